Context: an optimization exercise on an open-source flow, tuned for small area. The choices shown serve that exercise and are no tape-out recipe.
Function was checked by simulation only, so behaviour that the tests miss may differ from the original.
The runs stand in the order in which they began. Some may have run side by side, so a run need not build on the results above it, and the first need not be the original design.
The series may have gaps, and a smaller design here may also do less where the tests do not look.
Power is estimated from default activity; no workload was simulated.

--- flow/design.v ---
`timescale 1ns / 1ns
module gp1(input wire a, b,
output wire g, p);
assign g = a & b;
assign p = a | b;
endmodule
module gp4(input wire [3:0] gin, pin,
input wire cin,
output wire gout, pout,
output wire [2:0] cout);
assign cout[0] = gin[0] | (pin[0] & cin);
assign cout[1] = gin[1] | (pin[1] & gin[0]) | (pin[1] & pin[0] & cin);
assign cout[2] = gin[2] | (pin[2] & gin[1]) | (pin[2] & pin[1] & gin[0]) |  (pin[2] & pin[1] & pin[0] & cin);
assign pout = &pin; 
assign gout = gin[3] | (pin[3] & gin[2]) | 
              (pin[3] & pin[2] & gin[1]) | 
              (pin[3] & pin[2] & pin[1] & gin[0]);   
endmodule
module gp8(input wire [7:0] gin, pin,
input wire cin,
output wire gout, pout,
output wire [6:0] cout);
wire [1:0] g4, p4;
wire [2:0] c_low, c_high;
wire       carry4;
gp4 gp_low (
    .gin(gin[3:0]),
    .pin(pin[3:0]),
    .cin(cin),
    .gout(g4[0]),
    .pout(p4[0]),
    .cout(c_low));
assign carry4 = g4[0] | (p4[0] & cin);
 gp4 gp_high (
    .gin(gin[7:4]),
    .pin(pin[7:4]),
    .cin(carry4),
    .gout(g4[1]),
    .pout(p4[1]),
    .cout(c_high)
);
assign cout = {c_high, carry4, c_low};
assign pout = p4[1] & p4[0];
assign gout = g4[1] | (p4[1] & g4[0]);
endmodule
module cla
(input wire [31:0]  a, b,
input wire         cin,
output wire [31:0] sum);
wire [31:0] gin, pin;
wire [3:0]  g8, p8;
wire [30:0] c;
wire [2:0]  carry8;
genvar i;
generate
for (i = 0; i < 32; i = i + 1) begin : GP1
gp1 gp1_inst (.a(a[i]), .b(b[i]), .g(gin[i]), .p(pin[i]));
end
endgenerate
gp8 gp8_0 (.gin(gin[7:0]),   .pin(pin[7:0]),   .cin(cin),        .gout(g8[0]), .pout(p8[0]), .cout(c[6:0]));
gp8 gp8_1 (.gin(gin[15:8]),  .pin(pin[15:8]),  .cin(carry8[0]),  .gout(g8[1]), .pout(p8[1]), .cout(c[14:8]));
gp8 gp8_2 (.gin(gin[23:16]), .pin(pin[23:16]), .cin(carry8[1]),  .gout(g8[2]), .pout(p8[2]), .cout(c[22:16]));
gp8 gp8_3 (.gin(gin[31:24]), .pin(pin[31:24]), .cin(carry8[2]),  .gout(g8[3]), .pout(p8[3]), .cout(c[30:24]));
assign carry8[0] = g8[0] | (p8[0] & cin);
assign carry8[1] = g8[1] | (p8[1] & carry8[0]);
assign carry8[2] = g8[2] | (p8[2] & carry8[1]);
assign c[7]  = carry8[0];
assign c[15] = carry8[1];
assign c[23] = carry8[2];
assign sum[0] = a[0] ^ b[0] ^ cin;
assign sum[31:1] = a[31:1] ^ b[31:1] ^ c[30:0];
endmodule
module RegFile (
    input          [        4:0] rd,
    input          [31:0] rd_data,
    input          [        4:0] rs1,
    output reg     [31:0] rs1_data,
    input          [        4:0] rs2,
    output reg     [31:0] rs2_data,
    input                        clk,
    input                        we,
    input                        rst
);
  localparam NumRegs = 32;
  reg [31:0] regs[0:NumRegs-1];
  integer i;
  always @(posedge clk) begin
    if (rst) begin
      for (i = 0; i < 32; i = i + 1) begin
        regs[i] <= 32'd0;
      end
    end else begin
      if (we && (rd != 5'd0)) begin
        regs[rd] <= rd_data;
      end
    end
  end
  always @(*) begin
    rs1_data = regs[rs1];
    rs2_data = regs[rs2];
  end
endmodule
module DatapathSingleCycle (
    input                        clk,
    input                        rst,
    output reg                   halt,
    output        [31:0]  pc_to_imem,
    input         [31:0]  inst_from_imem,
    output reg    [31:0]  addr_to_dmem,
    input         [31:0]  load_data_from_dmem,
    output reg    [31:0]  store_data_to_dmem,
    output reg    [        3:0]  store_we_to_dmem,
    input      ack_from_rsa,
    output reg rsa_en,
    output reg mem_en
);
  wire [          6:0] inst_funct7;
  wire [          4:0] inst_rs2;
  wire [          4:0] inst_rs1;
  wire [          2:0] inst_funct3;
  wire [          4:0] inst_rd;
  wire [6:0] inst_opcode;
  assign {inst_funct7, inst_rs2, inst_rs1, inst_funct3, inst_rd, inst_opcode} = inst_from_imem;
  wire [11:0] imm_i = inst_from_imem[31:20];
  wire [ 4:0] imm_shamt = inst_from_imem[24:20];
  wire [11:0] imm_s = {inst_funct7, inst_rd};
  wire [12:0] imm_b;
  assign {imm_b[12], imm_b[10:1], imm_b[11], imm_b[0]} = {inst_funct7, inst_rd, 1'b0};
  wire [20:0] imm_j;
  assign {imm_j[20], imm_j[10:1], imm_j[11], imm_j[19:12], imm_j[0]} = {inst_from_imem[31:12], 1'b0};
  wire [31:0] imm_i_sext = {{20{imm_i[11]}}, imm_i[11:0]};
  wire [31:0] imm_s_sext = {{20{imm_s[11]}}, imm_s[11:0]};
  wire [31:0] imm_b_sext = {{19{imm_b[12]}}, imm_b[12:0]};
  wire [31:0] imm_j_sext = {{11{imm_j[20]}}, imm_j[20:0]};
  localparam [6:0] OpLoad    = 7'b00_000_11;
  localparam [6:0] OpStore   = 7'b01_000_11;
  localparam [6:0] OpBranch  = 7'b11_000_11;
  localparam [6:0] OpJalr    = 7'b11_001_11;
  localparam [6:0] OpMiscMem = 7'b00_011_11;
  localparam [6:0] OpJal     = 7'b11_011_11;
  localparam [6:0] OpRegImm  = 7'b00_100_11;
  localparam [6:0] OpRegReg  = 7'b01_100_11;
  localparam [6:0] OpEnviron = 7'b11_100_11;
  localparam [6:0] OpAuipc   = 7'b00_101_11;
  localparam [6:0] OpLui     = 7'b01_101_11;
  reg [31:0] pcNext, pcCurrent;
  always @(posedge clk) begin
    if (rst) begin
      pcCurrent <= 32'd0;
    end 
    else if(rsa_en) begin
      if (ack_from_rsa)
        pcCurrent <= pcNext;  
      else
        pcCurrent <= pcCurrent;  
    end
    else begin
      pcCurrent <= pcNext;
    end
  end
  assign pc_to_imem = pcCurrent;
  reg regfile_we;
  reg [31:0] wb_data;
  reg take_branch;
  reg illegal_inst;
  wire [31:0] rs1_data;
  wire [31:0] rs2_data;
  RegFile rf (
    .clk      (clk),
    .rst      (rst),
    .we       (regfile_we),
    .rd       (inst_rd),
    .rd_data  (wb_data),
    .rs1      (inst_rs1),
    .rs2      (inst_rs2),
    .rs1_data (rs1_data),
    .rs2_data (rs2_data)
  );
  wire [31:0] cla_result;
  cla alu_adder (
        .a   (rs1_data),
        .b   (~rs2_data), 
        .cin (1'b1),
        .sum (cla_result)
  );
  always @(*) begin
    illegal_inst       = 1'b0;
    regfile_we         = 1'b0;
    wb_data            = 32'd0;
    addr_to_dmem       = 32'd0;
    store_data_to_dmem = 32'd0;
    store_we_to_dmem   = 4'b0000;
    halt               = 1'b0;
    take_branch        = 1'b0;
    rsa_en             = 1'b0;
    mem_en             = 1'b0;
    pcNext             = pcCurrent + 4;
    case (inst_opcode)
      OpLui: begin
        regfile_we = 1'b1;
        wb_data    = {inst_from_imem[31:12], 12'd0};
      end
      OpAuipc: begin
         regfile_we = 1'b1;
         wb_data    = pcCurrent + {inst_from_imem[31:12], 12'd0};
      end
      OpJal: begin
        regfile_we = 1'b1;
        pcNext     = pcCurrent + imm_j_sext;
        wb_data    = pcCurrent + 4;
      end
      OpJalr: begin
        regfile_we = 1'b1;
        pcNext     = (rs1_data + imm_i_sext) & ~32'd1;
        wb_data    = pcCurrent + 4;
      end
      OpBranch: begin
        case (inst_funct3)
          3'b000: take_branch = (rs1_data == rs2_data);  
          3'b001: take_branch = (rs1_data != rs2_data);  
          3'b100: take_branch = ($signed(rs1_data) < $signed(rs2_data));  
          3'b101: take_branch = ($signed(rs1_data) >= $signed(rs2_data));  
          3'b110: take_branch = (rs1_data < rs2_data);  
          3'b111: take_branch = (rs1_data >= rs2_data);  
          default: illegal_inst = 1'b1;
        endcase
        if(take_branch) begin
          pcNext = pcCurrent + imm_b_sext;
        end
      end
      OpLoad: begin
        regfile_we   = 1'b1;
        addr_to_dmem = rs1_data + imm_i_sext;
        if(addr_to_dmem[19:16] != 4'h4) begin 
          rsa_en = 1'b1;
          mem_en = 1'b0;
        end
        else begin
          rsa_en = 1'b0;
          mem_en = 1'b1;
        end
        case (inst_funct3)
          3'b000: wb_data = {{24{load_data_from_dmem[7]}}, load_data_from_dmem[7:0]};  
          3'b001: wb_data = {{16{load_data_from_dmem[15]}}, load_data_from_dmem[15:0]};  
          3'b010: begin 
            wb_data = load_data_from_dmem;  
          end
          3'b100: wb_data = {24'b0, load_data_from_dmem[7:0]};  
          3'b101: wb_data = {16'b0, load_data_from_dmem[15:0]};  
          default: illegal_inst = 1'b1;
        endcase
      end
      OpStore: begin
        addr_to_dmem = rs1_data + imm_s_sext;
        if(addr_to_dmem[19:16] != 4'h4) begin 
          rsa_en = 1'b1;
          mem_en = 1'b0;
        end
        else begin
          rsa_en = 1'b0;
          mem_en = 1'b1;
        end
        case (inst_funct3)
          3'b000: begin  
            store_data_to_dmem = {4{rs2_data[7:0]}};
            store_we_to_dmem   = 4'b0001;
          end
          3'b001: begin  
            store_data_to_dmem = {2{rs2_data[15:0]}};
            store_we_to_dmem   = 4'b0011;
          end
          3'b010: begin  
            store_data_to_dmem = rs2_data;
            store_we_to_dmem   = 4'b1111;
          end
          default: illegal_inst = 1'b1;
        endcase
      end
      OpRegImm: begin
        regfile_we = 1'b1;
        case (inst_funct3)
          3'b000: wb_data = rs1_data + imm_i_sext;  
          3'b010: wb_data = ($signed(rs1_data) < $signed(imm_i_sext)) ? 32'd1 : 32'd0;  
          3'b011: wb_data = (rs1_data < imm_i_sext) ? 32'd1 : 32'd0;  
          3'b100: wb_data = rs1_data ^ imm_i_sext;  
          3'b110: wb_data = rs1_data | imm_i_sext;  
          3'b111: wb_data = rs1_data & imm_i_sext;  
          3'b001: begin  
            if(inst_funct7 == 7'd0) wb_data = rs1_data << imm_shamt;
          end
          3'b101: begin 
            if(inst_funct7 == 7'd0)        wb_data = rs1_data >> imm_shamt;  
            else if(inst_funct7[5] == 1'b1) wb_data = $signed(rs1_data) >>> imm_shamt;  
          end
          default: illegal_inst = 1'b1;
        endcase
      end
      OpRegReg: begin
        regfile_we = 1'b1;
        case (inst_funct3)
          3'b000: begin 
            if(inst_funct7 == 7'd0)        wb_data = rs1_data + rs2_data;  
            else if(inst_funct7 == 7'b0100000) wb_data = rs1_data - rs2_data;  
          end
          3'b001: begin 
                              wb_data = rs1_data << rs2_data[4:0];    
          end
          3'b010: begin 
                               wb_data = ($signed(rs1_data) < $signed(rs2_data)) ? 32'd1 : 32'd0;  
          end
          3'b011: begin 
                           wb_data = (rs1_data < rs2_data) ? 32'd1 : 32'd0;  
          end
          3'b100: begin 
                           wb_data = rs1_data ^ rs2_data;  
          end
          3'b101: begin 
            if(inst_funct7 == 7'd0)        wb_data = rs1_data >> rs2_data[4:0];  
            else if(inst_funct7 == 7'b0100000) wb_data = $signed(rs1_data) >>> rs2_data[4:0];  
          end
          3'b110: begin 
                        wb_data = rs1_data | rs2_data;  
          end
          3'b111: begin 
                       wb_data = rs1_data & rs2_data;  
          end
          default: illegal_inst = 1'b1;
        endcase
      end
      OpEnviron: begin
        if (inst_opcode == 7'h73) begin
           halt = 1'b1;
        end
      end
      OpMiscMem: begin
      end
      default: begin
        illegal_inst = 1'b1;
      end
    endcase
  end
endmodule
--- flow/run.sh ---
#!/bin/bash
# synth_recipe.tcl (not shown) runs the flow's synth.tcl, then flattens the netlist and writes it again
# the make line also repeats each setting of config.mk as NAME=value (left out here)
make -C /OpenROAD-flow-scripts/flow DESIGN_CONFIG=/design/flow/config.mk WORK_HOME=/design/flow/orfs CLKGATE_MAP_FILE= SYNTH_SCRIPT=/design/flow/synth_recipe.tcl finish
--- flow/config.mk ---
export PLATFORM = sky130hd
export DESIGN_NAME = DatapathSingleCycle
export DESIGN_NICKNAME = DatapathSingleCycle
export VERILOG_FILES = /design/flow/design.v
export SDC_FILE = /design/flow/constraint.sdc
export NUM_CORES = 4
export LEC_CHECK = 0
export CAP_MARGIN = 20
export CORE_MARGIN = 2
export CORE_UTILIZATION = 40
export PLACE_DENSITY = 0.6
export SETUP_SLACK_MARGIN = 0.2
export SLEW_MARGIN = 20
--- flow/constraint.sdc ---
create_clock -name core_clock -period 12.0 [get_ports {clk}]
set_input_delay 2.4000 -clock core_clock [delete_from_list [all_inputs] [get_ports {clk}]]
set_output_delay 2.4000 -clock core_clock [all_outputs]
set_load 0.01 [all_outputs]
==> impl_metrics.json, run 1 <==
{
  "dr.first_iter.drc_count": 12674,
  "rr_startpoint": "rf.regs[22][11]$_SDFFCE_PN0P_",
  "final_core_util": 0.4478,
  "cp-end-kind": "output port",
  "post-route-drc-count": 0,
  "async_flop_share": 0,
  "ys_types": 113,
  "ir_drop_mv": 0.1261,
  "start_kind": "input port",
  "crit_arrival_ns": 9.26,
  "regArea_sq_um": 31370,
  "cts_resized": 0,
  "track_usage": 0.4202,
  "setup_tns_ns": 0,
  "rr_endpoint": "rf.regs[28][19]$_SDFFCE_PN0P_",
  "synth-edff-count": 1024,
  "grt_max_degree": 116,
  "multi_input_area_sq_um": 43810,
  "hpwlAfterDp_um": 302100,
  "ys_warn_count": 2,
  "synth_top_area_share": 0.3903,
  "grt_overflow": 0,
  "syn_inst": 7741,
  "clk_path_buf_depth": 3,
  "die-area_sq_um": 200500,
  "reg2reg_depth": 17,
  "area_growth_pct": 11.07,
  "worstPathMaxFanout": 14,
  "layout_worst_path_cycle_share": 0.9713,
  "ys.flop_type": "edfxtp_1",
  "antenna_found_initial": 24,
  "num_io_pins": 170,
  "antenna_left": 0,
  "synth_seq_area_share": 0.3982,
  "crit_buf_inv": 5,
  "postLayoutCellArea_sq_um": 87500,
  "finalHoldViolCount": 0,
  "vias_per_cell": 6.985,
  "cts-root-buf": "clkbuf_16",
  "nFillCells": 18562,
  "rsz0062_at_grt": "no",
  "tritoncts": "yes",
  "wl_per_cell_um": 41.31,
  "r2r_slack_ns": 3.54,
  "avgSynthCellArea_sq_um": 10.18,
  "cp.required_ns": 9.60,
  "io_buffers": 168,
  "fp.dieW_um": 447.8,
  "worstPathCellList": "clkdlybuf4s50_1 > nand4b_2 > buf_4 > o22ai_1 > nor4_1 > nand3_1 > inv_1 > ha_1 > nand2_1 > o21ai_0 > a21oi_1 > o21bai_1 > xor2_1 > buf_4 > nand2_1 > o41ai_1 > clkdlybuf4s50_1",
  "synth_area_leaders": "edfxtp_1 (39%), mux4_2 (10%), mux2i_1 (8.4%), nor2_1 (6.6%), ha_1 (4.4%)",
  "num_vias": 73020,
  "finalWirelength_um": 431800,
  "skew_ns": 0.06708,
  "min_from": "pcCurrent[31]$_SDFFE_PP0P_",
  "hold_path.class": "reg2reg",
  "dpl_cell_area_sq_um": 83810,
  "min_period_ns": 11.66,
  "post-cts-setup-buffers": 0,
  "yosysTopAreaCell": "edfxtp_1",
  "cp_slowest_cell": "nand4b_2",
  "critPathKind": "in2out",
  "timing.fmax_mhz": 85.79,
  "clock-sinks": 1055,
  "layout.nets": 8075,
  "crit_cells": 17,
  "grt_pass1_wl_um": 581800,
  "gp_congestion": 1.134,
  "clk_latency_ns": 0.80,
  "hold_end": "pcCurrent[31]$_SDFFE_PP0P_",
  "min_path_cells": 2,
  "worst_slew_pin_slew_ns": 1.296,
  "relSlewSlack": 0.1136,
  "rows": 162,
  "synth-seq-cells": 1055,
  "syn_area_sq_um": 78780,
  "cpPeakStageDelay_ns": 0.97,
  "cts_buffers": 114,
  "grt_pass1_vias": 68721,
  "die_y_um": 447.8,
  "htree_levels": 3,
  "p_leak_uw": 0.03144,
  "dr.pass1.iters": 7,
  "cap_violations": 0,
  "path_clk_slew_ns": 0.07,
  "status": "no timing/DRC/antenna violations",
  "path_delay_family": "buffers and inverters",
  "finalMaxSlewViolations": 0,
  "setup_violations": 0,
  "core_area_sq_um": 195400,
  "power_density_nw_per_um2": 130.1,
  "drive_above_1_share": 0.1568,
  "initial_utilization": 0.4032,
  "holdBufCountCts": 0
}
-- cell usage in the layout (no fill, tap or decap), types with 100 or more instances in the layout --
cell type,n
nor2_1,1377
edfxtp_1,1024
mux2i_1,658
a21oi_1,444
nand2_1,378
buf_4,373
mux4_2,350
o21ai_0,297
ha_1,279
a22oi_1,174
o22ai_1,167
clkdlybuf4s50_1,155
nand3_1,141
inv_1,129
clkbuf_16,115
nor3_1,100
-- registers in the layout, summed over array words and instances, names as in the netlist --
| register | cells |
|---|---|
| rf.regs | 1024 |
| pcCurrent | 31 |
-- stage by stage --
step           cells  power (uW)  hold WS, ns  worst slack [ns]
2_1_floorplan   7773        6270       0.5520             3.165
3_3_place_gp   10222        7819       0.5951            0.7285
3_5_place_dp   10224        7804       0.5972            0.6011
4_1_cts        10437       11200       0.6052            0.5668
5_1_grt        10447       11570       0.6102            0.2184
6_report       10454       11380       0.5991            0.3441
-- worst min-delay path: stages (launching register included) --
cell and delay, ns:
dfxtp_1 0.39, nor2_1 0.13, nor3_1 0.05
-- cell type report --
class | count | share of cell area
Antenna cell | 11 | 0.0003146
Clock buffer | 138 | 0.03388
Clock inverter | 75 | 0.006892
Inverter | 150 | 0.006521
Multi-Input combinational cell | 5842 | 0.5007
Sequential cell | 1055 | 0.3585
Tap cell | 2624 | 0.03752
Timing Repair Buffer | 559 | 0.05564
-- worst max path at each step --
stage / from / to
floorplan: inst_from_imem[17] / mem_en
global placement: inst_from_imem[15] / mem_en
finish: inst_from_imem[15] / mem_en
global route: inst_from_imem[15] / mem_en
CTS: inst_from_imem[15] / mem_en
detailed placement: inst_from_imem[15] / mem_en
-- where the power goes --
part / total [uW] / switching [uW] / internal, uW
combinational: 3660 / 2570 / 1090
clock: 3460 / 1590 / 1870
sequential: 4270 / 99.6 / 4170
-- layer usage --
metal / global-route usage / vias to the layer above / share of wire
met1: 0.5262 / 36245 / 0.36
met5: 0 / - / 0.00026
met4: 0.3273 / 16 / 0.096
met2: 0.6106 / 6187 / 0.42
met3: 0.1177 / 1510 / 0.13
li1: - / 29062 / -
-- Yosys cell counts, drive strengths merged (99+ instances only) --
library cell / number
nand2: 410
mux4: 352
xnor2: 99
clkbuf: 360
mux2i: 664
nor2: 1472
o22ai: 167
o21ai: 311
nor3: 109
edfxtp: 1024
buf: 366
nand3: 146
a21oi: 450
a22oi: 174
ha: 279
inv: 150
-- cell families (layout without fill, tap and decap cells) --
family                   after synthesis  count (layout)  share of synthesized area
multiplexers                        1055            1055                     0.1911
AND/OR/NAND/NOR                     2486            2486                     0.1394
adder cells (fa/ha/maj)              286             286                    0.04609
flip-flops                          1055            1055                     0.3982
AO/OA/AOI/OAI                       1813            1813                     0.1528
other                                  1              44                 0.00004760
XOR/XNOR                             169             169                    0.01879
buffers and inverters                876             922                    0.05363
==> run 2, diff against run 1 <==
==> flow/design.v (replaced) <==
`timescale 1ns / 1ns
module g_inv   (input a, output y);        assign y = ~a;            endmodule
module g_nand2 (input a, b, output y);     assign y = ~(a & b);      endmodule
module g_nor2  (input a, b, output y);     assign y = ~(a | b);      endmodule
module g_nor2b (input a, bn, output y);    assign y = ~a & bn;       endmodule
module g_and2  (input a, b, output y);     assign y = a & b;         endmodule
module g_xor2  (input a, b, output y);     assign y = a ^ b;         endmodule
module g_xnor2 (input a, b, output y);     assign y = ~(a ^ b);      endmodule
module g_a21oi (input a1, a2, b1, output y); assign y = ~((a1 & a2) | b1); endmodule
module g_o21ai (input a1, a2, b1, output y); assign y = ~((a1 | a2) & b1); endmodule
module g_mux2i (input a0, a1, s, output y);  assign y = ~(s ? a1 : a0);    endmodule
module g_ao22  (input a1, a2, b1, b2, output y); assign y = (a1 & a2) | (b1 & b2); endmodule
module g_ha    (input a, b, output s, co);  assign s = a ^ b; assign co = a & b; endmodule
module g_aoi222 (input a1, a2, b1, b2, c1, c2, output y);
  assign y = ~((a1 & a2) | (b1 & b2) | (c1 & c2));
endmodule
module rf_read (input [991:0] q, input [31:1] sel, output [31:0] data);
  genvar b, g;
  generate
    for (b = 0; b < 32; b = b + 1) begin : bit_
      wire [10:0] n;
      for (g = 0; g < 10; g = g + 1) begin : grp
        g_aoi222 u (.a1(sel[3*g+1]), .a2(q[32*(3*g)+b]),
                    .b1(sel[3*g+2]), .b2(q[32*(3*g+1)+b]),
                    .c1(sel[3*g+3]), .c2(q[32*(3*g+2)+b]), .y(n[g]));
      end
      g_nand2 u31 (.a(sel[31]), .b(q[32*30+b]), .y(n[10]));
      assign data[b] = ~&n;
    end
  endgenerate
endmodule
module alu_add (input [31:0] a, input [31:0] b, input ci,
                output [31:0] s, output co, output [31:0] p, output [31:0] g);
  wire n129;
  wire n131;
  wire n133;
  wire n135;
  wire n137;
  wire n139;
  wire n141;
  wire n143;
  wire n145;
  wire n147;
  wire n149;
  wire n151;
  wire n153;
  wire n155;
  wire n157;
  wire n159;
  wire n161;
  wire n163;
  wire n165;
  wire n167;
  wire n169;
  wire n171;
  wire n173;
  wire n175;
  wire n177;
  wire n179;
  wire n181;
  wire n183;
  wire n185;
  wire n187;
  wire n189;
  wire n191;
  wire n193;
  wire n195;
  wire n197;
  wire n199;
  wire n201;
  wire n203;
  wire n205;
  wire n207;
  wire n209;
  wire n211;
  wire n213;
  wire n215;
  wire n217;
  wire n219;
  wire n221;
  wire n223;
  wire n225;
  wire n227;
  wire n229;
  wire n231;
  wire n233;
  wire n235;
  wire n237;
  wire n239;
  wire n241;
  wire n243;
  wire n245;
  wire n247;
  wire n249;
  wire n251;
  wire n253;
  wire n255;
  wire n257;
  wire n259;
  wire n261;
  wire n263;
  wire n265;
  wire n267;
  wire n269;
  wire n271;
  wire n273;
  wire n275;
  wire n277;
  wire n279;
  wire n281;
  wire n283;
  wire n285;
  wire n287;
  wire n289;
  wire n291;
  wire n293;
  wire n295;
  wire n297;
  wire n299;
  wire n301;
  wire n303;
  wire n305;
  wire n307;
  wire n309;
  wire n311;
  wire n313;
  wire n315;
  wire n317;
  g_xor2 u2 (.y(p[0]), .a(a[0]), .b(b[0]));
  g_xor2 u4 (.y(p[1]), .a(a[1]), .b(b[1]));
  g_xor2 u6 (.y(p[2]), .a(a[2]), .b(b[2]));
  g_xor2 u8 (.y(p[3]), .a(a[3]), .b(b[3]));
  g_xor2 u10 (.y(p[4]), .a(a[4]), .b(b[4]));
  g_xor2 u12 (.y(p[5]), .a(a[5]), .b(b[5]));
  g_xor2 u14 (.y(p[6]), .a(a[6]), .b(b[6]));
  g_xor2 u16 (.y(p[7]), .a(a[7]), .b(b[7]));
  g_xor2 u18 (.y(p[8]), .a(a[8]), .b(b[8]));
  g_xor2 u20 (.y(p[9]), .a(a[9]), .b(b[9]));
  g_xor2 u22 (.y(p[10]), .a(a[10]), .b(b[10]));
  g_xor2 u24 (.y(p[11]), .a(a[11]), .b(b[11]));
  g_xor2 u26 (.y(p[12]), .a(a[12]), .b(b[12]));
  g_xor2 u28 (.y(p[13]), .a(a[13]), .b(b[13]));
  g_xor2 u30 (.y(p[14]), .a(a[14]), .b(b[14]));
  g_xor2 u32 (.y(p[15]), .a(a[15]), .b(b[15]));
  g_xor2 u34 (.y(p[16]), .a(a[16]), .b(b[16]));
  g_xor2 u36 (.y(p[17]), .a(a[17]), .b(b[17]));
  g_xor2 u38 (.y(p[18]), .a(a[18]), .b(b[18]));
  g_xor2 u40 (.y(p[19]), .a(a[19]), .b(b[19]));
  g_xor2 u42 (.y(p[20]), .a(a[20]), .b(b[20]));
  g_xor2 u44 (.y(p[21]), .a(a[21]), .b(b[21]));
  g_xor2 u46 (.y(p[22]), .a(a[22]), .b(b[22]));
  g_xor2 u48 (.y(p[23]), .a(a[23]), .b(b[23]));
  g_xor2 u50 (.y(p[24]), .a(a[24]), .b(b[24]));
  g_xor2 u52 (.y(p[25]), .a(a[25]), .b(b[25]));
  g_xor2 u54 (.y(p[26]), .a(a[26]), .b(b[26]));
  g_xor2 u56 (.y(p[27]), .a(a[27]), .b(b[27]));
  g_xor2 u58 (.y(p[28]), .a(a[28]), .b(b[28]));
  g_xor2 u60 (.y(p[29]), .a(a[29]), .b(b[29]));
  g_xor2 u62 (.y(p[30]), .a(a[30]), .b(b[30]));
  g_xor2 u64 (.y(p[31]), .a(a[31]), .b(b[31]));
  g_and2 u66 (.y(g[0]), .a(a[0]), .b(b[0]));
  g_and2 u68 (.y(g[1]), .a(a[1]), .b(b[1]));
  g_and2 u70 (.y(g[2]), .a(a[2]), .b(b[2]));
  g_and2 u72 (.y(g[3]), .a(a[3]), .b(b[3]));
  g_and2 u74 (.y(g[4]), .a(a[4]), .b(b[4]));
  g_and2 u76 (.y(g[5]), .a(a[5]), .b(b[5]));
  g_and2 u78 (.y(g[6]), .a(a[6]), .b(b[6]));
  g_and2 u80 (.y(g[7]), .a(a[7]), .b(b[7]));
  g_and2 u82 (.y(g[8]), .a(a[8]), .b(b[8]));
  g_and2 u84 (.y(g[9]), .a(a[9]), .b(b[9]));
  g_and2 u86 (.y(g[10]), .a(a[10]), .b(b[10]));
  g_and2 u88 (.y(g[11]), .a(a[11]), .b(b[11]));
  g_and2 u90 (.y(g[12]), .a(a[12]), .b(b[12]));
  g_and2 u92 (.y(g[13]), .a(a[13]), .b(b[13]));
  g_and2 u94 (.y(g[14]), .a(a[14]), .b(b[14]));
  g_and2 u96 (.y(g[15]), .a(a[15]), .b(b[15]));
  g_and2 u98 (.y(g[16]), .a(a[16]), .b(b[16]));
  g_and2 u100 (.y(g[17]), .a(a[17]), .b(b[17]));
  g_and2 u102 (.y(g[18]), .a(a[18]), .b(b[18]));
  g_and2 u104 (.y(g[19]), .a(a[19]), .b(b[19]));
  g_and2 u106 (.y(g[20]), .a(a[20]), .b(b[20]));
  g_and2 u108 (.y(g[21]), .a(a[21]), .b(b[21]));
  g_and2 u110 (.y(g[22]), .a(a[22]), .b(b[22]));
  g_and2 u112 (.y(g[23]), .a(a[23]), .b(b[23]));
  g_and2 u114 (.y(g[24]), .a(a[24]), .b(b[24]));
  g_and2 u116 (.y(g[25]), .a(a[25]), .b(b[25]));
  g_and2 u118 (.y(g[26]), .a(a[26]), .b(b[26]));
  g_and2 u120 (.y(g[27]), .a(a[27]), .b(b[27]));
  g_and2 u122 (.y(g[28]), .a(a[28]), .b(b[28]));
  g_and2 u124 (.y(g[29]), .a(a[29]), .b(b[29]));
  g_and2 u126 (.y(g[30]), .a(a[30]), .b(b[30]));
  g_and2 u128 (.y(g[31]), .a(a[31]), .b(b[31]));
  g_a21oi u130 (.y(n129), .a1(p[0]), .a2(ci), .b1(g[0]));
  g_inv u132 (.y(n131), .a(n129));
  g_a21oi u134 (.y(n133), .a1(p[1]), .a2(n131), .b1(g[1]));
  g_a21oi u136 (.y(n135), .a1(p[3]), .a2(g[2]), .b1(g[3]));
  g_nand2 u138 (.y(n137), .a(p[3]), .b(p[2]));
  g_a21oi u140 (.y(n139), .a1(p[5]), .a2(g[4]), .b1(g[5]));
  g_nand2 u142 (.y(n141), .a(p[5]), .b(p[4]));
  g_a21oi u144 (.y(n143), .a1(p[7]), .a2(g[6]), .b1(g[7]));
  g_nand2 u146 (.y(n145), .a(p[7]), .b(p[6]));
  g_a21oi u148 (.y(n147), .a1(p[9]), .a2(g[8]), .b1(g[9]));
  g_nand2 u150 (.y(n149), .a(p[9]), .b(p[8]));
  g_a21oi u152 (.y(n151), .a1(p[11]), .a2(g[10]), .b1(g[11]));
  g_nand2 u154 (.y(n153), .a(p[11]), .b(p[10]));
  g_a21oi u156 (.y(n155), .a1(p[13]), .a2(g[12]), .b1(g[13]));
  g_nand2 u158 (.y(n157), .a(p[13]), .b(p[12]));
  g_a21oi u160 (.y(n159), .a1(p[15]), .a2(g[14]), .b1(g[15]));
  g_nand2 u162 (.y(n161), .a(p[15]), .b(p[14]));
  g_a21oi u164 (.y(n163), .a1(p[17]), .a2(g[16]), .b1(g[17]));
  g_nand2 u166 (.y(n165), .a(p[17]), .b(p[16]));
  g_a21oi u168 (.y(n167), .a1(p[19]), .a2(g[18]), .b1(g[19]));
  g_nand2 u170 (.y(n169), .a(p[19]), .b(p[18]));
  g_a21oi u172 (.y(n171), .a1(p[21]), .a2(g[20]), .b1(g[21]));
  g_nand2 u174 (.y(n173), .a(p[21]), .b(p[20]));
  g_a21oi u176 (.y(n175), .a1(p[23]), .a2(g[22]), .b1(g[23]));
  g_nand2 u178 (.y(n177), .a(p[23]), .b(p[22]));
  g_a21oi u180 (.y(n179), .a1(p[25]), .a2(g[24]), .b1(g[25]));
  g_nand2 u182 (.y(n181), .a(p[25]), .b(p[24]));
  g_a21oi u184 (.y(n183), .a1(p[27]), .a2(g[26]), .b1(g[27]));
  g_nand2 u186 (.y(n185), .a(p[27]), .b(p[26]));
  g_a21oi u188 (.y(n187), .a1(p[29]), .a2(g[28]), .b1(g[29]));
  g_nand2 u190 (.y(n189), .a(p[29]), .b(p[28]));
  g_a21oi u192 (.y(n191), .a1(p[31]), .a2(g[30]), .b1(g[31]));
  g_nand2 u194 (.y(n193), .a(p[31]), .b(p[30]));
  g_o21ai u196 (.y(n195), .a1(n137), .a2(n133), .b1(n135));
  g_o21ai u198 (.y(n197), .a1(n145), .a2(n139), .b1(n143));
  g_nor2 u200 (.y(n199), .a(n145), .b(n141));
  g_o21ai u202 (.y(n201), .a1(n153), .a2(n147), .b1(n151));
  g_nor2 u204 (.y(n203), .a(n153), .b(n149));
  g_o21ai u206 (.y(n205), .a1(n161), .a2(n155), .b1(n159));
  g_nor2 u208 (.y(n207), .a(n161), .b(n157));
  g_o21ai u210 (.y(n209), .a1(n169), .a2(n163), .b1(n167));
  g_nor2 u212 (.y(n211), .a(n169), .b(n165));
  g_o21ai u214 (.y(n213), .a1(n177), .a2(n171), .b1(n175));
  g_nor2 u216 (.y(n215), .a(n177), .b(n173));
  g_o21ai u218 (.y(n217), .a1(n185), .a2(n179), .b1(n183));
  g_nor2 u220 (.y(n219), .a(n185), .b(n181));
  g_o21ai u222 (.y(n221), .a1(n193), .a2(n187), .b1(n191));
  g_nor2 u224 (.y(n223), .a(n193), .b(n189));
  g_a21oi u226 (.y(n225), .a1(n199), .a2(n195), .b1(n197));
  g_a21oi u228 (.y(n227), .a1(n207), .a2(n201), .b1(n205));
  g_nand2 u230 (.y(n229), .a(n207), .b(n203));
  g_a21oi u232 (.y(n231), .a1(n215), .a2(n209), .b1(n213));
  g_nand2 u234 (.y(n233), .a(n215), .b(n211));
  g_a21oi u236 (.y(n235), .a1(n223), .a2(n217), .b1(n221));
  g_nand2 u238 (.y(n237), .a(n223), .b(n219));
  g_o21ai u240 (.y(n239), .a1(n229), .a2(n225), .b1(n227));
  g_o21ai u242 (.y(n241), .a1(n237), .a2(n231), .b1(n235));
  g_nor2 u244 (.y(n243), .a(n237), .b(n233));
  g_a21oi u246 (.y(n245), .a1(n243), .a2(n239), .b1(n241));
  g_inv u248 (.y(n247), .a(n239));
  g_o21ai u250 (.y(n249), .a1(n233), .a2(n247), .b1(n231));
  g_inv u252 (.y(n251), .a(n225));
  g_a21oi u254 (.y(n253), .a1(n203), .a2(n251), .b1(n201));
  g_a21oi u256 (.y(n255), .a1(n211), .a2(n239), .b1(n209));
  g_a21oi u258 (.y(n257), .a1(n219), .a2(n249), .b1(n217));
  g_inv u260 (.y(n259), .a(n195));
  g_o21ai u262 (.y(n261), .a1(n141), .a2(n259), .b1(n139));
  g_o21ai u264 (.y(n263), .a1(n149), .a2(n225), .b1(n147));
  g_o21ai u266 (.y(n265), .a1(n157), .a2(n253), .b1(n155));
  g_inv u268 (.y(n267), .a(n239));
  g_o21ai u270 (.y(n269), .a1(n165), .a2(n267), .b1(n163));
  g_o21ai u272 (.y(n271), .a1(n173), .a2(n255), .b1(n171));
  g_inv u274 (.y(n273), .a(n249));
  g_o21ai u276 (.y(n275), .a1(n181), .a2(n273), .b1(n179));
  g_o21ai u278 (.y(n277), .a1(n189), .a2(n257), .b1(n187));
  g_inv u280 (.y(n279), .a(n133));
  g_a21oi u282 (.y(n281), .a1(p[2]), .a2(n279), .b1(g[2]));
  g_a21oi u284 (.y(n283), .a1(p[4]), .a2(n195), .b1(g[4]));
  g_a21oi u286 (.y(n285), .a1(p[6]), .a2(n261), .b1(g[6]));
  g_inv u288 (.y(n287), .a(n225));
  g_a21oi u290 (.y(n289), .a1(p[8]), .a2(n287), .b1(g[8]));
  g_a21oi u292 (.y(n291), .a1(p[10]), .a2(n263), .b1(g[10]));
  g_inv u294 (.y(n293), .a(n253));
  g_a21oi u296 (.y(n295), .a1(p[12]), .a2(n293), .b1(g[12]));
  g_a21oi u298 (.y(n297), .a1(p[14]), .a2(n265), .b1(g[14]));
  g_a21oi u300 (.y(n299), .a1(p[16]), .a2(n239), .b1(g[16]));
  g_a21oi u302 (.y(n301), .a1(p[18]), .a2(n269), .b1(g[18]));
  g_inv u304 (.y(n303), .a(n255));
  g_a21oi u306 (.y(n305), .a1(p[20]), .a2(n303), .b1(g[20]));
  g_a21oi u308 (.y(n307), .a1(p[22]), .a2(n271), .b1(g[22]));
  g_a21oi u310 (.y(n309), .a1(p[24]), .a2(n249), .b1(g[24]));
  g_a21oi u312 (.y(n311), .a1(p[26]), .a2(n275), .b1(g[26]));
  g_inv u314 (.y(n313), .a(n257));
  g_a21oi u316 (.y(n315), .a1(p[28]), .a2(n313), .b1(g[28]));
  g_a21oi u318 (.y(n317), .a1(p[30]), .a2(n277), .b1(g[30]));
  g_xor2 u320 (.y(s[0]), .a(p[0]), .b(ci));
  g_xnor2 u322 (.y(s[1]), .a(p[1]), .b(n129));
  g_xnor2 u324 (.y(s[2]), .a(p[2]), .b(n133));
  g_xnor2 u326 (.y(s[3]), .a(p[3]), .b(n281));
  g_xor2 u328 (.y(s[4]), .a(p[4]), .b(n195));
  g_xnor2 u330 (.y(s[5]), .a(p[5]), .b(n283));
  g_xor2 u332 (.y(s[6]), .a(p[6]), .b(n261));
  g_xnor2 u334 (.y(s[7]), .a(p[7]), .b(n285));
  g_xnor2 u336 (.y(s[8]), .a(p[8]), .b(n225));
  g_xnor2 u338 (.y(s[9]), .a(p[9]), .b(n289));
  g_xor2 u340 (.y(s[10]), .a(p[10]), .b(n263));
  g_xnor2 u342 (.y(s[11]), .a(p[11]), .b(n291));
  g_xnor2 u344 (.y(s[12]), .a(p[12]), .b(n253));
  g_xnor2 u346 (.y(s[13]), .a(p[13]), .b(n295));
  g_xor2 u348 (.y(s[14]), .a(p[14]), .b(n265));
  g_xnor2 u350 (.y(s[15]), .a(p[15]), .b(n297));
  g_xor2 u352 (.y(s[16]), .a(p[16]), .b(n239));
  g_xnor2 u354 (.y(s[17]), .a(p[17]), .b(n299));
  g_xor2 u356 (.y(s[18]), .a(p[18]), .b(n269));
  g_xnor2 u358 (.y(s[19]), .a(p[19]), .b(n301));
  g_xnor2 u360 (.y(s[20]), .a(p[20]), .b(n255));
  g_xnor2 u362 (.y(s[21]), .a(p[21]), .b(n305));
  g_xor2 u364 (.y(s[22]), .a(p[22]), .b(n271));
  g_xnor2 u366 (.y(s[23]), .a(p[23]), .b(n307));
  g_xor2 u368 (.y(s[24]), .a(p[24]), .b(n249));
  g_xnor2 u370 (.y(s[25]), .a(p[25]), .b(n309));
  g_xor2 u372 (.y(s[26]), .a(p[26]), .b(n275));
  g_xnor2 u374 (.y(s[27]), .a(p[27]), .b(n311));
  g_xnor2 u376 (.y(s[28]), .a(p[28]), .b(n257));
  g_xnor2 u378 (.y(s[29]), .a(p[29]), .b(n315));
  g_xor2 u380 (.y(s[30]), .a(p[30]), .b(n277));
  g_xnor2 u382 (.y(s[31]), .a(p[31]), .b(n317));
  g_inv u384 (.y(co), .a(n245));
endmodule
module pc_add (input [31:0] a, input [31:0] b, output [31:1] s);
  wire n3;
  wire n5;
  wire n9;
  wire n11;
  wire n13;
  wire n17;
  wire n19;
  wire n21;
  wire n25;
  wire n27;
  wire n29;
  wire n33;
  wire n35;
  wire n37;
  wire n41;
  wire n43;
  wire n45;
  wire n49;
  wire n51;
  wire n53;
  wire n57;
  wire n59;
  wire n61;
  wire n65;
  wire n67;
  wire n69;
  wire n73;
  wire n75;
  wire n77;
  wire n81;
  wire n83;
  wire n85;
  wire n89;
  wire n91;
  wire n93;
  wire n97;
  wire n99;
  wire n101;
  wire n105;
  wire n107;
  wire n109;
  wire n113;
  wire n115;
  wire n117;
  wire n121;
  wire n123;
  wire n125;
  wire n129;
  wire n131;
  wire n133;
  wire n137;
  wire n139;
  wire n141;
  wire n145;
  wire n147;
  wire n149;
  wire n153;
  wire n155;
  wire n157;
  wire n161;
  wire n163;
  wire n165;
  wire n169;
  wire n171;
  wire n173;
  wire n177;
  wire n179;
  wire n181;
  wire n185;
  wire n187;
  wire n189;
  wire n193;
  wire n195;
  wire n197;
  wire n201;
  wire n203;
  wire n205;
  wire n209;
  wire n211;
  wire n213;
  wire n217;
  wire n219;
  wire n221;
  wire n225;
  wire n227;
  wire n229;
  wire n233;
  wire n235;
  wire n237;
  g_xor2 u2 (.y(s[1]), .a(a[1]), .b(b[1]));
  g_and2 u4 (.y(n3), .a(a[1]), .b(b[1]));
  g_xor2 u6 (.y(n5), .a(a[2]), .b(b[2]));
  g_xor2 u8 (.y(s[2]), .a(n5), .b(n3));
  g_and2 u10 (.y(n9), .a(a[2]), .b(b[2]));
  g_a21oi u12 (.y(n11), .a1(n5), .a2(n3), .b1(n9));
  g_xnor2 u14 (.y(n13), .a(a[3]), .b(b[3]));
  g_xor2 u16 (.y(s[3]), .a(n13), .b(n11));
  g_nand2 u18 (.y(n17), .a(a[3]), .b(b[3]));
  g_o21ai u20 (.y(n19), .a1(n13), .a2(n11), .b1(n17));
  g_xor2 u22 (.y(n21), .a(a[4]), .b(b[4]));
  g_xor2 u24 (.y(s[4]), .a(n21), .b(n19));
  g_and2 u26 (.y(n25), .a(a[4]), .b(b[4]));
  g_a21oi u28 (.y(n27), .a1(n21), .a2(n19), .b1(n25));
  g_xnor2 u30 (.y(n29), .a(a[5]), .b(b[5]));
  g_xor2 u32 (.y(s[5]), .a(n29), .b(n27));
  g_nand2 u34 (.y(n33), .a(a[5]), .b(b[5]));
  g_o21ai u36 (.y(n35), .a1(n29), .a2(n27), .b1(n33));
  g_xor2 u38 (.y(n37), .a(a[6]), .b(b[6]));
  g_xor2 u40 (.y(s[6]), .a(n37), .b(n35));
  g_and2 u42 (.y(n41), .a(a[6]), .b(b[6]));
  g_a21oi u44 (.y(n43), .a1(n37), .a2(n35), .b1(n41));
  g_xnor2 u46 (.y(n45), .a(a[7]), .b(b[7]));
  g_xor2 u48 (.y(s[7]), .a(n45), .b(n43));
  g_nand2 u50 (.y(n49), .a(a[7]), .b(b[7]));
  g_o21ai u52 (.y(n51), .a1(n45), .a2(n43), .b1(n49));
  g_xor2 u54 (.y(n53), .a(a[8]), .b(b[8]));
  g_xor2 u56 (.y(s[8]), .a(n53), .b(n51));
  g_and2 u58 (.y(n57), .a(a[8]), .b(b[8]));
  g_a21oi u60 (.y(n59), .a1(n53), .a2(n51), .b1(n57));
  g_xnor2 u62 (.y(n61), .a(a[9]), .b(b[9]));
  g_xor2 u64 (.y(s[9]), .a(n61), .b(n59));
  g_nand2 u66 (.y(n65), .a(a[9]), .b(b[9]));
  g_o21ai u68 (.y(n67), .a1(n61), .a2(n59), .b1(n65));
  g_xor2 u70 (.y(n69), .a(a[10]), .b(b[10]));
  g_xor2 u72 (.y(s[10]), .a(n69), .b(n67));
  g_and2 u74 (.y(n73), .a(a[10]), .b(b[10]));
  g_a21oi u76 (.y(n75), .a1(n69), .a2(n67), .b1(n73));
  g_xnor2 u78 (.y(n77), .a(a[11]), .b(b[11]));
  g_xor2 u80 (.y(s[11]), .a(n77), .b(n75));
  g_nand2 u82 (.y(n81), .a(a[11]), .b(b[11]));
  g_o21ai u84 (.y(n83), .a1(n77), .a2(n75), .b1(n81));
  g_xor2 u86 (.y(n85), .a(a[12]), .b(b[12]));
  g_xor2 u88 (.y(s[12]), .a(n85), .b(n83));
  g_and2 u90 (.y(n89), .a(a[12]), .b(b[12]));
  g_a21oi u92 (.y(n91), .a1(n85), .a2(n83), .b1(n89));
  g_xnor2 u94 (.y(n93), .a(a[13]), .b(b[13]));
  g_xor2 u96 (.y(s[13]), .a(n93), .b(n91));
  g_nand2 u98 (.y(n97), .a(a[13]), .b(b[13]));
  g_o21ai u100 (.y(n99), .a1(n93), .a2(n91), .b1(n97));
  g_xor2 u102 (.y(n101), .a(a[14]), .b(b[14]));
  g_xor2 u104 (.y(s[14]), .a(n101), .b(n99));
  g_and2 u106 (.y(n105), .a(a[14]), .b(b[14]));
  g_a21oi u108 (.y(n107), .a1(n101), .a2(n99), .b1(n105));
  g_xnor2 u110 (.y(n109), .a(a[15]), .b(b[15]));
  g_xor2 u112 (.y(s[15]), .a(n109), .b(n107));
  g_nand2 u114 (.y(n113), .a(a[15]), .b(b[15]));
  g_o21ai u116 (.y(n115), .a1(n109), .a2(n107), .b1(n113));
  g_xor2 u118 (.y(n117), .a(a[16]), .b(b[16]));
  g_xor2 u120 (.y(s[16]), .a(n117), .b(n115));
  g_and2 u122 (.y(n121), .a(a[16]), .b(b[16]));
  g_a21oi u124 (.y(n123), .a1(n117), .a2(n115), .b1(n121));
  g_xnor2 u126 (.y(n125), .a(a[17]), .b(b[17]));
  g_xor2 u128 (.y(s[17]), .a(n125), .b(n123));
  g_nand2 u130 (.y(n129), .a(a[17]), .b(b[17]));
  g_o21ai u132 (.y(n131), .a1(n125), .a2(n123), .b1(n129));
  g_xor2 u134 (.y(n133), .a(a[18]), .b(b[18]));
  g_xor2 u136 (.y(s[18]), .a(n133), .b(n131));
  g_and2 u138 (.y(n137), .a(a[18]), .b(b[18]));
  g_a21oi u140 (.y(n139), .a1(n133), .a2(n131), .b1(n137));
  g_xnor2 u142 (.y(n141), .a(a[19]), .b(b[19]));
  g_xor2 u144 (.y(s[19]), .a(n141), .b(n139));
  g_nand2 u146 (.y(n145), .a(a[19]), .b(b[19]));
  g_o21ai u148 (.y(n147), .a1(n141), .a2(n139), .b1(n145));
  g_xor2 u150 (.y(n149), .a(a[20]), .b(b[20]));
  g_xor2 u152 (.y(s[20]), .a(n149), .b(n147));
  g_and2 u154 (.y(n153), .a(a[20]), .b(b[20]));
  g_a21oi u156 (.y(n155), .a1(n149), .a2(n147), .b1(n153));
  g_xnor2 u158 (.y(n157), .a(a[21]), .b(b[21]));
  g_xor2 u160 (.y(s[21]), .a(n157), .b(n155));
  g_nand2 u162 (.y(n161), .a(a[21]), .b(b[21]));
  g_o21ai u164 (.y(n163), .a1(n157), .a2(n155), .b1(n161));
  g_xor2 u166 (.y(n165), .a(a[22]), .b(b[22]));
  g_xor2 u168 (.y(s[22]), .a(n165), .b(n163));
  g_and2 u170 (.y(n169), .a(a[22]), .b(b[22]));
  g_a21oi u172 (.y(n171), .a1(n165), .a2(n163), .b1(n169));
  g_xnor2 u174 (.y(n173), .a(a[23]), .b(b[23]));
  g_xor2 u176 (.y(s[23]), .a(n173), .b(n171));
  g_nand2 u178 (.y(n177), .a(a[23]), .b(b[23]));
  g_o21ai u180 (.y(n179), .a1(n173), .a2(n171), .b1(n177));
  g_xor2 u182 (.y(n181), .a(a[24]), .b(b[24]));
  g_xor2 u184 (.y(s[24]), .a(n181), .b(n179));
  g_and2 u186 (.y(n185), .a(a[24]), .b(b[24]));
  g_a21oi u188 (.y(n187), .a1(n181), .a2(n179), .b1(n185));
  g_xnor2 u190 (.y(n189), .a(a[25]), .b(b[25]));
  g_xor2 u192 (.y(s[25]), .a(n189), .b(n187));
  g_nand2 u194 (.y(n193), .a(a[25]), .b(b[25]));
  g_o21ai u196 (.y(n195), .a1(n189), .a2(n187), .b1(n193));
  g_xor2 u198 (.y(n197), .a(a[26]), .b(b[26]));
  g_xor2 u200 (.y(s[26]), .a(n197), .b(n195));
  g_and2 u202 (.y(n201), .a(a[26]), .b(b[26]));
  g_a21oi u204 (.y(n203), .a1(n197), .a2(n195), .b1(n201));
  g_xnor2 u206 (.y(n205), .a(a[27]), .b(b[27]));
  g_xor2 u208 (.y(s[27]), .a(n205), .b(n203));
  g_nand2 u210 (.y(n209), .a(a[27]), .b(b[27]));
  g_o21ai u212 (.y(n211), .a1(n205), .a2(n203), .b1(n209));
  g_xor2 u214 (.y(n213), .a(a[28]), .b(b[28]));
  g_xor2 u216 (.y(s[28]), .a(n213), .b(n211));
  g_and2 u218 (.y(n217), .a(a[28]), .b(b[28]));
  g_a21oi u220 (.y(n219), .a1(n213), .a2(n211), .b1(n217));
  g_xnor2 u222 (.y(n221), .a(a[29]), .b(b[29]));
  g_xor2 u224 (.y(s[29]), .a(n221), .b(n219));
  g_nand2 u226 (.y(n225), .a(a[29]), .b(b[29]));
  g_o21ai u228 (.y(n227), .a1(n221), .a2(n219), .b1(n225));
  g_xor2 u230 (.y(n229), .a(a[30]), .b(b[30]));
  g_xor2 u232 (.y(s[30]), .a(n229), .b(n227));
  g_and2 u234 (.y(n233), .a(a[30]), .b(b[30]));
  g_a21oi u236 (.y(n235), .a1(n229), .a2(n227), .b1(n233));
  g_xnor2 u238 (.y(n237), .a(a[31]), .b(b[31]));
  g_xor2 u240 (.y(s[31]), .a(n237), .b(n235));
endmodule
module pc_inc (input [29:0] a, output [29:0] s);
  wire n4;
  wire n7;
  wire n10;
  wire n13;
  wire n16;
  wire n19;
  wire n22;
  wire n25;
  wire n28;
  wire n31;
  wire n34;
  wire n37;
  wire n40;
  wire n43;
  wire n46;
  wire n49;
  wire n52;
  wire n55;
  wire n58;
  wire n61;
  wire n64;
  wire n67;
  wire n70;
  wire n73;
  wire n76;
  wire n79;
  wire n82;
  wire n85;
  g_inv u2 (.y(s[0]), .a(a[0]));
  g_ha u5 (.a(a[1]), .b(a[0]), .s(s[1]), .co(n4));
  g_ha u8 (.a(a[2]), .b(n4), .s(s[2]), .co(n7));
  g_ha u11 (.a(a[3]), .b(n7), .s(s[3]), .co(n10));
  g_ha u14 (.a(a[4]), .b(n10), .s(s[4]), .co(n13));
  g_ha u17 (.a(a[5]), .b(n13), .s(s[5]), .co(n16));
  g_ha u20 (.a(a[6]), .b(n16), .s(s[6]), .co(n19));
  g_ha u23 (.a(a[7]), .b(n19), .s(s[7]), .co(n22));
  g_ha u26 (.a(a[8]), .b(n22), .s(s[8]), .co(n25));
  g_ha u29 (.a(a[9]), .b(n25), .s(s[9]), .co(n28));
  g_ha u32 (.a(a[10]), .b(n28), .s(s[10]), .co(n31));
  g_ha u35 (.a(a[11]), .b(n31), .s(s[11]), .co(n34));
  g_ha u38 (.a(a[12]), .b(n34), .s(s[12]), .co(n37));
  g_ha u41 (.a(a[13]), .b(n37), .s(s[13]), .co(n40));
  g_ha u44 (.a(a[14]), .b(n40), .s(s[14]), .co(n43));
  g_ha u47 (.a(a[15]), .b(n43), .s(s[15]), .co(n46));
  g_ha u50 (.a(a[16]), .b(n46), .s(s[16]), .co(n49));
  g_ha u53 (.a(a[17]), .b(n49), .s(s[17]), .co(n52));
  g_ha u56 (.a(a[18]), .b(n52), .s(s[18]), .co(n55));
  g_ha u59 (.a(a[19]), .b(n55), .s(s[19]), .co(n58));
  g_ha u62 (.a(a[20]), .b(n58), .s(s[20]), .co(n61));
  g_ha u65 (.a(a[21]), .b(n61), .s(s[21]), .co(n64));
  g_ha u68 (.a(a[22]), .b(n64), .s(s[22]), .co(n67));
  g_ha u71 (.a(a[23]), .b(n67), .s(s[23]), .co(n70));
  g_ha u74 (.a(a[24]), .b(n70), .s(s[24]), .co(n73));
  g_ha u77 (.a(a[25]), .b(n73), .s(s[25]), .co(n76));
  g_ha u80 (.a(a[26]), .b(n76), .s(s[26]), .co(n79));
  g_ha u83 (.a(a[27]), .b(n79), .s(s[27]), .co(n82));
  g_ha u86 (.a(a[28]), .b(n82), .s(s[28]), .co(n85));
  g_xor2 u88 (.y(s[29]), .a(a[29]), .b(n85));
endmodule
module shr32 (input [31:0] xn, input fill, input [4:0] sh, output [31:0] y);
  wire n1;
  wire n3;
  wire n5;
  wire n7;
  wire n9;
  wire n11;
  wire n13;
  wire n15;
  wire n17;
  wire n19;
  wire n21;
  wire n23;
  wire n25;
  wire n27;
  wire n29;
  wire n31;
  wire n33;
  wire n35;
  wire n37;
  wire n39;
  wire n41;
  wire n43;
  wire n45;
  wire n47;
  wire n49;
  wire n51;
  wire n53;
  wire n55;
  wire n57;
  wire n59;
  wire n61;
  wire n63;
  wire n65;
  wire n67;
  wire n69;
  wire n71;
  wire n73;
  wire n75;
  wire n77;
  wire n79;
  wire n81;
  wire n83;
  wire n85;
  wire n87;
  wire n89;
  wire n91;
  wire n93;
  wire n95;
  wire n97;
  wire n99;
  wire n101;
  wire n103;
  wire n105;
  wire n107;
  wire n109;
  wire n111;
  wire n113;
  wire n115;
  wire n117;
  wire n119;
  wire n121;
  wire n123;
  wire n125;
  wire n127;
  wire n129;
  wire n131;
  wire n133;
  wire n135;
  wire n137;
  wire n139;
  wire n141;
  wire n143;
  wire n145;
  wire n147;
  wire n149;
  wire n151;
  wire n153;
  wire n155;
  wire n157;
  wire n159;
  wire n161;
  wire n163;
  wire n165;
  wire n167;
  wire n169;
  wire n171;
  wire n173;
  wire n175;
  wire n177;
  wire n179;
  wire n181;
  wire n183;
  wire n185;
  wire n187;
  wire n189;
  wire n191;
  wire n193;
  wire n195;
  wire n197;
  wire n199;
  wire n201;
  wire n203;
  wire n205;
  wire n207;
  wire n209;
  wire n211;
  wire n213;
  wire n215;
  wire n217;
  wire n219;
  wire n221;
  wire n223;
  wire n225;
  wire n227;
  wire n229;
  wire n231;
  wire n233;
  wire n235;
  wire n237;
  wire n239;
  wire n241;
  wire n243;
  wire n245;
  wire n247;
  wire n249;
  wire n251;
  wire n253;
  wire n255;
  wire n257;
  g_inv u2 (.y(n1), .a(fill));
  g_mux2i u4 (.y(n3), .a0(xn[0]), .a1(xn[1]), .s(sh[0]));
  g_mux2i u6 (.y(n5), .a0(xn[1]), .a1(xn[2]), .s(sh[0]));
  g_mux2i u8 (.y(n7), .a0(xn[2]), .a1(xn[3]), .s(sh[0]));
  g_mux2i u10 (.y(n9), .a0(xn[3]), .a1(xn[4]), .s(sh[0]));
  g_mux2i u12 (.y(n11), .a0(xn[4]), .a1(xn[5]), .s(sh[0]));
  g_mux2i u14 (.y(n13), .a0(xn[5]), .a1(xn[6]), .s(sh[0]));
  g_mux2i u16 (.y(n15), .a0(xn[6]), .a1(xn[7]), .s(sh[0]));
  g_mux2i u18 (.y(n17), .a0(xn[7]), .a1(xn[8]), .s(sh[0]));
  g_mux2i u20 (.y(n19), .a0(xn[8]), .a1(xn[9]), .s(sh[0]));
  g_mux2i u22 (.y(n21), .a0(xn[9]), .a1(xn[10]), .s(sh[0]));
  g_mux2i u24 (.y(n23), .a0(xn[10]), .a1(xn[11]), .s(sh[0]));
  g_mux2i u26 (.y(n25), .a0(xn[11]), .a1(xn[12]), .s(sh[0]));
  g_mux2i u28 (.y(n27), .a0(xn[12]), .a1(xn[13]), .s(sh[0]));
  g_mux2i u30 (.y(n29), .a0(xn[13]), .a1(xn[14]), .s(sh[0]));
  g_mux2i u32 (.y(n31), .a0(xn[14]), .a1(xn[15]), .s(sh[0]));
  g_mux2i u34 (.y(n33), .a0(xn[15]), .a1(xn[16]), .s(sh[0]));
  g_mux2i u36 (.y(n35), .a0(xn[16]), .a1(xn[17]), .s(sh[0]));
  g_mux2i u38 (.y(n37), .a0(xn[17]), .a1(xn[18]), .s(sh[0]));
  g_mux2i u40 (.y(n39), .a0(xn[18]), .a1(xn[19]), .s(sh[0]));
  g_mux2i u42 (.y(n41), .a0(xn[19]), .a1(xn[20]), .s(sh[0]));
  g_mux2i u44 (.y(n43), .a0(xn[20]), .a1(xn[21]), .s(sh[0]));
  g_mux2i u46 (.y(n45), .a0(xn[21]), .a1(xn[22]), .s(sh[0]));
  g_mux2i u48 (.y(n47), .a0(xn[22]), .a1(xn[23]), .s(sh[0]));
  g_mux2i u50 (.y(n49), .a0(xn[23]), .a1(xn[24]), .s(sh[0]));
  g_mux2i u52 (.y(n51), .a0(xn[24]), .a1(xn[25]), .s(sh[0]));
  g_mux2i u54 (.y(n53), .a0(xn[25]), .a1(xn[26]), .s(sh[0]));
  g_mux2i u56 (.y(n55), .a0(xn[26]), .a1(xn[27]), .s(sh[0]));
  g_mux2i u58 (.y(n57), .a0(xn[27]), .a1(xn[28]), .s(sh[0]));
  g_mux2i u60 (.y(n59), .a0(xn[28]), .a1(xn[29]), .s(sh[0]));
  g_mux2i u62 (.y(n61), .a0(xn[29]), .a1(xn[30]), .s(sh[0]));
  g_mux2i u64 (.y(n63), .a0(xn[30]), .a1(xn[31]), .s(sh[0]));
  g_mux2i u66 (.y(n65), .a0(xn[31]), .a1(n1), .s(sh[0]));
  g_mux2i u68 (.y(n67), .a0(n3), .a1(n7), .s(sh[1]));
  g_mux2i u70 (.y(n69), .a0(n5), .a1(n9), .s(sh[1]));
  g_mux2i u72 (.y(n71), .a0(n7), .a1(n11), .s(sh[1]));
  g_mux2i u74 (.y(n73), .a0(n9), .a1(n13), .s(sh[1]));
  g_mux2i u76 (.y(n75), .a0(n11), .a1(n15), .s(sh[1]));
  g_mux2i u78 (.y(n77), .a0(n13), .a1(n17), .s(sh[1]));
  g_mux2i u80 (.y(n79), .a0(n15), .a1(n19), .s(sh[1]));
  g_mux2i u82 (.y(n81), .a0(n17), .a1(n21), .s(sh[1]));
  g_mux2i u84 (.y(n83), .a0(n19), .a1(n23), .s(sh[1]));
  g_mux2i u86 (.y(n85), .a0(n21), .a1(n25), .s(sh[1]));
  g_mux2i u88 (.y(n87), .a0(n23), .a1(n27), .s(sh[1]));
  g_mux2i u90 (.y(n89), .a0(n25), .a1(n29), .s(sh[1]));
  g_mux2i u92 (.y(n91), .a0(n27), .a1(n31), .s(sh[1]));
  g_mux2i u94 (.y(n93), .a0(n29), .a1(n33), .s(sh[1]));
  g_mux2i u96 (.y(n95), .a0(n31), .a1(n35), .s(sh[1]));
  g_mux2i u98 (.y(n97), .a0(n33), .a1(n37), .s(sh[1]));
  g_mux2i u100 (.y(n99), .a0(n35), .a1(n39), .s(sh[1]));
  g_mux2i u102 (.y(n101), .a0(n37), .a1(n41), .s(sh[1]));
  g_mux2i u104 (.y(n103), .a0(n39), .a1(n43), .s(sh[1]));
  g_mux2i u106 (.y(n105), .a0(n41), .a1(n45), .s(sh[1]));
  g_mux2i u108 (.y(n107), .a0(n43), .a1(n47), .s(sh[1]));
  g_mux2i u110 (.y(n109), .a0(n45), .a1(n49), .s(sh[1]));
  g_mux2i u112 (.y(n111), .a0(n47), .a1(n51), .s(sh[1]));
  g_mux2i u114 (.y(n113), .a0(n49), .a1(n53), .s(sh[1]));
  g_mux2i u116 (.y(n115), .a0(n51), .a1(n55), .s(sh[1]));
  g_mux2i u118 (.y(n117), .a0(n53), .a1(n57), .s(sh[1]));
  g_mux2i u120 (.y(n119), .a0(n55), .a1(n59), .s(sh[1]));
  g_mux2i u122 (.y(n121), .a0(n57), .a1(n61), .s(sh[1]));
  g_mux2i u124 (.y(n123), .a0(n59), .a1(n63), .s(sh[1]));
  g_mux2i u126 (.y(n125), .a0(n61), .a1(n65), .s(sh[1]));
  g_mux2i u128 (.y(n127), .a0(n63), .a1(fill), .s(sh[1]));
  g_mux2i u130 (.y(n129), .a0(n65), .a1(fill), .s(sh[1]));
  g_mux2i u132 (.y(n131), .a0(n67), .a1(n75), .s(sh[2]));
  g_mux2i u134 (.y(n133), .a0(n69), .a1(n77), .s(sh[2]));
  g_mux2i u136 (.y(n135), .a0(n71), .a1(n79), .s(sh[2]));
  g_mux2i u138 (.y(n137), .a0(n73), .a1(n81), .s(sh[2]));
  g_mux2i u140 (.y(n139), .a0(n75), .a1(n83), .s(sh[2]));
  g_mux2i u142 (.y(n141), .a0(n77), .a1(n85), .s(sh[2]));
  g_mux2i u144 (.y(n143), .a0(n79), .a1(n87), .s(sh[2]));
  g_mux2i u146 (.y(n145), .a0(n81), .a1(n89), .s(sh[2]));
  g_mux2i u148 (.y(n147), .a0(n83), .a1(n91), .s(sh[2]));
  g_mux2i u150 (.y(n149), .a0(n85), .a1(n93), .s(sh[2]));
  g_mux2i u152 (.y(n151), .a0(n87), .a1(n95), .s(sh[2]));
  g_mux2i u154 (.y(n153), .a0(n89), .a1(n97), .s(sh[2]));
  g_mux2i u156 (.y(n155), .a0(n91), .a1(n99), .s(sh[2]));
  g_mux2i u158 (.y(n157), .a0(n93), .a1(n101), .s(sh[2]));
  g_mux2i u160 (.y(n159), .a0(n95), .a1(n103), .s(sh[2]));
  g_mux2i u162 (.y(n161), .a0(n97), .a1(n105), .s(sh[2]));
  g_mux2i u164 (.y(n163), .a0(n99), .a1(n107), .s(sh[2]));
  g_mux2i u166 (.y(n165), .a0(n101), .a1(n109), .s(sh[2]));
  g_mux2i u168 (.y(n167), .a0(n103), .a1(n111), .s(sh[2]));
  g_mux2i u170 (.y(n169), .a0(n105), .a1(n113), .s(sh[2]));
  g_mux2i u172 (.y(n171), .a0(n107), .a1(n115), .s(sh[2]));
  g_mux2i u174 (.y(n173), .a0(n109), .a1(n117), .s(sh[2]));
  g_mux2i u176 (.y(n175), .a0(n111), .a1(n119), .s(sh[2]));
  g_mux2i u178 (.y(n177), .a0(n113), .a1(n121), .s(sh[2]));
  g_mux2i u180 (.y(n179), .a0(n115), .a1(n123), .s(sh[2]));
  g_mux2i u182 (.y(n181), .a0(n117), .a1(n125), .s(sh[2]));
  g_mux2i u184 (.y(n183), .a0(n119), .a1(n127), .s(sh[2]));
  g_mux2i u186 (.y(n185), .a0(n121), .a1(n129), .s(sh[2]));
  g_mux2i u188 (.y(n187), .a0(n123), .a1(n1), .s(sh[2]));
  g_mux2i u190 (.y(n189), .a0(n125), .a1(n1), .s(sh[2]));
  g_mux2i u192 (.y(n191), .a0(n127), .a1(n1), .s(sh[2]));
  g_mux2i u194 (.y(n193), .a0(n129), .a1(n1), .s(sh[2]));
  g_mux2i u196 (.y(n195), .a0(n131), .a1(n147), .s(sh[3]));
  g_mux2i u198 (.y(n197), .a0(n133), .a1(n149), .s(sh[3]));
  g_mux2i u200 (.y(n199), .a0(n135), .a1(n151), .s(sh[3]));
  g_mux2i u202 (.y(n201), .a0(n137), .a1(n153), .s(sh[3]));
  g_mux2i u204 (.y(n203), .a0(n139), .a1(n155), .s(sh[3]));
  g_mux2i u206 (.y(n205), .a0(n141), .a1(n157), .s(sh[3]));
  g_mux2i u208 (.y(n207), .a0(n143), .a1(n159), .s(sh[3]));
  g_mux2i u210 (.y(n209), .a0(n145), .a1(n161), .s(sh[3]));
  g_mux2i u212 (.y(n211), .a0(n147), .a1(n163), .s(sh[3]));
  g_mux2i u214 (.y(n213), .a0(n149), .a1(n165), .s(sh[3]));
  g_mux2i u216 (.y(n215), .a0(n151), .a1(n167), .s(sh[3]));
  g_mux2i u218 (.y(n217), .a0(n153), .a1(n169), .s(sh[3]));
  g_mux2i u220 (.y(n219), .a0(n155), .a1(n171), .s(sh[3]));
  g_mux2i u222 (.y(n221), .a0(n157), .a1(n173), .s(sh[3]));
  g_mux2i u224 (.y(n223), .a0(n159), .a1(n175), .s(sh[3]));
  g_mux2i u226 (.y(n225), .a0(n161), .a1(n177), .s(sh[3]));
  g_mux2i u228 (.y(n227), .a0(n163), .a1(n179), .s(sh[3]));
  g_mux2i u230 (.y(n229), .a0(n165), .a1(n181), .s(sh[3]));
  g_mux2i u232 (.y(n231), .a0(n167), .a1(n183), .s(sh[3]));
  g_mux2i u234 (.y(n233), .a0(n169), .a1(n185), .s(sh[3]));
  g_mux2i u236 (.y(n235), .a0(n171), .a1(n187), .s(sh[3]));
  g_mux2i u238 (.y(n237), .a0(n173), .a1(n189), .s(sh[3]));
  g_mux2i u240 (.y(n239), .a0(n175), .a1(n191), .s(sh[3]));
  g_mux2i u242 (.y(n241), .a0(n177), .a1(n193), .s(sh[3]));
  g_mux2i u244 (.y(n243), .a0(n179), .a1(fill), .s(sh[3]));
  g_mux2i u246 (.y(n245), .a0(n181), .a1(fill), .s(sh[3]));
  g_mux2i u248 (.y(n247), .a0(n183), .a1(fill), .s(sh[3]));
  g_mux2i u250 (.y(n249), .a0(n185), .a1(fill), .s(sh[3]));
  g_mux2i u252 (.y(n251), .a0(n187), .a1(fill), .s(sh[3]));
  g_mux2i u254 (.y(n253), .a0(n189), .a1(fill), .s(sh[3]));
  g_mux2i u256 (.y(n255), .a0(n191), .a1(fill), .s(sh[3]));
  g_mux2i u258 (.y(n257), .a0(n193), .a1(fill), .s(sh[3]));
  g_mux2i u260 (.y(y[0]), .a0(n195), .a1(n227), .s(sh[4]));
  g_mux2i u262 (.y(y[1]), .a0(n197), .a1(n229), .s(sh[4]));
  g_mux2i u264 (.y(y[2]), .a0(n199), .a1(n231), .s(sh[4]));
  g_mux2i u266 (.y(y[3]), .a0(n201), .a1(n233), .s(sh[4]));
  g_mux2i u268 (.y(y[4]), .a0(n203), .a1(n235), .s(sh[4]));
  g_mux2i u270 (.y(y[5]), .a0(n205), .a1(n237), .s(sh[4]));
  g_mux2i u272 (.y(y[6]), .a0(n207), .a1(n239), .s(sh[4]));
  g_mux2i u274 (.y(y[7]), .a0(n209), .a1(n241), .s(sh[4]));
  g_mux2i u276 (.y(y[8]), .a0(n211), .a1(n243), .s(sh[4]));
  g_mux2i u278 (.y(y[9]), .a0(n213), .a1(n245), .s(sh[4]));
  g_mux2i u280 (.y(y[10]), .a0(n215), .a1(n247), .s(sh[4]));
  g_mux2i u282 (.y(y[11]), .a0(n217), .a1(n249), .s(sh[4]));
  g_mux2i u284 (.y(y[12]), .a0(n219), .a1(n251), .s(sh[4]));
  g_mux2i u286 (.y(y[13]), .a0(n221), .a1(n253), .s(sh[4]));
  g_mux2i u288 (.y(y[14]), .a0(n223), .a1(n255), .s(sh[4]));
  g_mux2i u290 (.y(y[15]), .a0(n225), .a1(n257), .s(sh[4]));
  g_mux2i u292 (.y(y[16]), .a0(n227), .a1(n1), .s(sh[4]));
  g_mux2i u294 (.y(y[17]), .a0(n229), .a1(n1), .s(sh[4]));
  g_mux2i u296 (.y(y[18]), .a0(n231), .a1(n1), .s(sh[4]));
  g_mux2i u298 (.y(y[19]), .a0(n233), .a1(n1), .s(sh[4]));
  g_mux2i u300 (.y(y[20]), .a0(n235), .a1(n1), .s(sh[4]));
  g_mux2i u302 (.y(y[21]), .a0(n237), .a1(n1), .s(sh[4]));
  g_mux2i u304 (.y(y[22]), .a0(n239), .a1(n1), .s(sh[4]));
  g_mux2i u306 (.y(y[23]), .a0(n241), .a1(n1), .s(sh[4]));
  g_mux2i u308 (.y(y[24]), .a0(n243), .a1(n1), .s(sh[4]));
  g_mux2i u310 (.y(y[25]), .a0(n245), .a1(n1), .s(sh[4]));
  g_mux2i u312 (.y(y[26]), .a0(n247), .a1(n1), .s(sh[4]));
  g_mux2i u314 (.y(y[27]), .a0(n249), .a1(n1), .s(sh[4]));
  g_mux2i u316 (.y(y[28]), .a0(n251), .a1(n1), .s(sh[4]));
  g_mux2i u318 (.y(y[29]), .a0(n253), .a1(n1), .s(sh[4]));
  g_mux2i u320 (.y(y[30]), .a0(n255), .a1(n1), .s(sh[4]));
  g_mux2i u322 (.y(y[31]), .a0(n257), .a1(n1), .s(sh[4]));
endmodule
module DatapathSingleCycle (
    input             clk,
    input             rst,
    output            halt,
    output     [31:0] pc_to_imem,
    input      [31:0] inst_from_imem,
    output     [31:0] addr_to_dmem,
    input      [31:0] load_data_from_dmem,
    output     [31:0] store_data_to_dmem,
    output     [ 3:0] store_we_to_dmem,
    input             ack_from_rsa,
    output            rsa_en,
    output            mem_en
);
  wire [31:0] inst = inst_from_imem;
  wire [ 4:0] rd   = inst[11:7];
  wire [ 2:0] f3   = inst[14:12];
  wire [ 4:0] rs1  = inst[19:15];
  wire [ 4:0] rs2  = inst[24:20];
  wire [4:0] opc = inst[6:2];
  wire is_load   = (opc == 5'b00000);
  wire is_store  = (opc == 5'b01000);
  wire is_branch = (opc == 5'b11000);
  wire is_jalr   = (opc == 5'b11001);
  wire is_jal    = (opc == 5'b11011);
  wire is_opimm  = (opc == 5'b00100);
  wire is_op     = (opc == 5'b01100);
  wire is_auipc  = (opc == 5'b00101);
  wire is_lui    = (opc == 5'b01101);
  wire is_sys    = (opc == 5'b11100);
  wire is_alu    = is_op | is_opimm;
  genvar gi;
  reg  [31:0]  pc;
  reg  [991:0] rfq;    
  assign pc_to_imem = pc;
  wire [31:1] sel1, sel2, sel_rd;
  generate
    for (gi = 1; gi < 32; gi = gi + 1) begin : dec_
      assign sel1[gi]   = (rs1 == gi);
      assign sel2[gi]   = (rs2 == gi);
      assign sel_rd[gi] = (rd == gi);
    end
  endgenerate
  wire [31:0] rs1_data, rs2_data;
  rf_read rp1 (.q(rfq), .sel(sel1), .data(rs1_data));
  rf_read rp2 (.q(rfq), .sel(sel2), .data(rs2_data));
  wire        use_rs2 = is_op | is_branch;
  wire        do_sub  = is_branch | (is_alu & (f3[2:1] == 2'b01)) |
                        (is_op & (f3 == 3'b000) & inst[30]);
  wire [31:0] imm_is  = {{21{inst[31]}}, inst[30:25],
                         is_store ? inst[11:7] : inst[24:20]};
  wire [31:0] opb_x   = use_rs2 ? (rs2_data ^ {32{do_sub}}) : (imm_is ^ {32{do_sub}});
  wire [31:0] sum, ap, ag;
  wire        carry;
  alu_add adder (.a(rs1_data), .b(opb_x), .ci(do_sub), .s(sum), .co(carry), .p(ap), .g(ag));
  wire eq  = &ap;
  wire ltu = ~carry;
  wire lt  = (rs1_data[31] ^ ~opb_x[31]) ? rs1_data[31] : ~carry;
  wire        sh_left = ~f3[2];
  wire [31:0] shx_n;
  generate
    for (gi = 0; gi < 32; gi = gi + 1) begin : shin_
      g_mux2i u (.a0(rs1_data[gi]), .a1(rs1_data[31-gi]), .s(sh_left), .y(shx_n[gi]));
    end
  endgenerate
  wire        sh_fill = inst[30] & rs1_data[31] & ~sh_left;
  wire [31:0] shr;
  shr32 shifter (.xn(shx_n), .fill(sh_fill), .sh(opb_x[4:0]), .y(shr));
  reg br_cond;
  always @(*) begin
    case ({f3[2], f3[1]})
      2'b00: br_cond = eq;
      2'b10: br_cond = lt;
      default: br_cond = ltu;
    endcase
  end
  wire take = is_jal | (is_branch & (br_cond ^ f3[0]));
  wire [31:0] imm_b  = {{20{inst[31]}}, inst[7], inst[30:25], inst[11:8], 1'b0};
  wire [31:0] imm_j  = {{12{inst[31]}}, inst[19:12], inst[20], inst[30:21], 1'b0};
  wire [31:0] imm_u  = {inst[31:12], 12'd0};
  wire [31:0] pc_imm = is_branch ? imm_b : (is_jal ? imm_j : imm_u);
  wire [31:0] pc_tgt, pc_inc;
  pc_add tgt_adder (.a(pc), .b(pc_imm), .s(pc_tgt[31:1]));
  assign pc_tgt[0] = pc[0];
  wire [31:2] pc_inc_hi;
  pc_inc inc_adder (.a(pc[31:2]), .s(pc_inc_hi));
  assign pc_inc = {pc_inc_hi, pc[1:0]};
  wire is_mem = is_load | is_store;
  wire in_mem_region = (sum[19:16] == 4'h4);
  assign addr_to_dmem = sum;
  assign rsa_en = is_mem & ~in_mem_region;
  assign mem_en = is_mem & in_mem_region;
  assign store_we_to_dmem = is_store ? {f3[1], f3[1], f3[1] | f3[0], 1'b1} : 4'b0000;
  assign store_data_to_dmem = {f3[1] ? rs2_data[31:24] : (f3[0] ? rs2_data[15:8] : rs2_data[7:0]),
                               f3[1] ? rs2_data[23:16] : rs2_data[7:0],
                               f3[1] | f3[0] ? rs2_data[15:8] : rs2_data[7:0],
                               rs2_data[7:0]};
  assign halt = is_sys;
  wire stall  = rsa_en & ~ack_from_rsa;
  wire run    = ~rst & ~stall;
  wire e_hold = ~rst & stall;
  wire e_jalr = run & is_jalr;
  wire e_tgt  = run & take;
  wire e_inc  = run & ~is_jalr & ~take;
  wire [31:0] pc_d;
  generate
    for (gi = 0; gi < 32; gi = gi + 1) begin : pcn_
      wire t0, t1;
      if (gi == 0) begin : b0
        wire h0, h1;
        g_nand2 u3 (.a(e_hold), .b(pc[gi]), .y(h0));
        g_nand2 u4 (.a(e_inc), .b(pc_inc[gi]), .y(h1));
        assign t0 = h0 & h1;
      end else begin : bn
        g_aoi222 u0 (.a1(e_hold), .a2(pc[gi]), .b1(e_inc), .b2(pc_inc[gi]),
                     .c1(e_jalr), .c2(sum[gi]), .y(t0));
      end
      g_nand2 u1 (.a(e_tgt), .b(pc_tgt[gi]), .y(t1));
      g_nand2 u2 (.a(t0), .b(t1), .y(pc_d[gi]));
    end
  endgenerate
  wire nr      = ~rst;
  wire alu_on  = nr & is_alu;
  wire e_sum   = alu_on & (f3 == 3'b000);
  wire e_p     = alu_on & ((f3 == 3'b100) | (f3 == 3'b110));    
  wire e_g     = alu_on & ((f3 == 3'b111) | (f3 == 3'b110));    
  wire e_sr    = alu_on & (f3 == 3'b101);
  wire e_sl    = alu_on & (f3 == 3'b001);
  wire e_slt   = alu_on & (f3[2:1] == 2'b01);
  wire slt_v   = f3[0] ? ltu : lt;
  wire e_lui   = nr & is_lui;
  wire e_auipc = nr & is_auipc;
  wire e_link  = nr & (is_jal | is_jalr);
  wire ld_on   = nr & is_load;
  wire e_ld16  = ld_on & (f3[1] | f3[0]);
  wire e_ld32  = ld_on & f3[1];
  wire [31:0] ld = load_data_from_dmem;
  wire ld_sx   = ld_on & ~f3[2] & ~f3[1] & (f3[0] ? ld[15] : ld[7]);
  wire ld_sx8  = ld_sx & ~f3[0];
  wire [31:0] wdata;
  generate
    for (gi = 0; gi < 32; gi = gi + 1) begin : wb_
      wire t0, t1, t2, t3, t4;
      g_aoi222 u0 (.a1(e_sum), .a2(sum[gi]), .b1(e_p), .b2(ap[gi]), .c1(e_g), .c2(ag[gi]), .y(t0));
      g_aoi222 u1 (.a1(e_sr), .a2(shr[gi]), .b1(e_sl), .b2(shr[31-gi]),
                   .c1(e_link), .c2(pc_inc[gi]), .y(t1));
      if (gi == 0) begin : b0
        g_aoi222 u2 (.a1(e_auipc), .a2(pc_tgt[gi]), .b1(ld_on), .b2(ld[gi]),
                     .c1(e_slt), .c2(slt_v), .y(t2));
        assign t3 = 1'b1;
      end else if (gi < 8) begin : b1
        wire h0, h1;
        g_nand2 u3 (.a(e_auipc), .b(pc_tgt[gi]), .y(h0));
        g_nand2 u4 (.a(ld_on), .b(ld[gi]), .y(h1));
        assign t2 = h0 & h1;
        assign t3 = 1'b1;
      end else if (gi < 12) begin : b2
        wire h0, h1;
        g_nand2 u3 (.a(e_auipc), .b(pc_tgt[gi]), .y(h0));
        g_nand2 u4 (.a(e_ld16), .b(ld[gi]), .y(h1));
        assign t2 = h0 & h1;
        assign t3 = ~ld_sx8;
      end else if (gi < 16) begin : b3
        g_aoi222 u2 (.a1(e_auipc), .a2(pc_tgt[gi]), .b1(e_ld16), .b2(ld[gi]),
                     .c1(e_lui), .c2(inst[gi]), .y(t2));
        assign t3 = ~ld_sx8;
      end else begin : b4
        g_aoi222 u2 (.a1(e_auipc), .a2(pc_tgt[gi]), .b1(e_ld32), .b2(ld[gi]),
                     .c1(e_lui), .c2(inst[gi]), .y(t2));
        assign t3 = ~ld_sx;
      end
      assign wdata[gi] = ~(t0 & t1 & t2 & t3);
    end
  endgenerate
  wire rf_we = is_load | is_lui | is_auipc | is_jal | is_jalr | is_opimm | is_op;
  wire [31:1]  we_r   = {31{rst}} | ({31{rf_we}} & sel_rd);
  wire [31:1]  hold_r = ~we_r;
  wire [991:0] rf_d;
  generate
    for (gi = 0; gi < 992; gi = gi + 1) begin : st_
      g_ao22 u (.a1(we_r[gi/32+1]), .a2(wdata[gi%32]),
                .b1(hold_r[gi/32+1]), .b2(rfq[gi]), .y(rf_d[gi]));
    end
  endgenerate
  always @(posedge clk) begin
    rfq <= rf_d;
    pc  <= pc_d;
  end
endmodule
--- a/flow/config.mk
+++ b/flow/config.mk
@@ -13 +13,2 @@
 export SLEW_MARGIN = 20
+export SYNTH_HIERARCHICAL = 1
==> run 2 against run 1 <==
Sequential share of layout area is 0.18 points higher. Power shrank 29%. Register-to-register slack better by 0.64 ns. Wire length shrank 45%. Synthesized area fell by 41%. Via count decreased by 34%. Die area fell by 41%. First-iteration DRC count decreased by 5.0%. Synthesized cell count decreased by 45%. Combinational power fell by 74%. Setup slack worse by 0.036 ns.
==> impl_metrics.json, run 2 <==
{
  "cts-root-buf": "clkbuf_16",
  "cp_slowest_cell": "clkdlybuf4s50_1",
  "largest_reg_flops": 992,
  "switching_share": 0.2743,
  "p_total_uw": 8037,
  "grt_overflow": 0,
  "rows": 125,
  "num_io_pins": 170,
  "syn_area_sq_um": 46480,
  "finalHoldViolCount": 0,
  "reg_top3": "rfq: 992 flops, pc: 32 flops",
  "switching_power_uw": 2204,
  "htree_levels": 3,
  "avgSynthCellArea_sq_um": 11.00,
  "p_leak_uw": 0.02164,
  "combPwrFrac": 0.117,
  "post-route-drc-count": 0,
  "met1_usage": 0.4705,
  "multi_input_area_sq_um": 26650,
  "clk_latency_ns": 0.76,
  "gp_congestion": 1.018,
  "cap_violations": 0,
  "ir_drop_mv": 0.1149,
  "grt_pass1_wl_um": 330700,
  "drive_above_1_share": 0.1388,
  "min_period_ns": 11.69,
  "clock-sinks": 1024,
  "regArea_sq_um": 20500,
  "top_usage_layer": "met2",
  "gr-usage-met2": 0.5505,
  "crit_arrival_ns": 9.29,
  "grt_max_degree": 36,
  "initial_utilization": 0.4016,
  "cpPeakStageDelay_ns": 0.67,
  "postLayoutCellArea_sq_um": 56890,
  "dr.first_iter.drc_count": 12045,
  "holdBufCountCts": 0,
  "path_clk_slew_ns": 0.06,
  "finalMaxSlewViolations": 0,
  "layout.nets": 4838,
  "layout_commonest_cell": "dfxtp_1",
  "worstPathMaxFanout": 20,
  "die-area_sq_um": 118900,
  "fp.dieW_um": 344.9,
  "finalWirelength_um": 237300,
  "vias_per_cell": 7.623,
  "die_y_um": 344.9,
  "antenna_found_initial": 21,
  "io_buffers": 167,
  "relSlewSlack": 0.2268,
  "path_delay_family": "buffers and inverters",
  "grt_pass1_vias": 44870,
  "status": "no timing/DRC/antenna violations",
  "timing.fmax_mhz": 85.53,
  "layout_worst_path_cycle_share": 0.9743,
  "nFillCells": 10560,
  "cellInternalPower_uw": 5833,
  "cp.required_ns": 9.60,
  "worst_slew_pin_slew_ns": 1.156,
  "area_growth_pct": 22.39,
  "crit_buf_inv": 7,
  "dpl_cell_area_sq_um": 53150,
  "num_vias": 48474,
  "hpwlAfterDp_um": 154300,
  "skew_ns": 0.07626,
  "dr.pass1.iters": 15,
  "regMostFlops": "rfq",
  "ys_warn_count": 7,
  "clk_path_buf_depth": 3,
  "tritoncts": "yes",
  "critPathKind": "in2out",
  "setup_tns_ns": 0,
  "p_clk_frac": 0.437,
  "power_density_nw_per_um2": 141.3,
  "antenna_left": 0,
  "grtUsageMet3": 0.1330,
  "core_area_sq_um": 115700,
  "track_usage": 0.3789,
  "hold_path.class": "reg2reg",
  "rsz0062_at_grt": "no",
  "setup_violations": 0,
  "start_kind": "input port",
  "seqPwrFrac": 0.446,
  "cp-end-kind": "output port",
  "cts_buffers": 107,
  "layout_common_cells": "dfxtp_1 (1,024), a22o_1 (997), a222oi_1 (756)",
  "wl_per_cell_um": 37.32,
  "syn_inst": 4226
}
[run 2: stage by stage]
| stage | util | setup slack (ns) | instances | hold slack [ns] |
|---|---|---|---|---|
| after global placement | 0.4590 | 0.2723 | 6154 | 0.4723 |
| after CTS | 0.4909 | 0.2699 | 6348 | 0.4966 |
| after detailed placement | 0.4593 | 0.2946 | 6155 | 0.4762 |
| after floorplan | - | 0.5412 | 4226 | 0.4599 |
| after global routing | 0.4914 | 0.2092 | 6355 | 0.5063 |
| final | 0.4915 | 0.3081 | 6359 | 0.4978 |
[run 2: layout make-up]
class	count	share of cell area
Multi-Input combinational cell	3109	0.4686
Tap cell	1524	0.03352
Inverter	38	0.002507
Antenna cell	8	0.0003519
Timing Repair Buffer	463	0.07030
Clock buffer	158	0.05574
Clock inverter	35	0.008666
Sequential cell	1024	0.3604
[run 2: path summary, 6_finish.rpt]
| check | start | end | slack [ns] | cells after the start |
|---|---|---|---|---|
| setup / recovery | inst_from_imem[21] | mem_en | 0.31 | 25 |
| hold / removal | rfq[346]$_DFF_P_ | rfq[346]$_DFF_P_ | 0.50 | 1 |
| setup reg to reg | pc[1]$_DFF_P_ | rfq[895]$_DFF_P_ | 4.18 | 36 |
| hold reg to reg | rfq[346]$_DFF_P_ | rfq[346]$_DFF_P_ | 0.50 | 1 |
[run 2: routing by layer]
metal | vias up | share of wire | wire (um)
met1 | 23790 | 0.36 | 86410
li1 | 19911 | - | -
met4 | 16 | 0.076 | 17940
met5 | - | 0.00052 | 123
met3 | 765 | 0.15 | 34540
met2 | 3992 | 0.41 | 98290
[run 2: power by group through the flow]
stage / combinational, uW / clock (uW) / sequential (uW)
after floorplan: 456 / 0 / 3630
after global placement: 897 / 0 / 3650
after detailed placement: 905 / 0 / 3650
after CTS: 907 / 3520 / 3580
after global routing: 962 / 3650 / 3590
final: 944 / 3510 / 3580
[run 2: repair_timing]
action	in CTS	in global routing
setup endpoints to repair	0	2
resized for setup	0	3
buffers inserted	0	3
==> run 3, diff against run 2 <==
==> flow/flow/run.sh (new file) <==
#!/bin/bash
set -euo pipefail
cd "$(dirname "$0")/.."
export BUFFER_PORTS_ARGS="-buffer_cell sky130_fd_sc_hd__buf_2"
export CTS_ARGS="-sink_clustering_enable -repair_clock_nets -dont_use_dummy_load -sink_clustering_size 25 -sink_clustering_max_diameter 80 -buf_list sky130_fd_sc_hd__clkbuf_16"
bash standard.sh > standard.log 2>&1
==> flow/standard.sh (new file) <==
#!/bin/bash
# synth_recipe.tcl (not shown) runs the flow's synth.tcl, then flattens the netlist and writes it again
# the make line also repeats each setting of config.mk as NAME=value (left out here)
make -C /OpenROAD-flow-scripts/flow DESIGN_CONFIG=/design/flow/config.mk WORK_HOME=/design/flow/orfs CLKGATE_MAP_FILE= SYNTH_SCRIPT=/design/flow/synth_recipe.tcl "${@:-finish}"
--- a/flow/config.mk
+++ b/flow/config.mk
@@ -9,5 +9,5 @@
 export CORE_MARGIN = 2
-export CORE_UTILIZATION = 40
-export PLACE_DENSITY = 0.6
-export SETUP_SLACK_MARGIN = 0.2
+export CORE_UTILIZATION = 50
+export PLACE_DENSITY = 0.65
+export SETUP_SLACK_MARGIN = 0.3
 export SLEW_MARGIN = 20
removed: flow/run.sh
==> run 3 against run 2 <==
First-iteration DRC count up 5.9%. Critical path type unchanged. Largest power group unchanged. Clock skew rose by 0.052 ns. Largest cell class unchanged. Register-to-register slack gained 0.12 ns.
==> impl_metrics.json, run 3 <==
{
  "finalMaxSlewViolations": 0,
  "combPwrFrac": 0.139,
  "cp.required_ns": 9.60,
  "die-area_sq_um": 95410,
  "regMostFlops": "rfq",
  "syn_area_sq_um": 46480,
  "cts-root-buf": "clkbuf_16",
  "area_growth_pct": 13.69,
  "initial_utilization": 0.5055,
  "reg_top3": "rfq: 992 flops, pc: 32 flops",
  "min_path_cells": 1,
  "status": "no timing/DRC/antenna violations",
  "critPathKind": "in2out",
  "antenna_left": 0,
  "avgSynthCellArea_sq_um": 11.00,
  "layout_common_cells": "dfxtp_1 (1,024), a22o_1 (997), a222oi_1 (756)",
  "cap_violations": 0,
  "rr_startpoint": "pc[2]$_DFF_P_",
  "clock-sinks": 1024,
  "grt_pass1_wl_um": 324700,
  "ys_warn_count": 7,
  "min_period_ns": 11.59,
  "seqPwrFrac": 0.561,
  "p_leak_uw": 0.02030,
  "syn_inst": 4226,
  "grt_overflow": 0,
  "clk_path_buf_depth": 3,
  "switching_share": 0.2914,
  "gp_congestion": 1.068,
  "power_density_nw_per_um2": 120.8,
  "skew_ns": 0.1278,
  "final_core_util": 0.5747,
  "io_buffers": 167,
  "p_clk_frac": 0.300,
  "layout.nets": 4720,
  "fin_ws_ns": 0.4093,
  "dr.first_iter.drc_count": 12752,
  "grt_max_degree": 48,
  "antenna_found_initial": 37,
  "largest_reg_flops": 992,
  "post-route-drc-count": 0,
  "hold_path.class": "reg2reg",
  "reg2reg_depth": 35,
  "path_clk_slew_ns": 0.07,
  "hpwlAfterDp_um": 150900,
  "track_usage": 0.4671,
  "cellInternalPower_uw": 4523,
  "setup_tns_ns": 0,
  "core_area_sq_um": 91940,
  "fp.dieW_um": 308.9,
  "num_vias": 48587,
  "layout_worst_path_cycle_share": 0.9659,
  "post-cts-setup-buffers": 0,
  "relSlewSlack": 0.2141,
  "start_kind": "input port",
  "r2r_slack_ns": 4.30,
  "drive_above_1_share": 0.1410,
  "cp-end-kind": "output port",
  "worst_slew_pin_slew_ns": 1.174,
  "setup_violations": 0,
  "switching_power_uw": 1860,
  "rows": 111,
  "cts_buffers": 52,
  "crit_arrival_ns": 9.19,
  "clk_latency_ns": 0.73,
  "num_io_pins": 170,
  "die_y_um": 308.9,
  "hold_end": "rfq[944]$_DFF_P_",
  "grt_pass1_vias": 43841,
  "p_total_uw": 6383,
  "vias_per_cell": 8.255,
  "wl_per_cell_um": 39.79,
  "min_from": "rfq[944]$_DFF_P_",
  "finalWirelength_um": 234200,
  "dr.pass1.iters": 12,
  "rr_endpoint": "rfq[95]$_DFF_P_",
  "timing.fmax_mhz": 86.28,
  "rsz0062_at_grt": "no",
  "htree_levels": 2,
  "layout_commonest_cell": "dfxtp_1",
  "finalHoldViolCount": 0,
  "tritoncts": "yes",
  "worstPathMaxFanout": 33,
  "dp_slack_ns": 0.8261,
  "ir_drop_mv": 0.1144
}
## run 3: worst max path at each step
stage,start,endpoint,cells after the start
2_1_floorplan,inst_from_imem[24],mem_en,21
3_3_place_gp,inst_from_imem[23],addr_to_dmem[31],23
3_5_place_dp,inst_from_imem[23],addr_to_dmem[31],25
4_1_cts,inst_from_imem[23],addr_to_dmem[31],25
5_1_grt,inst_from_imem[24],addr_to_dmem[31],23
6_report,inst_from_imem[24],addr_to_dmem[31],23
## run 3: routing by layer
metal / track usage / vias up / wire length (um)
met4: 0.3259 / 32 / 19300
met3: 0.2017 / 969 / 38930
met5: 0.007583 / - / 366
met1: 0.5786 / 23558 / 82510
li1: - / 19626 / -
met2: 0.6477 / 4402 / 93130
## run 3: final cells by class
class,instances,area [sq um]
antenna,20,50.05
clock buffer,52,1301
fill,8050,39100
inverter,38,142.6
multi-input combinational,3109,26620
sequential,1024,20500
tap,1243,1555
timing repair buffer,400,2668
## run 3: what timing repair did
| item | CTS | global route |
|---|---|---|
| resized for setup | 0 | 1 |
| hold buffers | 0 | 0 |
| setup endpoints to repair | 0 | 1 |
## run 3: power by group through the flow
stage	combinational, uW	clock [uW]	sequential (uW)
final	887	1920	3580
after global placement	827	0	3650
after CTS	839	1910	3570
after detailed placement	838	0	3650
after global routing	896	2030	3590
after floorplan	456	0	3630
## run 3: worst max-delay path, cell delays in order
cell	delay [ns]
buf_2	0.52
nand3_1	0.39
nor2_4	0.59
a222oi_1	0.23
nand4_1	0.34
or3_1	0.62
nand2_1	0.09
o21ai_1	0.22
xor2_4	0.20
buf_4	0.48
and2_1	0.26
a21oi_2	0.07
o21ai_1	0.50
a21oi_2	0.22
o21ai_1	0.19
buf_4	0.21
inv_1	0.05
o21ai_1	0.36
a21oi_2	0.15
o21ai_1	0.32
a21oi_2	0.10
xnor2_1	0.38
buf_2	0.21
## run 3: stage by stage
stage / instance area [sq um] / instances / hold WS [ns]
final: 52840 / 5886 / 0.4997
after global routing: 52800 / 5871 / 0.5117
after CTS: 52760 / 5865 / 0.5005
after detailed placement: 51460 / 5813 / 0.4754
after global placement: 51400 / 5810 / 0.4722
after floorplan: 46570 / 4226 / 0.4599
==> run 4, diff against run 3 <==
==> flow/flow/run.sh (replaced) <==
#!/bin/bash
set -euo pipefail
cd "$(dirname "$0")/.."
export BUFFER_PORTS_ARGS="-buffer_cell sky130_fd_sc_hd__buf_2"
export CTS_ARGS="-sink_clustering_enable -repair_clock_nets -dont_use_dummy_load -sink_clustering_size 15 -sink_clustering_max_diameter 60 -buf_list sky130_fd_sc_hd__clkbuf_8"
bash standard.sh > standard.log 2>&1
==> run 4 against run 3 <==
Clock skew shrank 0.025 ns. Core utilization is essentially flat. Clock power decreased by 4%.
==> impl_metrics.json, run 4 <==
{
  "status": "no timing/DRC/antenna violations",
  "critPathKind": "in2out",
  "hold_ws_ns": 0.4997,
  "ir_drop_mv": 0.09381,
  "cpPeakStageDelay_ns": 0.65,
  "dp_slack_ns": 0.8261,
  "finalHoldViolCount": 0,
  "p_total_uw": 6306,
  "switching_power_uw": 1894,
  "track_usage": 0.4706,
  "dr.first_iter.drc_count": 12953,
  "hpwlAfterDp_um": 150900,
  "path_clk_slew_ns": 0.07,
  "cellInternalPower_uw": 4411,
  "relSlewSlack": 0.2224,
  "largest_reg_flops": 992,
  "combPwrFrac": 0.141,
  "core_area_sq_um": 91940,
  "layout_common_cells": "dfxtp_1 (1,024), a22o_1 (997), a222oi_1 (756)",
  "crit_buf_inv": 6,
  "finalMaxSlewViolations": 0,
  "worst_slew_pin_slew_ns": 1.164,
  "dpl_cell_area_sq_um": 51460,
  "clock-sinks": 1024,
  "post-route-drc-count": 0,
  "num_io_pins": 170,
  "worstPathCellList": "buf_2 > nand3_1 > nor2_2 > buf_4 > nand2_1 > nand4_1 > or3_1 > nand2_1 > o21ai_1 > xor2_4 > buf_4 > and2_1 > a21oi_2 > o21ai_1 > a21oi_2 > o21ai_1 > buf_4 > inv_1 > o21ai_1 > a21oi_2 > o21ai_1 > a21oi_2 > xnor2_1 > buf_2",
  "path_delay_family": "simple AND/OR/NAND/NOR gates",
  "cp_slowest_cell": "nor2_2",
  "wl_per_cell_um": 39.62,
  "holdBufCountCts": 0,
  "avgSynthCellArea_sq_um": 11.00,
  "grt_overflow": 0,
  "setup_tns_ns": 0,
  "antenna_found_initial": 44,
  "layout_worst_path_cycle_share": 0.9407,
  "finalWirelength_um": 235000,
  "rows": 111,
  "rsz0062_at_grt": "no",
  "tritoncts": "yes",
  "ys_warn_count": 7,
  "layout_commonest_cell": "dfxtp_1",
  "area_growth_pct": 13.59,
  "power_density_nw_per_um2": 119.4,
  "grt_pass1_wl_um": 326300,
  "gp_congestion": 1.068,
  "fp.dieW_um": 308.9,
  "vias_per_cell": 8.227,
  "worstPathMaxFanout": 33,
  "grt_pass1_vias": 43989,
  "clk_latency_ns": 0.84,
  "seqPwrFrac": 0.568,
  "io_buffers": 167,
  "cts_resized": 0,
  "num_vias": 48805,
  "cap_violations": 0,
  "reg_top3": "rfq: 992 flops, pc: 32 flops",
  "cp-end-kind": "output port",
  "hold_path.class": "reg2reg",
  "fin_ws_ns": 0.7115,
  "post-cts-setup-buffers": 0,
  "grt_max_degree": 48,
  "switching_share": 0.3004,
  "clk_path_buf_depth": 3,
  "p_clk_frac": 0.292,
  "postLayoutCellArea_sq_um": 52800,
  "initial_utilization": 0.5055,
  "antenna_left": 0,
  "drive_above_1_share": 0.1485,
  "cp.required_ns": 9.60,
  "start_kind": "input port",
  "layout.nets": 4757,
  "path_common_cell": "o21ai_1",
  "p_leak_uw": 0.02030,
  "setup_violations": 0,
  "skew_ns": 0.1032,
  "dr.pass1.iters": 14,
  "nFillCells": 8056,
  "die_y_um": 308.9,
  "cts-root-buf": "clkbuf_8",
  "min_period_ns": 11.29,
  "die-area_sq_um": 95410,
  "syn_inst": 4226,
  "crit_arrival_ns": 8.89,
  "htree_levels": 3,
  "syn_area_sq_um": 46480,
  "cts_buffers": 89,
  "timing.fmax_mhz": 88.59,
  "regMostFlops": "rfq"
}
run 4: final timing paths:
check | startpoint | to | slack, ns | depth (start not counted)
worst max-delay path | inst_from_imem[24] | addr_to_dmem[31] | 0.71 | 24
worst min-delay path | rfq[244]$_DFF_P_ | rfq[244]$_DFF_P_ | 0.50 | 1
worst max register to register | pc[2]$_DFF_P_ | rfq[255]$_DFF_P_ | 4.21 | 35
worst min register to register | rfq[244]$_DFF_P_ | rfq[244]$_DFF_P_ | 0.50 | 1
run 4: power groups by stage:
stage | combinational (uW) | sequential, uW | clock, uW
finish | 887 | 3580 | 1840
global route | 896 | 3590 | 1940
CTS | 839 | 3570 | 1820
detailed placement | 838 | 3650 | 0
global placement | 827 | 3650 | 0
floorplan | 456 | 3630 | 0
run 4: per-layer routing:
metal	track usage	vias up	wire length [um]	part of all wire
met3	0.2157	937	39060	0.17
met1	0.5780	23711	83530	0.36
met2	0.6475	4451	93580	0.40
li1	-	19672	-	-
met5	0.02326	-	361	0.0015
met4	0.3280	34	18510	0.079
run 4: layout make-up:
type / count / area, sq um / share of cell area
antenna: 29 / 72.57 / 0.001375
inverter: 38 / 142.6 / 0.002702
clock buffer: 89 / 1225 / 0.02320
tap: 1243 / 1555 / 0.02946
sequential: 1024 / 20500 / 0.3883
multi-input combinational: 3109 / 26630 / 0.5045
timing repair buffer: 400 / 2668 / 0.05052
run 4: through the flow:
step	instances	utilization
3_5_place_dp	5813	0.5597
6_report	5932	0.5742
2_1_floorplan	4226	-
5_1_grt	5916	0.5738
3_3_place_gp	5810	0.5590
4_1_cts	5902	0.5730
==> run 5, diff against run 4 <==
--- a/flow/config.mk
+++ b/flow/config.mk
@@ -9,4 +9,4 @@
 export CORE_MARGIN = 2
-export CORE_UTILIZATION = 50
-export PLACE_DENSITY = 0.65
+export CORE_UTILIZATION = 60
+export PLACE_DENSITY = 0.72
 export SETUP_SLACK_MARGIN = 0.3
==> run 5 against run 4 <==
Still clean on timing, DRC and antenna. Power shrank 0.97%. Count of clock-buffer cells in the layout fell by 4. Register-to-register slack lost 0.28 ns. Synthesized area unchanged. Hold slack improved by 0.0020 ns. Final area fell by 0.63%. Critical path type unchanged. Highest routed layer unchanged.
==> impl_metrics.json, run 5 <==
{
  "tritoncts": "yes",
  "finalHoldViolCount": 0,
  "holdBufCountCts": 0,
  "gp_congestion": 1.092,
  "cpPeakStageDelay_ns": 0.73,
  "skew_ns": 0.1116,
  "cp.required_ns": 9.60,
  "cts_buffers": 85,
  "antenna_left": 0,
  "layout_worst_path_cycle_share": 0.9598,
  "timing.fmax_mhz": 86.82,
  "grt_max_degree": 36,
  "cp_slowest_cell": "or3_1",
  "num_vias": 49752,
  "num_io_pins": 170,
  "hpwlAfterDp_um": 146600,
  "syn_inst": 4226,
  "status": "no timing/DRC/antenna violations",
  "crit_buf_inv": 5,
  "initial_utilization": 0.6030,
  "grt_overflow": 0,
  "relSlewSlack": 0.1644,
  "grt_pass1_vias": 44355,
  "cts_resized": 0,
  "postLayoutCellArea_sq_um": 52470,
  "ir_drop_mv": 0.1059,
  "die-area_sq_um": 79710,
  "finalWirelength_um": 230000,
  "layout_commonest_cell": "dfxtp_1",
  "syn_area_sq_um": 46480,
  "worstPathMaxFanout": 17,
  "io_buffers": 167,
  "dr.first_iter.drc_count": 14083,
  "vias_per_cell": 8.699,
  "min_period_ns": 11.52,
  "area_growth_pct": 12.88,
  "post-cts-setup-buffers": 0,
  "rsz0062_at_grt": "no",
  "drive_above_1_share": 0.1458,
  "clk_path_buf_depth": 3,
  "worstPathCellList": "buf_2 > nand2b_1 > nor2_4 > buf_4 > a222oi_1 > nand4_1 > or3_1 > mux2i_1 > xnor2_1 > xor2_1 > nand2_1 > nor2_1 > a21oi_2 > o21ai_1 > inv_1 > o21ai_1 > inv_1 > o21ai_1 > a21oi_2 > xnor2_1 > buf_2",
  "regMostFlops": "rfq",
  "cp-end-kind": "output port",
  "hold_path.class": "reg2reg",
  "setup_violations": 0,
  "fp.dieW_um": 282.3,
  "p_leak_uw": 0.02027,
  "path_clk_slew_ns": 0.09,
  "ys_warn_count": 7,
  "clock-sinks": 1024,
  "rows": 102,
  "htree_levels": 3,
  "avgSynthCellArea_sq_um": 11.00,
  "layout.nets": 4748,
  "post-route-drc-count": 0,
  "layout_common_cells": "dfxtp_1 (1,024), a22o_1 (997), a222oi_1 (756)",
  "path_common_cell": "o21ai_1",
  "cts-root-buf": "clkbuf_8",
  "worst_slew_pin_slew_ns": 1.253,
  "dr.pass1.iters": 17,
  "crit_arrival_ns": 9.12,
  "largest_reg_flops": 992,
  "start_kind": "input port",
  "reg_top3": "rfq: 992 flops, pc: 32 flops",
  "antenna_found_initial": 53,
  "cap_violations": 0,
  "track_usage": 0.5455,
  "power_density_nw_per_um2": 119.0,
  "path_delay_family": "simple AND/OR/NAND/NOR gates",
  "critPathKind": "in2out",
  "die_y_um": 282.3,
  "hold_ws_ns": 0.5017,
  "core_area_sq_um": 77080,
  "clk_latency_ns": 0.80,
  "wl_per_cell_um": 40.21,
  "setup_tns_ns": 0,
  "dpl_cell_area_sq_um": 51080,
  "final_core_util": 0.6806,
  "finalMaxSlewViolations": 0,
  "grt_pass1_wl_um": 316700
}
[run 5: cell count changes in the layout (fill, tap and decap cells not counted), moves of 2 or more]
cell,before,now
buf_4,228,223
clkbuf_8,89,85
buf_16,2,5
buf_8,2,0
clkinv_1,3,1
inv_1,33,35
nand2b_1,10,12
nand2b_2,2,0
[run 5: worst paths after layout]
check                     start               end  slack (ns)  depth (start not counted)
max          inst_from_imem[21]  addr_to_dmem[27]        0.48                         21
min            rfq[243]$_DFF_P_  rfq[243]$_DFF_P_        0.50                          1
max reg2reg       pc[2]$_DFF_P_  rfq[927]$_DFF_P_        3.93                         35
min reg2reg    rfq[243]$_DFF_P_  rfq[243]$_DFF_P_        0.50                          1
[run 5: layout make-up]
cell class                      count  area [sq um]
Multi-Input combinational cell   3109         26620
Fill cell                        6193         24620
Timing Repair Buffer              395          2663
Tap cell                         1040          1301
Clock buffer                       85          1170
Inverter                           38         142.6
Sequential cell                  1024         20500
Antenna cell                       28         70.07
[run 5: per-layer routing]
layer	part of all wire	vias up	track usage	routed length, um
met3	0.18	1279	0.2619	41670
met5	0.0021	-	0.01221	475
met2	0.39	5198	0.7431	89400
li1	-	19651	-	-
met4	0.094	56	0.4069	21640
met1	0.33	23568	0.6602	76770
[run 5: where the power goes]
part,switching [uW],internal (uW)
clock network,1140,632
logic,634,255
registers,84.4,3500
[run 5: metrics by stage]
| stage | setup WS, ns | instances | power, uW |
|---|---|---|---|
| after floorplan | 0.5412 | 4226 | 4091 |
| after global placement | 1.002 | 5601 | 4459 |
| after detailed placement | 0.9786 | 5601 | 4474 |
| after CTS | 0.9656 | 5686 | 6141 |
| after global routing | 0.4908 | 5695 | 6345 |
| final | 0.4821 | 5719 | 6245 |

## static timing again, ports no longer ideal
The results above use ideal ports. As a check the final layouts listed here were re-extracted and re-timed, cells and wires unchanged. Step 1 sets driving cells, clkbuf_16 on the clock port and buf_2 on the other inputs (assumed; they add their load-dependent delay and slew). Step 2 times the ports against the registers' clock, not the clock port: input delays grow and output delays shrink by t, the midpoint of the rising clock arrivals with the driver on. Slacks: ideal / step 1 / step 2; pairs: ideal / step 1.
| run | shift t [ns] | setup slack, ns | hold slack, ns | worst slew at a driven data input, ns | pins driven straight from the clock port |
|---|---|---|---|---|---|
| run 1 | 0.859 | 0.344 / 0.319 / 0.319 | 0.599 / 0.599 / 0.599 | 0.17 | 1 |
| run 2 | 0.800 | 0.308 / 0.283 / 0.283 | 0.498 / 0.498 / 0.498 | 0.16 | 1 |
| run 3 | 0.733 | 0.409 / 0.371 / 0.371 | 0.500 / 0.500 / 0.500 | 0.14 | 1 |
| run 4 | 0.858 | 0.711 / 0.674 / 0.674 | 0.500 / 0.500 / 0.500 | 0.14 | 1 |
| run 5 | 0.819 | 0.482 / 0.456 / 0.456 | 0.502 / 0.502 / 0.502 | 0.06 | 1 |
After both steps setup and hold are still met in every run listed. For run 3, which loses most, drivers alone change the setup slack by -0.038 ns; drivers and shift together by -0.038 ns.
